Context: an optimization exercise on an open-source flow, tuned for small area and a short achievable clock period. The choices shown serve that exercise and are no tape-out recipe.
At most, simulation tests tie the RTL to the original design; equivalence was not proved.
Order is by start time. A run may have started before the one above it ended, and the first run may already hold edits.
The series may have gaps, and a smaller design here may also do less where the tests do not look.
Function not checked in runs 2 to 7: the RTL went through the layout flow alone.

--- flow/design.v ---
module D_ff(input clk, input reset, input regWrite,input d, output reg q);
	always@(posedge clk)
		begin
			if(reset)
				q<=0;
			else
				if(regWrite == 1) begin q<=d; end
		end
endmodule
module D_ff_reg (input clk, input reset, input regWrite, input decOut1b, input d, output reg q);
	always @ (posedge clk)
		begin
			if(reset==1)
				q<=1;
			else
				if(regWrite == 1 && decOut1b==1)
					begin
						q<=d;
					end
		end
endmodule
module register16bit( input clk, input reset, input regWrite, input decOut1b, input [15:0] writeData, output  [15:0] outR );
	D_ff_reg d0(clk, reset, regWrite, decOut1b, writeData[0], outR[0]);
	D_ff_reg d1(clk, reset, regWrite, decOut1b, writeData[1], outR[1]);
	D_ff_reg d2(clk, reset, regWrite, decOut1b, writeData[2], outR[2]);
	D_ff_reg d3(clk, reset, regWrite, decOut1b, writeData[3], outR[3]);
	D_ff_reg d4(clk, reset, regWrite, decOut1b, writeData[4], outR[4]);
	D_ff_reg d5(clk, reset, regWrite, decOut1b, writeData[5], outR[5]);
	D_ff_reg d6(clk, reset, regWrite, decOut1b, writeData[6], outR[6]);
	D_ff_reg d7(clk, reset, regWrite, decOut1b, writeData[7], outR[7]);
	D_ff_reg d8(clk, reset, regWrite, decOut1b, writeData[8], outR[8]);
	D_ff_reg d9(clk, reset, regWrite, decOut1b, writeData[9], outR[9]);
	D_ff_reg d10(clk, reset, regWrite, decOut1b, writeData[10], outR[10]);
	D_ff_reg d11(clk, reset, regWrite, decOut1b, writeData[11], outR[11]);
	D_ff_reg d12(clk, reset, regWrite, decOut1b, writeData[12], outR[12]);
	D_ff_reg d13(clk, reset, regWrite, decOut1b, writeData[13], outR[13]);
	D_ff_reg d14(clk, reset, regWrite, decOut1b, writeData[14], outR[14]);
	D_ff_reg d15(clk, reset, regWrite, decOut1b, writeData[15], outR[15]);
endmodule
module registerSet( input clk, input reset, input regWrite, input [7:0] decOut, input [15:0] writeData,
output [15:0] outR0, output [15:0] outR1, output [15:0] outR2, output [15:0] outR3,
	output [15:0] outR4,output [15:0] outR5, output [15:0] outR6, output [15:0] outR7);
	register16bit rs0( clk, reset, regWrite, decOut[0], writeData, outR0 );
	register16bit rs1( clk, reset, regWrite, decOut[1], writeData, outR1 );
	register16bit rs2( clk, reset, regWrite, decOut[2], writeData, outR2 );
	register16bit rs3( clk, reset, regWrite, decOut[3], writeData, outR3 );
	register16bit rs4( clk, reset, regWrite, decOut[4], writeData, outR4 );
	register16bit rs5( clk, reset, regWrite, decOut[5], writeData, outR5 );
	register16bit rs6( clk, reset, regWrite, decOut[6], writeData, outR6 );
	register16bit rs7( clk, reset, regWrite, decOut[7], writeData, outR7 );
endmodule
module decoder( input [2:0] destReg, output reg [7:0] decOut);
always @(destReg)
	case(destReg)
	3'd0: decOut=8'b0000_0001;
	3'd1: decOut=8'b0000_0010;
	3'd2: decOut=8'b0000_0100;
	3'd3: decOut=8'b0000_1000;
	3'd4: decOut=8'b0001_0000;
	3'd5: decOut=8'b0010_0000;
	3'd6: decOut=8'b0100_0000;
	3'd7: decOut=8'b1000_0000;
	endcase
endmodule
module mux8to1( input [15:0] outR0, input [15:0] outR1, input [15:0] outR2, input [15:0] outR3, input [15:0] outR4, input [15:0] outR5, 
input [15:0] outR6, input [15:0] outR7, input [2:0] Sel, output reg [15:0] outBus );
always@(outR0,outR1,outR2,outR3,outR4,outR5,outR6,outR7,Sel)
	case(Sel)
		3'd0:outBus=outR0;
		3'd1:outBus=outR1;
		3'd2:outBus=outR2;
		3'd3:outBus=outR3;
		3'd4:outBus=outR4;
		3'd5:outBus=outR5;
		3'd6:outBus=outR6;
		3'd7:outBus=outR7;
	endcase
endmodule
module registerFile(input clk, input reset, input regWrite, input [2:0] rs, input [2:0] rt,input [2:0] rd, 
input [15:0] writeData, output [15:0] outR0, output [15:0] outR1);
	wire [7:0] decOut;
	wire [15:0] outR00,outR11, outR2, outR3, outR4, outR5, outR6, outR7;
	decoder dec(rd,decOut);
	registerSet rSet( clk, reset, regWrite,decOut, writeData,outR00,outR11, outR2, outR3, outR4, outR5, outR6, outR7);
	mux8to1 mux8_1_1( outR00, outR11,outR2,outR3,outR4, outR5, outR6,outR7, rs, outR0 );
	mux8to1 mux8_1_2( outR00, outR11,outR2,outR3,outR4, outR5, outR6,outR7, rt, outR1 );
endmodule
module register16bit_PC( input clk, input reset, input regWrite, input [15:0] writeData, output  [15:0] outR );
	D_ff d0(clk, reset, regWrite, writeData[0], outR[0]);
	D_ff d1(clk, reset, regWrite, writeData[1], outR[1]);
	D_ff d2(clk, reset, regWrite, writeData[2], outR[2]);
	D_ff d3(clk, reset, regWrite, writeData[3], outR[3]);
	D_ff d4(clk, reset, regWrite, writeData[4], outR[4]);
	D_ff d5(clk, reset, regWrite, writeData[5], outR[5]);
	D_ff d6(clk, reset, regWrite, writeData[6], outR[6]);
	D_ff d7(clk, reset, regWrite, writeData[7], outR[7]);
	D_ff d8(clk, reset, regWrite, writeData[8], outR[8]);
	D_ff d9(clk, reset, regWrite, writeData[9], outR[9]);
	D_ff d10(clk, reset, regWrite, writeData[10], outR[10]);
	D_ff d11(clk, reset, regWrite, writeData[11], outR[11]);
	D_ff d12(clk, reset, regWrite, writeData[12], outR[12]);
	D_ff d13(clk, reset, regWrite, writeData[13], outR[13]);
	D_ff d14(clk, reset, regWrite, writeData[14], outR[14]);
	D_ff d15(clk, reset, regWrite, writeData[15], outR[15]);
endmodule
module ctrlCkt	(input [3:0] opcode, output reg regWrite, output reg regDst, output reg [1:0] aluSrcB, output reg aluSrcC,
		output reg [1:0] aluOp, output reg hiWrite, output reg loWrite,output reg flagWr);
	always @ (opcode)
	begin
		regWrite=0;
		regDst=0;
		aluSrcB=2'b00;
		aluSrcC=0;
		aluOp=2'b00;
		hiWrite=0;
		loWrite=0;
		flagWr=0;
		case (opcode)
			4'b0000:
			begin
				regWrite=1;
				regDst=1;
				aluSrcB=2'b00;
				aluSrcC=0;
				aluOp=2'b00;
				hiWrite=0;
				loWrite=0;
				flagWr=1;
			end
			4'b0001:
			begin
				regWrite=1;
				regDst=1;
				aluSrcB=2'b00;
				aluSrcC=0;
				aluOp=2'b01;
				hiWrite=0;
				loWrite=0;
				flagWr=1;
			end
			4'b0010:
			begin
				regWrite=1;
				regDst=1;
				aluSrcB=2'b00;
				aluSrcC=1;
				aluOp=2'b00;
				hiWrite=0;
				loWrite=0;
				flagWr=1;
			end
			4'b0011:
			begin
				regWrite=1;
				regDst=0;
				aluSrcB=2'b01;
				aluSrcC=1;
				aluOp=2'b00;
				hiWrite=0;
				loWrite=0;
				flagWr=1;
			end
			4'b0100:
			begin
				regWrite=1;
				regDst=0;
				aluSrcB=2'b10;
				aluSrcC=0;
				aluOp=2'b10;
				hiWrite=0;
				loWrite=0;
				flagWr=1;
			end
			4'b0101:
			begin
				regWrite=0;
				regDst=0;
				aluSrcB=2'b00;
				aluSrcC=0;
				aluOp=2'b11;
				hiWrite=1;
				loWrite=1;
				flagWr=0;
			end
		endcase
	end
endmodule
module mux2to1_3bits(input [2:0] in1, input [2:0] in2, input sel, output reg [2:0] muxOut);
   always @ (in1 or in2 or sel)
   	begin
   		case (sel)
   			0:
   			begin
   				muxOut=in1;
   			end
   			1:
   			begin
   				muxOut=in2;
   			end
   		endcase
   	end
endmodule
module mux2to1_16bits(input [15:0] in1, input [15:0] in2, input sel, output reg [15:0] muxOut);
	always @ (in1 or in2 or sel)
   	begin
   		case (sel)
   			0:
   			begin
   				muxOut=in1;
   			end
   			1:
   			begin
   				muxOut=in2;
   			end
   		endcase
   	end
endmodule
module mux4to1_16bits(input [15:0] in1, input [15:0] in2, input [15:0] in3, input [1:0] sel, output reg [15:0] muxOut);
    always @ (in1 or in2 or in3 or sel)
   	begin
   		case (sel)
   			2'b00:
   			begin
   				muxOut=in1;
   			end
   			2'b01:
   			begin
   				muxOut=in2;
   			end
   			2'b10:
   			begin
   				muxOut=in3;
   			end
   			default:
   			begin
   				muxOut=in1;
   			end
   		endcase
   	end
endmodule
module adder(input [15:0] in1, input [15:0] in2, output reg [15:0] adder_out);
    always @ (in1 or in2)
    begin
    	adder_out=in1+in2;
    end
endmodule
module signExt6to16( input [5:0] offset, output reg [15:0] signExtOffset);
	always @ (offset)
	begin
		if (offset[5]==1)
		begin
			signExtOffset={10'b1111111111, offset};
		end
		else begin
			signExtOffset={10'd0, offset};
		end
	end
endmodule
module zeroExt4to16( input [3:0] offset, output reg [15:0] zeroExtOffset);
	always @ (offset)
	begin
		zeroExtOffset={12'd0, offset};
	end
endmodule
module alu(input [15:0] aluIn1, input [15:0] aluIn2,input [15:0] aluIn3, input [1:0] aluOp,output reg zero,output reg neg,output reg pos,
		output reg carry, output reg [15:0] aluOut1,output reg [15:0] aluOut2);
	always @ (aluIn1 or aluIn2 or aluIn3 or aluOp)
	begin
		carry=0;
		aluOut2=16'd0;
		zero=0;
		neg=0;
		pos=0;
		case (aluOp)
			2'b00:
			begin
				{carry, aluOut1}=aluIn1+aluIn2+aluIn3;
			end
			2'b01:
			begin
				{carry, aluOut1}=aluIn1-aluIn2;
			end
			2'b10:
			begin
				{carry, aluOut1}=aluIn1>>aluIn2;
			end
			2'b11:
			begin
				{aluOut2, aluOut1}=aluIn1*aluIn2;
			end
		endcase
		if (aluOut1>16'd0)
			pos=1;
		else if (aluOut1==16'd0)
			zero=1;
		else begin
			neg=1;
		end
	end
endmodule
module singleCycle(input clk, input reset, input [15:0] instr, output [15:0] pc, output [15:0] Result );
	wire [15:0] newPC, IR, addPC, writeData, aluIn1, regRt, aluIn2, aluIn3, signExtOffset, zeroExtOffset, aluOut2, hi, lo;
	wire [3:0] regRd;
	wire [1:0] aluSrcB, aluOp;
	wire regDst, aluSrcC, hiWrite, loWrite, flagWr, carry, zero, neg, pos, regWrite, cFlag, zFlag, pFlag, nFlag;
	register16bit_PC PC(clk, reset, 1, addPC, newPC);
	assign IR=instr;
	assign pc=newPC;
	adder a(newPC, 16'd2, addPC);
	ctrlCkt	CC(IR[15:12], regWrite, regDst, aluSrcB, aluSrcC, aluOp, hiWrite, loWrite, flagWr);
	mux2to1_3bits mux1(IR[8:6], IR[5:3], regDst, regRd);
	registerFile RF(clk, reset, regWrite, IR[11:9], IR[8:6], regRd, writeData, aluIn1, regRt);
	signExt6to16 sExt(IR[5:0], signExtOffset);
	zeroExt4to16 zExt(IR[3:0], zeroExtOffset);
	mux4to1_16bits mux2(regRt, signExtOffset, zeroExtOffset, aluSrcB, aluIn2);
	mux2to1_16bits mux3(16'd0, {15'd0, cFlag}, aluSrcC, aluIn3);
	alu ALU(aluIn1, aluIn2, aluIn3, aluOp, zero, neg, pos, carry, writeData, aluOut2);
	D_ff Fl0(clk, reset, flagWr, carry, cFlag);
	D_ff Fl1(clk, reset, flagWr, neg, nFlag);
	D_ff Fl2(clk, reset, flagWr, pos, pFlag);
	D_ff fl3(clk, reset, flagWr, zero, zFlag);
	register16bit_PC HI(clk, reset, hiWrite, aluOut2, hi);
	register16bit_PC LO(clk, reset, loWrite, writeData, lo);
	assign Result=writeData;
endmodule
--- flow/run.sh ---
#!/bin/bash
# synth_recipe.tcl (not shown) runs the flow's synth.tcl, then flattens the netlist and writes it again
# the make line also repeats each setting of config.mk as NAME=value (left out here)
make -C /OpenROAD-flow-scripts/flow DESIGN_CONFIG=/design/flow/config.mk WORK_HOME=/design/flow/orfs CLKGATE_MAP_FILE= SYNTH_SCRIPT=/design/flow/synth_recipe.tcl finish
--- flow/config.mk ---
export PLATFORM = sky130hd
export DESIGN_NAME = singleCycle
export DESIGN_NICKNAME = singleCycle
export VERILOG_FILES = /design/flow/design.v
export SDC_FILE = /design/flow/constraint.sdc
export NUM_CORES = 4
export LEC_CHECK = 0
export CAP_MARGIN = 20
export CORE_MARGIN = 2
export CORE_UTILIZATION = 40
export SLEW_MARGIN = 20
--- flow/constraint.sdc ---
create_clock -name core_clock -period 20.0 [get_ports {clk}]
set_input_delay 4.0000 -clock core_clock [delete_from_list [all_inputs] [get_ports {clk}]]
set_output_delay 4.0000 -clock core_clock [all_outputs]
set_load 0.01 [all_outputs]
==> results of run 1 <==
## worst register-to-register path, cell delays in order (launching register included)
cell and delay, ps:
dfxtp_1 350, mux2i_1 100, a221oi_1 270, a221oi_1 170
o21ai_1 1000, clkinv_1 690, nor2_1 310, fa_1 430
fa_1 440, ha_1 230, fa_1 530, inv_1 50
fa_1 480, fa_1 550, inv_1 40, ha_1 230
a2111oi_0 470, o31ai_1 270, xnor2_1 290, nor2_1 100
nor2_1 140, a32oi_1 110, o211ai_1 730, o21ai_0 210
## per-stage QoR
| step | cells | util (%) | hold WS, ps |
|---|---|---|---|
| 5_1_grt | 2258 | 43.9 | 510 |
| 3_3_place_gp | 2226 | 42.1 | 446 |
| 4_1_cts | 2258 | 43.9 | 478 |
| 6_report | 2259 | 43.9 | 475 |
| 2_1_floorplan | 1828 | - | 429 |
| 3_5_place_dp | 2226 | 42.1 | 463 |
## synthesized netlist by cell type (all sizes together), types with 5 or more instances
cell type / n / area (µm²)
o21bai: 8 / 60.1
o31ai: 13 / 143
nor3: 33 / 165
a221o: 5 / 50.1
and2: 12 / 75.1
o211ai: 70 / 526
inv: 194 / 731
mux2: 10 / 113
a221oi: 30 / 282
a22o: 12 / 105
mux4: 5 / 113
a211o: 11 / 96.3
dfxtp: 144 / 2880
a21boi: 6 / 45.0
and3: 15 / 93.8
nand3b: 18 / 135
nor2: 142 / 533
nand3: 44 / 220
o21ai: 90 / 450
o21a: 7 / 60.1
ha: 84 / 1050
nand2b: 28 / 175
or2: 13 / 81.3
o22ai: 18 / 113
nand2: 188 / 706
o221a: 5 / 56.3
o2bb2ai: 12 / 105
o221ai: 9 / 85.1
a31oi: 19 / 119
a22oi: 6 / 45.0
or3: 18 / 113
nor2b: 28 / 175
a211oi: 15 / 123
fa: 83 / 1660
or3b: 5 / 43.8
and3b: 5 / 43.8
xnor2: 36 / 315
mux2i: 36 / 360
a21oi: 112 / 561
buf: 70 / 459
clkbuf: 83 / 312
a21o: 12 / 90.1
xor2: 14 / 123
## worst paths after layout
path	from	end	slack, ps	depth (start not counted)
worst max register to register	RF.rSet.rs6.d3.q	RF.rSet.rs3.d12.q	11640	23
worst min register to register	PC.d1.q	PC.d1.q	470	1
worst min-delay path	PC.d1.q	PC.d1.q	470	1
worst max-delay path	instr[14]	Result[12]	1920	26
## layout make-up
class,instances,area share (%)
multi-input combinational,1335,64.2
sequential,144,18.5
timing repair buffer,90,4.92
inverter,196,4.74
tap,461,3.71
clock buffer,17,2.73
clock inverter,15,1.21
antenna,1,0.0161
## kinds of logic after synthesis
family / share of synthesized area, %
compound gates: 24.2
fa+ha+maj: 18.9
simple gates: 18.6
other cells: 0.0261
buf+inv: 10.5
flops: 20.1
xor+xnor: 3.68
mux: 4.08
## routing by layer
metal  GRT usage, %  wire (µm)  vias to the layer above
met5              0          0                        -
met4           10.7       1810                        0
met3           4.46       4130                      115
met2           45.2      24400                      653
met1           36.9      22100                     6687
li1               -          -                     6245
==> impl_metrics.yaml, run 1 <==
run_status:
  status: "complete, no violations"
clock_network:
  clkSinkCount: 144
  clk_transition_reported_paths_ps: 60
  cts_buffer_depth: 2
  clk-insertion-delay-late_ps: 440
  cts_post_setup_buffers_inserted: 0
  numCtsBuffers: 17
  cts_tree: "built"
  cts_max_level: 4
  hold_buffers: 0
  cts-root-buf: "clkbuf_16"
  cts_resized: 0
routing:
  routedWlPerCell_um: 23.2
  drt-total-wl_mm: 52.4
  num_vias: 13700
  drt_iter0_drc: 1406
  drc: 0
  postRouteAntennaNets: 0
  via_per_inst: 6.06
  dr.pass1.iters: 8
die:
  dieArea_um2: 37400
  die_y_um: 193
  core-area_um2: 35500
  start_util_pct: 40.5
  ios: 50
  fp.dieW_um: 193
  rows: 69
sta:
  slew_violations: 0
  tns_ps: 0
  tightest_slew_ps: 1210
  finalSetupViolations: 0
  hold_viol_final: 0
  rsz0062_at_grt: "no"
  max_freq_mhz: 55.3
  clock_skew_ps: 17.2
  relSlewSlack_pct: 18.9
  layout_min_cycle_time_ps: 18080
  layout_setup_ws_ps: 1920
  finalCritPeriodShare_pct: 90.4
synthesis:
  synthArstFlopShare_pct: 0
  synth_edf_count: 0
  syn_avg_cell_area_um2: 7.86
  synth_seq_cells: 144
  ys.flop_type: "dfxtp_1"
  yosysUniqueCellTypes: 85
  yosysSeqAreaShare_pct: 20.1
  syn_area_um2: 14400
  syn_nets: 2013
  yosys_warnings: 15
  syn_inst: 1828
finish:
  areaGrowthSynthToFinish_pct: 8.38
  fin_area_um2: 15600
  fill_cells: 3581
  mostFrequentLayoutCells: "inv_1, nand2_1, dfxtp_1, nor2_1, a21oi_1"
  drive_gt1_share_pct: 7.90
  seqCellArea_um2: 2880
  final_nets: 1969
  multi_input_area_um2: 9990
placement:
  portBuffers: 48
  place.gp.congestion: 0.975
  place_ws_ps: 2240
  place_hpwl_mm: 38.1
  place_area_um2: 14900
critical_path:
  cp.required_ps: 16000
  cp-start-kind: "primary input"
  worstPathMaxFanout: 18
  end_kind: "output pin"
  critPathArrivalTime_ps: 14080
  critPathKind: "primary input to output pin"
  max_stage_delay_ps: 960
  worst-path-buf-inv: 6
  timing.critical_path.mode_cell: "fa_1"
  critical-path-top-delay-family: "adder cells"
  crit_slowest_cell: "o21ai_1"
global_route:
  grt-ovfl-total: 0
  grt_pass1_vias: 13300
  grt_max_degree: 78
  antenna_found_initial: 0
  grtUsageTotal_pct: 27.8
  grt_pass1_wl_mm: 81.2
min_path:
  hold_path.class: "flip-flop to flip-flop"
job:
  cap_violations: 0
Power of run 1 is not shown: the default activity estimate is doubtful for this run.
==> run 2: changes to the inputs <==
==> flow/design.v (replaced) <==
module mul16lo(input [15:0] a, input [15:0] b, output [15:0] p);
  wire [15:0] pp [0:15];
  genvar gi;
  generate for (gi = 0; gi < 16; gi = gi + 1) begin : g_pp
    assign pp[gi] = a & {16{b[gi]}};
  end endgenerate
  wire s1, c2, s3, c4, s5, c6, s7, c8, s9, c10, s11, c12, s13, c14, s15, c16, s17, c18, s19, c20, s21, c22, s23, c24, s25, c26, s27, c28, s29, c30, s31, c32, s33, c34, s35, c36, s37, c38, s39, c40, s41, c42, s43, c44, s45, c46, s47, c48, s49, c50, s51, c52, s53, c54, s55, c56, s57, c58, s59, c60, s61, c62, s63, c64, s65, c66, s67, c68, s69, c70, s71, c72, s73, c74, s75, c76, s77, c78, s79, c80, s81, c82, s83, c84, s85, c86, s87, c88, s89, c90, s91, c92, s93, c94, s95, c96, s97, c98, s99, c100, s101, c102, s103, c104, s105, c106, s107, c108, s109, c110, s111, c112, s113, c114, s115, c116, s117, c118, s119, c120, s121, c122, s123, c124, s125, c126, s127, c128, s129, c130, s131, c132, s133, c134, s135, c136, s137, c138, s139, c140, s141, c142, s143, c144, s145, c146, s147, c148, s149, c150, s151, c152, s153, c154, s155, c156, s157, c158, s159, c160, s161, c162, s163, c164, s165, c166, s167, c168, s169, c170, s171, c172, s173, c174, s175, c176, s177, c178, s179, c180, s181, c182, x183, x184, x185, x186, x187, x188, x189, x190, x191, x192, x193, x194, x195, x196, x197, x198, x199, x200, x201, x202, x203, x204, x205, x206, x207, x208, x209;
  assign s1 = pp[2][0] ^ pp[1][1];
  assign c2 = pp[2][0] & pp[1][1];
  assign s3 = pp[3][0] ^ pp[2][1] ^ pp[1][2];
  assign c4 = (pp[3][0] & pp[2][1]) | (pp[3][0] & pp[1][2]) | (pp[2][1] & pp[1][2]);
  assign s5 = pp[0][3] ^ c2;
  assign c6 = pp[0][3] & c2;
  assign s7 = pp[4][0] ^ pp[3][1] ^ pp[2][2];
  assign c8 = (pp[4][0] & pp[3][1]) | (pp[4][0] & pp[2][2]) | (pp[3][1] & pp[2][2]);
  assign s9 = pp[1][3] ^ pp[0][4] ^ c4;
  assign c10 = (pp[1][3] & pp[0][4]) | (pp[1][3] & c4) | (pp[0][4] & c4);
  assign s11 = s7 ^ c6;
  assign c12 = s7 & c6;
  assign s13 = pp[5][0] ^ pp[4][1] ^ pp[3][2];
  assign c14 = (pp[5][0] & pp[4][1]) | (pp[5][0] & pp[3][2]) | (pp[4][1] & pp[3][2]);
  assign s15 = pp[2][3] ^ pp[1][4] ^ pp[0][5];
  assign c16 = (pp[2][3] & pp[1][4]) | (pp[2][3] & pp[0][5]) | (pp[1][4] & pp[0][5]);
  assign s17 = c8 ^ s13 ^ s15;
  assign c18 = (c8 & s13) | (c8 & s15) | (s13 & s15);
  assign s19 = c12 ^ c10;
  assign c20 = c12 & c10;
  assign s21 = pp[6][0] ^ pp[5][1] ^ pp[4][2];
  assign c22 = (pp[6][0] & pp[5][1]) | (pp[6][0] & pp[4][2]) | (pp[5][1] & pp[4][2]);
  assign s23 = pp[3][3] ^ pp[2][4] ^ pp[1][5];
  assign c24 = (pp[3][3] & pp[2][4]) | (pp[3][3] & pp[1][5]) | (pp[2][4] & pp[1][5]);
  assign s25 = pp[0][6] ^ c14 ^ c16;
  assign c26 = (pp[0][6] & c14) | (pp[0][6] & c16) | (c14 & c16);
  assign s27 = s21 ^ s23 ^ c18;
  assign c28 = (s21 & s23) | (s21 & c18) | (s23 & c18);
  assign s29 = s25 ^ c20;
  assign c30 = s25 & c20;
  assign s31 = pp[7][0] ^ pp[6][1] ^ pp[5][2];
  assign c32 = (pp[7][0] & pp[6][1]) | (pp[7][0] & pp[5][2]) | (pp[6][1] & pp[5][2]);
  assign s33 = pp[4][3] ^ pp[3][4] ^ pp[2][5];
  assign c34 = (pp[4][3] & pp[3][4]) | (pp[4][3] & pp[2][5]) | (pp[3][4] & pp[2][5]);
  assign s35 = pp[1][6] ^ pp[0][7] ^ c22;
  assign c36 = (pp[1][6] & pp[0][7]) | (pp[1][6] & c22) | (pp[0][7] & c22);
  assign s37 = c24 ^ s31 ^ s33;
  assign c38 = (c24 & s31) | (c24 & s33) | (s31 & s33);
  assign s39 = c26 ^ s35 ^ s37;
  assign c40 = (c26 & s35) | (c26 & s37) | (s35 & s37);
  assign s41 = c28 ^ c30;
  assign c42 = c28 & c30;
  assign s43 = pp[8][0] ^ pp[7][1] ^ pp[6][2];
  assign c44 = (pp[8][0] & pp[7][1]) | (pp[8][0] & pp[6][2]) | (pp[7][1] & pp[6][2]);
  assign s45 = pp[5][3] ^ pp[4][4] ^ pp[3][5];
  assign c46 = (pp[5][3] & pp[4][4]) | (pp[5][3] & pp[3][5]) | (pp[4][4] & pp[3][5]);
  assign s47 = pp[2][6] ^ pp[1][7] ^ pp[0][8];
  assign c48 = (pp[2][6] & pp[1][7]) | (pp[2][6] & pp[0][8]) | (pp[1][7] & pp[0][8]);
  assign s49 = c32 ^ c34 ^ s43;
  assign c50 = (c32 & c34) | (c32 & s43) | (c34 & s43);
  assign s51 = s45 ^ s47 ^ c36;
  assign c52 = (s45 & s47) | (s45 & c36) | (s47 & c36);
  assign s53 = c38 ^ s49 ^ s51;
  assign c54 = (c38 & s49) | (c38 & s51) | (s49 & s51);
  assign s55 = c40 ^ c42;
  assign c56 = c40 & c42;
  assign s57 = pp[9][0] ^ pp[8][1] ^ pp[7][2];
  assign c58 = (pp[9][0] & pp[8][1]) | (pp[9][0] & pp[7][2]) | (pp[8][1] & pp[7][2]);
  assign s59 = pp[6][3] ^ pp[5][4] ^ pp[4][5];
  assign c60 = (pp[6][3] & pp[5][4]) | (pp[6][3] & pp[4][5]) | (pp[5][4] & pp[4][5]);
  assign s61 = pp[3][6] ^ pp[2][7] ^ pp[1][8];
  assign c62 = (pp[3][6] & pp[2][7]) | (pp[3][6] & pp[1][8]) | (pp[2][7] & pp[1][8]);
  assign s63 = pp[0][9] ^ c44 ^ c46;
  assign c64 = (pp[0][9] & c44) | (pp[0][9] & c46) | (c44 & c46);
  assign s65 = c48 ^ s57 ^ s59;
  assign c66 = (c48 & s57) | (c48 & s59) | (s57 & s59);
  assign s67 = s61 ^ c50 ^ s63;
  assign c68 = (s61 & c50) | (s61 & s63) | (c50 & s63);
  assign s69 = s65 ^ c52 ^ s67;
  assign c70 = (s65 & c52) | (s65 & s67) | (c52 & s67);
  assign s71 = c54 ^ s69;
  assign c72 = c54 & s69;
  assign s73 = pp[10][0] ^ pp[9][1] ^ pp[8][2];
  assign c74 = (pp[10][0] & pp[9][1]) | (pp[10][0] & pp[8][2]) | (pp[9][1] & pp[8][2]);
  assign s75 = pp[7][3] ^ pp[6][4] ^ pp[5][5];
  assign c76 = (pp[7][3] & pp[6][4]) | (pp[7][3] & pp[5][5]) | (pp[6][4] & pp[5][5]);
  assign s77 = pp[4][6] ^ pp[3][7] ^ pp[2][8];
  assign c78 = (pp[4][6] & pp[3][7]) | (pp[4][6] & pp[2][8]) | (pp[3][7] & pp[2][8]);
  assign s79 = pp[1][9] ^ pp[0][10] ^ c58;
  assign c80 = (pp[1][9] & pp[0][10]) | (pp[1][9] & c58) | (pp[0][10] & c58);
  assign s81 = c60 ^ c62 ^ s73;
  assign c82 = (c60 & c62) | (c60 & s73) | (c62 & s73);
  assign s83 = s75 ^ s77 ^ c64;
  assign c84 = (s75 & s77) | (s75 & c64) | (s77 & c64);
  assign s85 = c66 ^ s79 ^ s81;
  assign c86 = (c66 & s79) | (c66 & s81) | (s79 & s81);
  assign s87 = c68 ^ s83 ^ s85;
  assign c88 = (c68 & s83) | (c68 & s85) | (s83 & s85);
  assign s89 = c70 ^ s87;
  assign c90 = c70 & s87;
  assign s91 = pp[11][0] ^ pp[10][1] ^ pp[9][2];
  assign c92 = (pp[11][0] & pp[10][1]) | (pp[11][0] & pp[9][2]) | (pp[10][1] & pp[9][2]);
  assign s93 = pp[8][3] ^ pp[7][4] ^ pp[6][5];
  assign c94 = (pp[8][3] & pp[7][4]) | (pp[8][3] & pp[6][5]) | (pp[7][4] & pp[6][5]);
  assign s95 = pp[5][6] ^ pp[4][7] ^ pp[3][8];
  assign c96 = (pp[5][6] & pp[4][7]) | (pp[5][6] & pp[3][8]) | (pp[4][7] & pp[3][8]);
  assign s97 = pp[2][9] ^ pp[1][10] ^ pp[0][11];
  assign c98 = (pp[2][9] & pp[1][10]) | (pp[2][9] & pp[0][11]) | (pp[1][10] & pp[0][11]);
  assign s99 = c74 ^ c76 ^ c78;
  assign c100 = (c74 & c76) | (c74 & c78) | (c76 & c78);
  assign s101 = s91 ^ s93 ^ s95;
  assign c102 = (s91 & s93) | (s91 & s95) | (s93 & s95);
  assign s103 = s97 ^ c80 ^ c82;
  assign c104 = (s97 & c80) | (s97 & c82) | (c80 & c82);
  assign s105 = s99 ^ s101 ^ c84;
  assign c106 = (s99 & s101) | (s99 & c84) | (s101 & c84);
  assign s107 = c86 ^ s103 ^ s105;
  assign c108 = (c86 & s103) | (c86 & s105) | (s103 & s105);
  assign s109 = c88 ^ c90;
  assign c110 = c88 & c90;
  assign s111 = pp[12][0] ^ pp[11][1] ^ pp[10][2];
  assign c112 = (pp[12][0] & pp[11][1]) | (pp[12][0] & pp[10][2]) | (pp[11][1] & pp[10][2]);
  assign s113 = pp[9][3] ^ pp[8][4] ^ pp[7][5];
  assign c114 = (pp[9][3] & pp[8][4]) | (pp[9][3] & pp[7][5]) | (pp[8][4] & pp[7][5]);
  assign s115 = pp[6][6] ^ pp[5][7] ^ pp[4][8];
  assign c116 = (pp[6][6] & pp[5][7]) | (pp[6][6] & pp[4][8]) | (pp[5][7] & pp[4][8]);
  assign s117 = pp[3][9] ^ pp[2][10] ^ pp[1][11];
  assign c118 = (pp[3][9] & pp[2][10]) | (pp[3][9] & pp[1][11]) | (pp[2][10] & pp[1][11]);
  assign s119 = pp[0][12] ^ c92 ^ c94;
  assign c120 = (pp[0][12] & c92) | (pp[0][12] & c94) | (c92 & c94);
  assign s121 = c96 ^ c98 ^ s111;
  assign c122 = (c96 & c98) | (c96 & s111) | (c98 & s111);
  assign s123 = s113 ^ s115 ^ s117;
  assign c124 = (s113 & s115) | (s113 & s117) | (s115 & s117);
  assign s125 = c100 ^ c102 ^ s119;
  assign c126 = (c100 & c102) | (c100 & s119) | (c102 & s119);
  assign s127 = s121 ^ s123 ^ c104;
  assign c128 = (s121 & s123) | (s121 & c104) | (s123 & c104);
  assign s129 = s125 ^ c106 ^ s127;
  assign c130 = (s125 & c106) | (s125 & s127) | (c106 & s127);
  assign s131 = c108 ^ s129;
  assign c132 = c108 & s129;
  assign s133 = pp[13][0] ^ pp[12][1] ^ pp[11][2];
  assign c134 = (pp[13][0] & pp[12][1]) | (pp[13][0] & pp[11][2]) | (pp[12][1] & pp[11][2]);
  assign s135 = pp[10][3] ^ pp[9][4] ^ pp[8][5];
  assign c136 = (pp[10][3] & pp[9][4]) | (pp[10][3] & pp[8][5]) | (pp[9][4] & pp[8][5]);
  assign s137 = pp[7][6] ^ pp[6][7] ^ pp[5][8];
  assign c138 = (pp[7][6] & pp[6][7]) | (pp[7][6] & pp[5][8]) | (pp[6][7] & pp[5][8]);
  assign s139 = pp[4][9] ^ pp[3][10] ^ pp[2][11];
  assign c140 = (pp[4][9] & pp[3][10]) | (pp[4][9] & pp[2][11]) | (pp[3][10] & pp[2][11]);
  assign s141 = pp[1][12] ^ pp[0][13] ^ c112;
  assign c142 = (pp[1][12] & pp[0][13]) | (pp[1][12] & c112) | (pp[0][13] & c112);
  assign s143 = c114 ^ c116 ^ c118;
  assign c144 = (c114 & c116) | (c114 & c118) | (c116 & c118);
  assign s145 = s133 ^ s135 ^ s137;
  assign c146 = (s133 & s135) | (s133 & s137) | (s135 & s137);
  assign s147 = s139 ^ c120 ^ c122;
  assign c148 = (s139 & c120) | (s139 & c122) | (c120 & c122);
  assign s149 = c124 ^ s141 ^ s143;
  assign c150 = (c124 & s141) | (c124 & s143) | (s141 & s143);
  assign s151 = s145 ^ c126 ^ s147;
  assign c152 = (s145 & c126) | (s145 & s147) | (c126 & s147);
  assign s153 = s149 ^ c128 ^ s151;
  assign c154 = (s149 & c128) | (s149 & s151) | (c128 & s151);
  assign s155 = c130 ^ s153;
  assign c156 = c130 & s153;
  assign s157 = pp[14][0] ^ pp[13][1] ^ pp[12][2];
  assign c158 = (pp[14][0] & pp[13][1]) | (pp[14][0] & pp[12][2]) | (pp[13][1] & pp[12][2]);
  assign s159 = pp[11][3] ^ pp[10][4] ^ pp[9][5];
  assign c160 = (pp[11][3] & pp[10][4]) | (pp[11][3] & pp[9][5]) | (pp[10][4] & pp[9][5]);
  assign s161 = pp[8][6] ^ pp[7][7] ^ pp[6][8];
  assign c162 = (pp[8][6] & pp[7][7]) | (pp[8][6] & pp[6][8]) | (pp[7][7] & pp[6][8]);
  assign s163 = pp[5][9] ^ pp[4][10] ^ pp[3][11];
  assign c164 = (pp[5][9] & pp[4][10]) | (pp[5][9] & pp[3][11]) | (pp[4][10] & pp[3][11]);
  assign s165 = pp[2][12] ^ pp[1][13] ^ pp[0][14];
  assign c166 = (pp[2][12] & pp[1][13]) | (pp[2][12] & pp[0][14]) | (pp[1][13] & pp[0][14]);
  assign s167 = c134 ^ c136 ^ c138;
  assign c168 = (c134 & c136) | (c134 & c138) | (c136 & c138);
  assign s169 = c140 ^ s157 ^ s159;
  assign c170 = (c140 & s157) | (c140 & s159) | (s157 & s159);
  assign s171 = s161 ^ s163 ^ s165;
  assign c172 = (s161 & s163) | (s161 & s165) | (s163 & s165);
  assign s173 = c142 ^ c144 ^ c146;
  assign c174 = (c142 & c144) | (c142 & c146) | (c144 & c146);
  assign s175 = s167 ^ s169 ^ s171;
  assign c176 = (s167 & s169) | (s167 & s171) | (s169 & s171);
  assign s177 = c148 ^ c150 ^ s173;
  assign c178 = (c148 & c150) | (c148 & s173) | (c150 & s173);
  assign s179 = s175 ^ c152 ^ s177;
  assign c180 = (s175 & c152) | (s175 & s177) | (c152 & s177);
  assign s181 = c154 ^ s179;
  assign c182 = c154 & s179;
  assign x183 = pp[15][0] ^ pp[14][1];
  assign x184 = pp[13][2] ^ pp[12][3];
  assign x185 = pp[11][4] ^ pp[10][5];
  assign x186 = pp[9][6] ^ pp[8][7];
  assign x187 = pp[7][8] ^ pp[6][9];
  assign x188 = pp[5][10] ^ pp[4][11];
  assign x189 = pp[3][12] ^ pp[2][13];
  assign x190 = pp[1][14] ^ pp[0][15];
  assign x191 = x183 ^ x184;
  assign x192 = x185 ^ x186;
  assign x193 = x187 ^ x188;
  assign x194 = x189 ^ x190;
  assign x195 = c158 ^ c160;
  assign x196 = c162 ^ c164;
  assign x197 = c166 ^ x191;
  assign x198 = x192 ^ x193;
  assign x199 = x194 ^ x195;
  assign x200 = x196 ^ x197;
  assign x201 = x198 ^ c168;
  assign x202 = c170 ^ c172;
  assign x203 = x199 ^ x200;
  assign x204 = x201 ^ x202;
  assign x205 = c174 ^ x203;
  assign x206 = c176 ^ x204;
  assign x207 = x205 ^ x206;
  assign x208 = c178 ^ x207;
  assign x209 = x208 ^ c180;
  wire [15:0] mx = {c182, c156, c132, c110, s107, c72, c56, s53, s39, s27, s17, s9, s3, pp[0][2], pp[1][0], pp[0][0]};
  wire [15:0] my = {x209, s181, s155, s131, s109, s89, s71, s55, s41, s29, s19, s11, s5, s1, pp[0][1], 1'b0};
  assign p = mx + my;
endmodule
module singleCycle(input clk, input reset, input [15:0] instr, output [15:0] pc, output [15:0] Result);
  reg [14:0] pcr;
  assign pc = {pcr, 1'b0};
  always @(posedge clk)
    if (reset) pcr <= 15'd0;
    else       pcr <= pcr + 15'd1;
  wire [3:0] op = instr[15:12];
  wire [2:0] s  = instr[11:9];
  wire [2:0] t  = instr[8:6];
  wire [2:0] d  = instr[5:3];
  reg [15:0] r0, r1, r2, r3, r4, r5, r6, r7;
  reg        C;
  reg [15:0] a, b;
  always @* begin
    case (s)
      3'd0: a = r0; 3'd1: a = r1; 3'd2: a = r2; 3'd3: a = r3;
      3'd4: a = r4; 3'd5: a = r5; 3'd6: a = r6; default: a = r7;
    endcase
    case (t)
      3'd0: b = r0; 3'd1: b = r1; 3'd2: b = r2; 3'd3: b = r3;
      3'd4: b = r4; 3'd5: b = r5; 3'd6: b = r6; default: b = r7;
    endcase
  end
  wire [15:0] sext = {{10{instr[5]}}, instr[5:0]};
  wire [15:0] bop  = (op[1] & op[0]) ? sext : (op[0] ? ~b : b);
  wire        cin  = op[1] ? C : op[0];
  wire [16:0] sum  = {1'b0, a} + {1'b0, bop} + {16'd0, cin};
  wire [15:0] shr = a >> instr[3:0];
  wire [15:0] mul;
  mul16lo u_mul(.a(a), .b(b), .p(mul));
  assign Result = op[2] ? (op[0] ? mul : shr) : sum[15:0];
  wire       we   = ~op[3] & ~(op[2] & (op[1] | op[0]));
  wire [2:0] dst  = (op[2] | (op[1] & op[0])) ? t : d;
  wire [15:0] wd  = Result | {16{reset}};
  wire [7:0] en;
  genvar gi;
  generate for (gi = 0; gi < 8; gi = gi + 1) begin : g_en
    assign en[gi] = reset | (we & (dst == gi));
  end endgenerate
  always @(posedge clk) begin
    if (en[0]) r0 <= wd;
    if (en[1]) r1 <= wd;
    if (en[2]) r2 <= wd;
    if (en[3]) r3 <= wd;
    if (en[4]) r4 <= wd;
    if (en[5]) r5 <= wd;
    if (en[6]) r6 <= wd;
    if (en[7]) r7 <= wd;
  end
  wire cnew = op[2] ? 1'b0 : (sum[16] ^ (~op[1] & op[0]));
  always @(posedge clk)
    if (reset)   C <= 1'b0;
    else if (we) C <= cnew;
endmodule
==> impl_metrics.yaml, run 2 <==
routing:
  dr.pass1.iters: 5
  num_vias: 9784
  via_per_inst: 5.92
  drt_iter0_drc: 1003
  routedWlPerCell_um: 23.2
  postRouteAntennaNets: 0
  drt-total-wl_mm: 38.3
  drc: 0
job:
  cap_violations: 0
synthesis:
  synth_seq_cells: 144
  yosysSeqAreaShare_pct: 33.6
  synth_top_area_share_pct: 31.0
  yosysUniqueCellTypes: 77
  synth_xor_area_share_pct: 4.61
  syn_area_um2: 12400
  synth_fa_ha_area_share_pct: 17.4
  ys.flop_type: "edfxtp_1"
  synth-simple-area-share_pct: 13.1
  ys_top_cells_by_area: "edfxtp_1, fa_1, ha_1, nor2_1, mux2i_1"
  synth_top_cells_by_count: "nor2_1, edfxtp_1, inv_1"
  synth_top_family_by_area: "adder cells"
  synth_edf_count: 128
  syn_avg_cell_area_um2: 10.2
  post-synth-top-count-cell: "nor2_1"
  synth_compound_area_share_pct: 15.6
  synthMuxAreaShare_pct: 8.91
  syn_nets: 1361
  synthArstFlopShare_pct: 0
  yosysTopAreaCell: "edfxtp_1"
  yosys_warnings: 2
  syn_inst: 1219
die:
  fp.dieW_um: 180
  rows: 64
  ios: 50
  dieArea_um2: 32400
  start_util_pct: 40.6
  die_y_um: 180
  core-area_um2: 30500
critical_path:
  critPathKind: "primary input to output pin"
  worstPathMaxFanout: 35
  critPathArrivalTime_ps: 12810
  cp.required_ps: 16000
  end_kind: "output pin"
  cp-start-kind: "primary input"
clock_network:
  cts_tree: "built"
  cts_max_level: 4
  hold_buffers: 0
  clk-insertion-delay-late_ps: 440
  cts-root-buf: "clkbuf_16"
  cts_resized: 0
  clk_transition_reported_paths_ps: 60
  cts_buffer_depth: 2
  clkSinkCount: 144
  numCtsBuffers: 17
  cts_post_setup_buffers_inserted: 0
global_route:
  grt_pass1_vias: 10000
  grt_pass1_wl_mm: 59.4
  grt-ovfl-total: 0
  antenna_found_initial: 1
  grt_max_degree: 63
  grtUsageTotal_pct: 23.8
finish:
  mostFrequentLayoutCells: "nor2_1, edfxtp_1, inv_1, fa_1"
  final_nets: 1385
  diodes: 0
  drive_gt1_share_pct: 13.9
  areaGrowthSynthToFinish_pct: 12.6
  final_common_cell: "nor2_1"
sta:
  hold_viol_final: 0
  finalSetupViolations: 0
  finalCritPeriodShare_pct: 84.1
  rsz0062_at_grt: "no"
  clock_skew_ps: 13.7
  tightest_slew_ps: 1100
  max_freq_mhz: 59.5
  slew_violations: 0
  layout_min_cycle_time_ps: 16810
  relSlewSlack_pct: 27.0
  tns_ps: 0
run_status:
  status: "complete, no violations"
placement:
  place_hpwl_mm: 26.4
  portBuffers: 48
  place.gp.congestion: 0.895
min_path:
  hold_path.class: "flip-flop to flip-flop"
## run 2: changes by cell type after synthesis, moves of 18 or more
cell,change
buf_4,-29
nor3_1,-27
nand3b_1,-18
or2_2,+34
dfxtp_1,-128
inv_1,-77
o211ai_1,-47
edfxtp_1,+128
nand2_1,-132
clkbuf_1,-40
a21oi_1,-65
ha_1,-41
nand3_1,-35
## run 2: layout make-up
| cell class | count | area (µm²) |
|---|---|---|
| inverter | 114 | 428 |
| fill | 2827 | 16600 |
| sequential | 144 | 4160 |
| clock inverter | 15 | 204 |
| timing repair buffer | 84 | 739 |
| multi-input combinational | 882 | 7490 |
| clock buffer | 17 | 425 |
| tap | 396 | 495 |
## run 2: worst paths after layout
| kind | from | endpoint | slack (ps) | cells after the start |
|---|---|---|---|---|
| max | instr[11] | Result[15] | 3190 | 24 |
| min | pcr[0] | pcr[0] | 470 | 1 |
| max reg2reg | r7[8] | r1[15] | 12380 | 23 |
| min reg2reg | pcr[0] | pcr[0] | 470 | 1 |
## run 2: metal layers
metal / up-vias / GRT usage [%] / wire length [µm]
li1: 4373 / - / -
met1: 4880 / 31.4 / 16100
met2: 443 / 38.7 / 18000
met3: 86 / 3.62 / 2530
met4: 2 / 11.0 / 1660
met5: - / 0 / 13
## run 2: cells by family (layout without fill, tap and decap cells)
| family | Yosys count | after routing |
|---|---|---|
| simple gates | 335 | 335 |
| compound gates | 276 | 276 |
| buf+inv | 193 | 230 |
| flops | 144 | 144 |
| fa+ha+maj | 124 | 124 |
| mux | 87 | 87 |
| xor+xnor | 59 | 59 |
| other cells | 1 | 1 |
## run 2: critical path: stages
cell	delay, ps
clkdlybuf4s50_1	460
buf_4	410
nand3_1	880
o22ai_1	1210
inv_1	250
nand2b_1	160
fa_1	440
fa_1	420
fa_1	400
fa_1	500
fa_1	550
inv_1	50
ha_1	200
xor2_1	150
xnor2_1	200
xnor2_1	150
xnor2_1	170
xnor2_1	150
xnor3_1	430
xnor3_1	350
xor2_1	160
a22oi_1	140
o21ai_0	320
clkdlybuf4s50_1	610
## run 2: metrics by stage
| stage | util [%] | hold slack, ps | instance area (µm²) | worst slack, ps | instances |
|---|---|---|---|---|---|
| floorplan | - | 469 | 12400 | 5680 | 1219 |
| global placement | 43.6 | 448 | 13300 | 3490 | 1619 |
| detailed placement | 43.6 | 458 | 13300 | 3350 | 1619 |
| CTS | 45.7 | 473 | 13900 | 3280 | 1651 |
| global route | 45.7 | 506 | 13900 | 2840 | 1652 |
| finish | 45.7 | 467 | 13900 | 3190 | 1652 |
Power of run 2 is left out: the tool's default activity adds up to more than one toggle a clock period on the data nets, which glitch-free logic cannot reach.
==> run 3: changes to the inputs <==
--- a/flow/config.mk
+++ b/flow/config.mk
@@ -8,4 +8,5 @@
 export CAP_MARGIN = 20
 export CORE_MARGIN = 2
 export CORE_UTILIZATION = 40
+export SETUP_SLACK_MARGIN = 5
 export SLEW_MARGIN = 20
==> impl_metrics.yaml, run 3 <==
run_status:
  status: "complete, no violations"
critical_path:
  timing.critical_path.mode_cell: "fa_1"
  max_stage_delay_ps: 610
  cp-start-kind: "primary input"
  critPathArrivalTime_ps: 10800
  end_kind: "output pin"
  cp.required_ps: 16000
  worstPathMaxFanout: 25
  critPathKind: "primary input to output pin"
  crit_slowest_cell: "clkdlybuf4s50_1"
finish:
  final_common_cell: "nor2_1"
  mostFrequentLayoutCells: "nor2_1, edfxtp_1, inv_1, fa_1, nand2_1"
  fin_cells: 1685
  multi_input_area_um2: 7690
  drive_gt1_share_pct: 18.3
  areaGrowthSynthToFinish_pct: 17.9
  diodes: 0
  final_nets: 1418
  fill_cells: 2757
  seqCellArea_um2: 4160
synthesis:
  syn_inst: 1219
  ys.flop_type: "edfxtp_1"
  synth_edf_count: 128
  synth_top_cells_by_count: "nor2_1, edfxtp_1, inv_1"
  synthArstFlopShare_pct: 0
  yosysUniqueCellTypes: 77
  syn_avg_cell_area_um2: 10.2
  syn_area_um2: 12400
  syn_nets: 1361
  yosysSeqAreaShare_pct: 33.6
  synth_top_area_share_pct: 31.0
  ys_top_cells_by_area: "edfxtp_1, fa_1, ha_1, nor2_1, mux2i_1"
  post-synth-top-count-cell: "nor2_1"
  synth_seq_cells: 144
  yosys_warnings: 2
  yosysTopAreaCell: "edfxtp_1"
sta:
  relSlewSlack_pct: 31.4
  finalSetupViolations: 0
  hold_viol_final: 0
  max_freq_mhz: 67.6
  layout_setup_ws_ps: 5200
  rsz0062_at_grt: "no"
  tightest_slew_ps: 1030
  slew_violations: 0
  finalCritPeriodShare_pct: 74.0
  tns_ps: 0
  layout_min_cycle_time_ps: 14800
  clock_skew_ps: 13.3
routing:
  routedWlPerCell_um: 23.9
  num_vias: 10000
  drt_iter0_drc: 1161
  drt-total-wl_mm: 40.4
  via_per_inst: 5.96
  drc: 0
  postRouteAntennaNets: 0
  dr.pass1.iters: 7
die:
  dieArea_um2: 32400
  fp.dieW_um: 180
  die_y_um: 180
  ios: 50
  rows: 64
  start_util_pct: 40.6
  core-area_um2: 30500
global_route:
  grt_max_degree: 63
  grt_util_met2_pct: 40.1
  grtUsageTotal_pct: 24.6
  grt_util_met3_pct: 3.94
  grt-ovfl-total: 0
  grt_pass1_wl_mm: 60.9
  top_usage_layer: "met2"
  antenna_found_initial: 1
  grt.met1_usage_pct: 32.1
  grt_pass1_vias: 10200
clock_network:
  clk-insertion-delay-late_ps: 440
  cts_buffer_depth: 2
  cts-root-buf: "clkbuf_16"
  cts_tree: "built"
  cts_max_level: 4
  clkSinkCount: 144
  clk_transition_reported_paths_ps: 60
  numCtsBuffers: 17
placement:
  place_hpwl_mm: 26.4
  place_ws_ps: 3350
  dp_cells: 1619
  portBuffers: 48
  place.gp.congestion: 0.895
job:
  cap_violations: 0
min_path:
  hold_path.class: "flip-flop to flip-flop"
## run 3: cell counts after synthesis
Identical to the previous run, type by type.
## run 3: what timing repair did
item / CTS / global route
pin swaps: 3 / 2
gates cloned: 3 / 3
hold buffers: 0 / 0
endpoints found under the setup margin: 6 / 2
resized for setup: 63 / 19
buffers inserted: 11 / 16
## run 3: critical path, delay by kind of cell
| family | cells | cell delay, ps |
|---|---|---|
| simple gates | 4 | 1040 |
| xor+xnor | 1 | 390 |
| compound gates | 6 | 1080 |
| fa+ha+maj | 7 | 2760 |
| buf+inv | 8 | 1480 |
## run 3: worst paths after layout
check | start | end | slack (ps) | cells after the start
max | instr[10] | Result[14] | 5200 | 26
min | pcr[0] | pcr[0] | 470 | 1
max reg2reg | r7[8] | r6[15] | 12760 | 24
min reg2reg | pcr[0] | pcr[0] | 470 | 1
## run 3: routing by layer
metal  share of wire, %  wire [µm]  vias to the layer above
met4                4.4       1770                        2
li1                   -          -                     4432
met5              0.032         13                        -
met3                6.9       2790                       96
met1                 42      16700                     5029
met2                 47      19000                      481
## run 3: kinds of logic after synthesis
family / Yosys count / share of synthesized area, %
AOI/OAI and AO/OA: 276 / 15.6
other: 1 / 0.0303
adders and majority gates: 124 / 17.4
buffers and inverters: 193 / 6.70
DFF: 144 / 33.6
muxes: 87 / 8.91
xor gates and xnor gates: 59 / 4.61
and+or+nand+nor: 335 / 13.1
## run 3: cell type report
cell class	instances	share of cell area, %
inverter	114	2.99
multi-input combinational	882	52.6
timing repair buffer	117	8.21
sequential	144	28.5
tap	396	3.39
clock buffer	17	2.91
clock inverter	15	1.40
## run 3: per-stage QoR
stage                     hold WS, ps  area, µm²  util [%]
after floorplan                   469      12400         -
after global placement            448      13300      43.6
after detailed placement          458      13300      43.6
after CTS                         473      14300      47.0
after global routing              506      14600      47.9
final                             467      14600      47.9
Power of run 3 is left out for the same reason.
==> run 4: changes to the inputs <==
==> flow/flow/run.sh (new file) <==
#!/bin/bash
# Standard ORFS layout (standard.sh, unchanged synthesis), with repair_timing
# asked to leave a larger setup margin so that it sizes the critical paths harder.
set -euo pipefail
bash standard.sh SETUP_SLACK_MARGIN=9 finish > flow_make.log 2>&1
==> flow/standard.sh (new file) <==
#!/bin/bash
# synth_recipe.tcl (not shown) runs the flow's synth.tcl, then flattens the netlist and writes it again
# the make line also repeats each setting of config.mk as NAME=value (left out here)
make -C /OpenROAD-flow-scripts/flow DESIGN_CONFIG=/design/flow/config.mk WORK_HOME=/design/flow/orfs CLKGATE_MAP_FILE= SYNTH_SCRIPT=/design/flow/synth_recipe.tcl "${@:-finish}"
--- a/flow/config.mk
+++ b/flow/config.mk
@@ -8,5 +8,4 @@
 export CAP_MARGIN = 20
 export CORE_MARGIN = 2
 export CORE_UTILIZATION = 40
-export SETUP_SLACK_MARGIN = 5
 export SLEW_MARGIN = 20
removed: flow/run.sh
==> impl_metrics.yaml, run 4 <==
run_status:
  status: "complete, no violations"
placement:
  place.gp.congestion: 0.879
  portBuffers: 48
  place_hpwl_mm: 26.0
die:
  ios: 50
  start_util_pct: 40.6
  core-area_um2: 30500
  dieArea_um2: 32400
  fp.dieW_um: 180
  die_y_um: 180
  rows: 64
sta:
  max_freq_mhz: 71.3
  layout_min_cycle_time_ps: 14030
  relSlewSlack_pct: 33.9
  finalSetupViolations: 0
  slew_violations: 0
  hold_viol_final: 0
  rsz0062_at_grt: "yes"
  finalCritPeriodShare_pct: 70.1
  tns_ps: 0
  clock_skew_ps: 10.5
  tightest_slew_ps: 989
clock_network:
  cts-root-buf: "clkbuf_16"
  cts_tree: "built"
  clk-insertion-delay-late_ps: 430
  hold_buffers: 0
  cts_max_level: 4
  cts_buffer_depth: 2
  clkSinkCount: 144
  clk_transition_reported_paths_ps: 60
  numCtsBuffers: 17
critical_path:
  crit_slowest_cell: "o22ai_1"
  rr_endpoint: "r1[15]"
  r2r-start: "r7[8]"
  critPathArrivalTime_ps: 10030
  critical-path-top-delay-family: "adder cells"
  reg2reg_depth: 24
  end_kind: "output pin"
  cp-start-kind: "primary input"
  critPathKind: "primary input to output pin"
  crit_start: "instr[7]"
  worst-path-buf-inv: 7
  max_stage_delay_ps: 550
  cp.required_ps: 16000
  rrSetupSlack_ps: 13320
  worstPathMaxFanout: 13
synthesis:
  synth_edf_count: 128
  synth_seq_cells: 144
  syn_inst: 1219
  synth_top_cells_by_count: "nor2_1, edfxtp_1, inv_1"
  synthArstFlopShare_pct: 0
  syn_area_um2: 12400
  yosysSeqAreaShare_pct: 33.6
  yosysTopAreaCell: "edfxtp_1"
  ys_top_cells_by_area: "edfxtp_1, fa_1, ha_1, nor2_1, mux2i_1"
  yosysUniqueCellTypes: 77
  post-synth-top-count-cell: "nor2_1"
  synth_top_area_share_pct: 31.0
  yosys_warnings: 2
  syn_avg_cell_area_um2: 10.2
  syn_nets: 1361
  ys.flop_type: "edfxtp_1"
routing:
  num_vias: 10900
  routedWlPerCell_um: 24.9
  drt-total-wl_mm: 44.4
  drc: 0
  dr.pass1.iters: 5
  drt_iter0_drc: 1192
  postRouteAntennaNets: 0
  via_per_inst: 6.08
global_route:
  grtUsageTotal_pct: 27.0
  grt-ovfl-total: 0
  antenna_found_initial: 0
  grt_pass1_wl_mm: 66.5
  grt_max_degree: 63
  grt_pass1_vias: 11100
finish:
  diodes: 0
  drive_gt1_share_pct: 34.7
  mostFrequentLayoutCells: "edfxtp_1, nor2_1, buf_4, inv_1, fa_1"
  final_common_cell: "edfxtp_1"
  final_nets: 1519
  areaGrowthSynthToFinish_pct: 34.3
  fill_cells: 2550
min_path:
  whs_path_depth: 1
  holdPathEnd: "pcr[0]"
  hold_path.class: "flip-flop to flip-flop"
  hold_start: "pcr[0]"
job:
  cap_violations: 0
run 4: cell counts after synthesis:
No cell type changed its count.
run 4: layout make-up:
cell class	instances	area (µm²)	share of cell area [%]
sequential	144	4160	25.0
clock buffer	17	425	2.56
multi-input combinational	882	8480	51.0
clock inverter	15	170	1.02
timing repair buffer	218	2460	14.8
inverter	114	445	2.68
tap	396	495	2.98
run 4: routing by layer:
metal,GRT usage (%),part of all wire (%)
met5,0,0
met4,13.6,5.4
met3,4.37,8.8
met2,44.7,47
met1,34.3,39
run 4: kinds of logic (layout without fill, tap and decap cells):
family | count (synthesis) | count (layout) | synth area share [%]
DFF | 144 | 144 | 33.6
buffers and inverters | 193 | 364 | 6.70
AOI/OAI and AO/OA | 276 | 276 | 15.6
adders and majority gates | 124 | 124 | 17.4
and+or+nand+nor | 335 | 335 | 13.1
other | 1 | 1 | 0.0303
xor gates and xnor gates | 59 | 59 | 4.61
muxes | 87 | 87 | 8.91
run 4: metrics by stage:
step	worst slack (ps)	hold slack, ps	instances	util [%]	area [µm²]
6_report	5970	466	1786	54.5	16600
5_1_grt	5780	501	1786	54.5	16600
4_1_cts	6130	474	1771	53.9	16400
3_5_place_dp	4330	457	1612	44.5	13600
3_3_place_gp	4230	450	1612	44.4	13600
2_1_floorplan	6580	469	1219	-	12800
run 4: repair_timing:
| action | CTS | global route |
|---|---|---|
| gates cloned | 15 | 1 |
| endpoints found under the setup margin | 32 | 16 |
| resized for setup | 272 | 16 |
| buffers inserted | 112 | 13 |
| pin swaps | 81 | 26 |
run 4: how the worst max path moves through the flow:
| stage | end | cells after the start |
|---|---|---|
| 2_1_floorplan | Result[15] | 26 |
| 3_3_place_gp | Result[15] | 24 |
| 3_5_place_dp | Result[15] | 29 |
| 4_1_cts | Result[15] | 27 |
| 5_1_grt | Result[15] | 30 |
| 6_report | Result[15] | 27 |
Power of run 4 is left out for the same reason.
==> run 5: changes to the inputs <==
==> flow/flow/run.sh (replaced) <==
#!/bin/bash
# Standard ORFS layout (standard.sh, unchanged synthesis), with repair_timing
# asked to leave a larger setup margin so that it sizes the critical paths harder.
set -euo pipefail
bash standard.sh SETUP_SLACK_MARGIN=7 finish > flow_make.log 2>&1
==> impl_metrics.yaml, run 5 <==
critical_path:
  r2r-start: "r7[8]"
  critPathArrivalTime_ps: 10040
  cp-start-kind: "primary input"
  reg2reg_depth: 25
  cp.required_ps: 16000
  rrSetupSlack_ps: 13140
  end_kind: "output pin"
  worstPathMaxFanout: 6
  rr_endpoint: "r2[15]"
  critPathKind: "primary input to output pin"
min_path:
  holdPathEnd: "pcr[0]"
  hold_start: "pcr[0]"
  hold_path.class: "flip-flop to flip-flop"
  whs_path_depth: 1
sta:
  finalSetupViolations: 0
  max_freq_mhz: 71.2
  layout_setup_ws_ps: 5960
  tns_ps: 0
  slew_violations: 0
  clock_skew_ps: 13.9
  relSlewSlack_pct: 25.3
  tightest_slew_ps: 1120
  finalCritPeriodShare_pct: 70.2
  hold_viol_final: 0
  rsz0062_at_grt: "yes"
  layout_min_cycle_time_ps: 14040
synthesis:
  syn_avg_cell_area_um2: 10.2
  yosysTopAreaCell: "edfxtp_1"
  syn_nets: 1361
  yosys_warnings: 2
  synth_compound_area_share_pct: 15.6
  synth_seq_cells: 144
  syn_inst: 1219
  post-synth-top-count-cell: "nor2_1"
  synth_edf_count: 128
  yosysSeqAreaShare_pct: 33.6
  syn_area_um2: 12400
  synth_xor_area_share_pct: 4.61
  synthMuxAreaShare_pct: 8.91
  ys.flop_type: "edfxtp_1"
  yosysUniqueCellTypes: 77
  synth_top_family_by_area: "adder cells"
  synthArstFlopShare_pct: 0
  synth_top_cells_by_count: "nor2_1, edfxtp_1, inv_1"
  synth-simple-area-share_pct: 13.1
  synth_fa_ha_area_share_pct: 17.4
  ys_top_cells_by_area: "edfxtp_1, fa_1, ha_1, nor2_1, mux2i_1"
  synth_top_area_share_pct: 31.0
routing:
  drt-total-wl_mm: 45.0
  dr.pass1.iters: 5
  drt_iter0_drc: 1148
  num_vias: 11000
  drc: 0
  postRouteAntennaNets: 0
  routedWlPerCell_um: 24.5
  via_per_inst: 5.97
finish:
  fill_cells: 2432
  mostFrequentLayoutCells: "buf_4, edfxtp_1, nor2_1, inv_1, fa_1"
  final_common_cell: "buf_4"
  final_nets: 1571
  diodes: 0
  seqCellArea_um2: 4160
  drive_gt1_share_pct: 37.3
  areaGrowthSynthToFinish_pct: 38.5
  multi_input_area_um2: 8550
  fin_area_um2: 17200
die:
  fp.dieW_um: 180
  rows: 64
  ios: 50
  start_util_pct: 40.6
  dieArea_um2: 32400
  die_y_um: 180
  core-area_um2: 30500
clock_network:
  cts_tree: "built"
  numCtsBuffers: 17
  cts_max_level: 4
  cts_buffer_depth: 2
  clkSinkCount: 144
  clk-insertion-delay-late_ps: 440
  clk_transition_reported_paths_ps: 50
  hold_buffers: 0
  cts-root-buf: "clkbuf_16"
placement:
  place_hpwl_mm: 26.1
  place.gp.congestion: 0.903
  place_ws_ps: 3900
  portBuffers: 48
  place_area_um2: 13400
run_status:
  status: "complete, no violations"
global_route:
  antenna_found_initial: 0
  grtUsageTotal_pct: 26.8
  grt_pass1_wl_mm: 66.1
  grt-ovfl-total: 0
  grt_max_degree: 63
  grt_pass1_vias: 11100
job:
  cap_violations: 0
run 5: cell count changes in the layout (fill, tap and decap cells not counted), moves of 5 or more:
cell / previous run / this run
buf_16: 5 / 12
ha_4: 17 / 11
buf_6: 28 / 48
nor2_2: 7 / 14
inv_8: 5 / 0
ha_1: 25 / 31
bufbuf_16: 10 / 3
buf_4: 108 / 136
buf_12: 21 / 26
nor2_1: 125 / 114
run 5: how the worst max path moves through the flow:
stage / from / to / cells after the start
final: instr[11] / Result[15] / 28
after global routing: instr[11] / Result[15] / 28
after floorplan: instr[11] / Result[15] / 29
after global placement: instr[9] / Result[15] / 26
after CTS: instr[10] / Result[15] / 27
after detailed placement: instr[9] / Result[15] / 26
run 5: final cells by class:
| class | instances | share of cell area (%) |
|---|---|---|
| inverters | 114 | 2.62 |
| well taps | 396 | 2.89 |
| repair buffers | 270 | 17.1 |
| multi-input cells | 882 | 49.8 |
| flip-flops and latches | 144 | 24.3 |
| clock inverters | 13 | 0.809 |
| clock buffers | 18 | 2.50 |
run 5: cells by family after synthesis:
kind of cell | Yosys count
AND/OR/NAND/NOR | 335
AO/OA/AOI/OAI | 276
buffers and inverters | 193
flip-flops | 144
adder cells (fa/ha/maj) | 124
multiplexers | 87
XOR/XNOR | 59
other | 1
run 5: through the flow:
step | cells | hold WS (ps) | util (%)
after floorplan | 1219 | 469 | -
after global placement | 1613 | 444 | 43.9
after detailed placement | 1613 | 463 | 43.9
after CTS | 1799 | 483 | 53.9
after global routing | 1837 | 511 | 56.3
final | 1837 | 479 | 56.3
run 5: layer usage:
layer	part of all wire, %	global-route usage (%)
met5	0	0
met4	5.2	13.8
met2	48	44.8
met3	8.2	4.83
met1	38	33.3
run 5: timing repair:
item,in CTS,in global routing
resized for setup,260,115
buffers inserted,143,36
endpoints found under the hold margin,0,0
endpoints found under the setup margin,14,16
pin swaps,72,60
gates cloned,12,1
run 5: worst max-delay path, stage by stage:
cell and delay (ps):
buf_8 110, buf_12 140, clkinvlp_4 240, buf_6 220
nor2_2 160, o32ai_4 110, buf_12 160, buf_4 140
or2_2 300, fa_1 470, fa_1 560, inv_1 70
fa_1 530, inv_2 50, fa_1 540, inv_1 50
ha_2 180, xor2_1 170, xnor2_1 140, xnor2_1 140
xnor2_1 230, xnor2_1 160, xnor3_1 240, xnor3_1 200
xor2_1 160, a22oi_2 250, o21ai_1 110, buf_2 180
Power of run 5 is left out for the same reason.
==> run 6: changes to the inputs <==
==> flow/flow/run.sh (replaced) <==
#!/bin/bash
# Standard ORFS layout (standard.sh, unchanged synthesis) with two changes:
# the port buffers are buf_2 cells instead of the default delay-buffer cell, and
# repair_timing aims for a larger setup margin.
set -euo pipefail
bash standard.sh "BUFFER_PORTS_ARGS=-buffer_cell sky130_fd_sc_hd__buf_2" SETUP_SLACK_MARGIN=6 finish > flow_make.log 2>&1
==> impl_metrics.yaml, run 6 <==
run_status:
  status: "complete, no violations"
synthesis:
  synthArstFlopShare_pct: 0
  yosysTopAreaCell: "edfxtp_1"
  synth_xor_area_share_pct: 4.61
  synth_compound_area_share_pct: 15.6
  post-synth-top-count-cell: "nor2_1"
  syn_nets: 1361
  yosysUniqueCellTypes: 77
  synth_seq_cells: 144
  yosys_warnings: 2
  synth_top_family_by_area: "adder cells"
  synth-simple-area-share_pct: 13.1
  yosysSeqAreaShare_pct: 33.6
  synth_top_cells_by_count: "nor2_1, edfxtp_1, inv_1"
  syn_avg_cell_area_um2: 10.2
  synth_top_area_share_pct: 31.0
  synth_edf_count: 128
  synthMuxAreaShare_pct: 8.91
  ys.flop_type: "edfxtp_1"
  syn_area_um2: 12400
  ys_top_cells_by_area: "edfxtp_1, fa_1, ha_1, nor2_1, mux2i_1"
  synth_fa_ha_area_share_pct: 17.4
  syn_inst: 1219
sta:
  rsz0062_at_grt: "yes"
  finalSetupViolations: 0
  clock_skew_ps: 12.6
  finalCritPeriodShare_pct: 70.3
  hold_viol_final: 0
  tns_ps: 0
  max_freq_mhz: 71.1
  relSlewSlack_pct: 41.7
  slew_violations: 0
  layout_min_cycle_time_ps: 14070
  tightest_slew_ps: 873
routing:
  drc: 0
  routedWlPerCell_um: 24.1
  postRouteAntennaNets: 0
  via_per_inst: 6.01
  dr.pass1.iters: 8
  num_vias: 10400
  drt-total-wl_mm: 41.6
  drt_iter0_drc: 1340
clock_network:
  cts_max_level: 4
  cts-root-buf: "clkbuf_16"
  cts_tree: "built"
  numCtsBuffers: 17
  clk-insertion-delay-late_ps: 440
  clkSinkCount: 144
  cts_buffer_depth: 2
  clk_transition_reported_paths_ps: 60
critical_path:
  cp-start-kind: "primary input"
  critPathArrivalTime_ps: 10070
  cp.required_ps: 16000
  rrSetupSlack_ps: 13140
  critPathKind: "primary input to output pin"
  end_kind: "output pin"
  worstPathMaxFanout: 5
global_route:
  grt_pass1_wl_mm: 62.1
  grt.met1_usage_pct: 32.7
  grt_util_met3_pct: 4.02
  grt-ovfl-total: 0
  top_usage_layer: "met2"
  grt_pass1_vias: 10300
  grt_max_degree: 63
  antenna_found_initial: 1
  grt_util_met2_pct: 41.7
  grtUsageTotal_pct: 25.2
die:
  rows: 64
  start_util_pct: 40.6
  core-area_um2: 30500
  fp.dieW_um: 180
  die_y_um: 180
  ios: 50
  dieArea_um2: 32400
job:
  cap_violations: 0
finish:
  final_common_cell: "nor2_1"
  diodes: 0
  areaGrowthSynthToFinish_pct: 23.5
  mostFrequentLayoutCells: "nor2_1, edfxtp_1, inv_1, fa_1, buf_4"
  final_nets: 1459
  fin_util_pct: 50.2
  drive_gt1_share_pct: 28.2
placement:
  place.gp.congestion: 0.861
  portBuffers: 48
  place_hpwl_mm: 25.8
min_path:
  hold_path.class: "flip-flop to flip-flop"
-- run 6: cell counts after synthesis --
No cell type changed its count.
-- run 6: area by class of cell --
| type | instances | area [µm²] |
|---|---|---|
| timing repair buffer | 157 | 1630 |
| tap | 396 | 495 |
| sequential | 144 | 4160 |
| clock inverter | 15 | 196 |
| fill | 2656 | 15200 |
| multi-input combinational | 883 | 7960 |
| clock buffer | 17 | 425 |
| inverter | 114 | 440 |
-- run 6: cells by family (layout without fill, tap and decap cells) --
group / Yosys count / count (layout)
AOI/OAI and AO/OA: 276 / 277
muxes: 87 / 87
adders and majority gates: 124 / 124
other: 1 / 1
buffers and inverters: 193 / 303
DFF: 144 / 144
xor gates and xnor gates: 59 / 59
and+or+nand+nor: 335 / 335
-- run 6: timing repair --
item,CTS,global route
setup buffers,51,13
hold buffers,0,0
cloned,9,3
endpoints found under the setup margin,7,5
resized for setup,123,40
endpoints found under the hold margin,0,0
pin swaps,34,35
-- run 6: path summary, 6_finish.rpt --
kind	from	end	cells past startpoint
max	instr[9]	Result[15]	28
min	pcr[0]	pcr[0]	1
max reg2reg	r7[8]	r2[15]	25
min reg2reg	pcr[0]	pcr[0]	1
-- run 6: routing by layer --
layer  part of all wire [%]  vias to the layer above
met2                     48                      568
met3                    8.3                      110
li1                       -                     4540
met1                     40                     5157
met4                    4.0                        0
met5                      0                        -
-- run 6: critical path: stages --
cell	delay, ps
buf_8	110
buf_12	130
mux4_2	500
nand2b_4	160
o2111ai_2	170
a21boi_4	350
buf_6	160
nor2_1	60
fa_1	500
inv_1	60
fa_1	540
inv_1	60
fa_1	520
inv_2	50
fa_1	550
inv_2	50
ha_4	170
xor2_4	160
xnor2_2	150
xnor2_1	180
xnor2_1	170
xnor2_1	160
xnor3_1	240
xnor3_1	230
xor2_1	190
a22oi_2	110
o21ai_2	190
buf_2	160
-- run 6: stage by stage --
step / cell area (µm²) / hold WS, ps / setup WS [ps] / instances
5_1_grt: 15300 / 514 / 5700 / 1726
3_3_place_gp: 13100 / 447 / 4370 / 1618
4_1_cts: 14900 / 474 / 6000 / 1710
3_5_place_dp: 13100 / 456 / 4230 / 1618
2_1_floorplan: 12400 / 469 / 6070 / 1219
6_report: 15300 / 472 / 5930 / 1726
Power of run 6 is left out for the same reason.
==> run 7: changes to the inputs <==
==> flow/flow/run.sh (replaced) <==
#!/bin/bash
# Standard ORFS layout (standard.sh, unchanged synthesis) with two changes:
# the port buffers are buf_2 cells instead of the default delay-buffer cell, and
# repair_timing aims for a larger setup margin.
set -euo pipefail
bash standard.sh "BUFFER_PORTS_ARGS=-buffer_cell sky130_fd_sc_hd__buf_2" SETUP_SLACK_MARGIN=5 finish > flow_make.log 2>&1
==> impl_metrics.yaml, run 7 <==
run_status:
  status: "complete, no violations"
critical_path:
  end_kind: "output pin"
  cp-start-kind: "primary input"
  cp-endpoint: "Result[15]"
  reg2reg_depth: 23
  rr_endpoint: "r0[15]"
  worstPathMaxFanout: 25
  r2r-start: "r7[8]"
  cp.required_ps: 16000
  crit_start: "instr[10]"
  rrSetupSlack_ps: 12810
  critPathArrivalTime_ps: 10720
  critPathKind: "primary input to output pin"
job:
  cap_violations: 0
placement:
  place_ws_ps: 4540
  place_hpwl_mm: 26.0
  place.gp.congestion: 0.899
  portBuffers: 48
sta:
  finalSetupViolations: 0
  tightest_slew_ps: 819
  max_freq_mhz: 67.9
  clock_skew_ps: 10.7
  tns_ps: 0
  rsz0062_at_grt: "no"
  relSlewSlack_pct: 45.3
  layout_setup_ws_ps: 5280
  slew_violations: 0
  layout_min_cycle_time_ps: 14720
  hold_viol_final: 0
  finalCritPeriodShare_pct: 73.6
finish:
  mostFrequentLayoutCells: "nor2_1, edfxtp_1, inv_1, fa_1, nand2_1"
  areaGrowthSynthToFinish_pct: 12.8
  fin_util_pct: 45.8
  final_nets: 1396
  drive_gt1_share_pct: 19.4
  final_common_cell: "nor2_1"
synthesis:
  yosysUniqueCellTypes: 77
  post-synth-top-count-cell: "nor2_1"
  syn_avg_cell_area_um2: 10.2
  syn_inst: 1219
  synth_edf_count: 128
  yosysTopAreaCell: "edfxtp_1"
  yosysSeqAreaShare_pct: 33.6
  synth_seq_cells: 144
  synthArstFlopShare_pct: 0
  ys.flop_type: "edfxtp_1"
  synth_top_area_share_pct: 31.0
  synth_top_cells_by_count: "nor2_1, edfxtp_1, inv_1"
  syn_nets: 1361
  yosys_warnings: 2
  ys_top_cells_by_area: "edfxtp_1, fa_1, ha_1, nor2_1, mux2i_1"
  syn_area_um2: 12400
die:
  die_y_um: 180
  core-area_um2: 30500
  fp.dieW_um: 180
  ios: 50
  dieArea_um2: 32400
  rows: 64
  start_util_pct: 40.6
clock_network:
  clkSinkCount: 144
  cts_max_level: 4
  hold_buffers: 0
  cts-root-buf: "clkbuf_16"
  cts_buffer_depth: 2
  clk_transition_reported_paths_ps: 60
  numCtsBuffers: 17
  cts_tree: "built"
  clk-insertion-delay-late_ps: 420
global_route:
  antenna_found_initial: 1
  grtUsageTotal_pct: 23.0
  grt-ovfl-total: 0
  grt_pass1_wl_mm: 57.2
  grt_max_degree: 63
  grt_pass1_vias: 9665
routing:
  drt-total-wl_mm: 37.8
  dr.pass1.iters: 5
  num_vias: 9787
  drc: 0
  routedWlPerCell_um: 22.7
  postRouteAntennaNets: 0
  drt_iter0_drc: 1082
  via_per_inst: 5.88
min_path:
  hold_path.class: "flip-flop to flip-flop"
[run 7: cell counts after synthesis]
Identical to the previous run, type by type.
[run 7: final cells by class]
class / instances / area (µm²)
Fill cell: 2790 / 16500
Multi-Input combinational cell: 882 / 7590
Sequential cell: 144 / 4160
Timing Repair Buffer: 95 / 692
Tap cell: 396 / 495
Inverter: 114 / 433
Clock buffer: 17 / 425
Clock inverter: 15 / 178
Antenna cell: 1 / 2.50
[run 7: how the worst min path moves through the flow]
stage          slack (ps)  cells after the start   start      to
2_1_floorplan         470                      1       C       C
3_3_place_gp          440                      1  pcr[0]  pcr[0]
3_5_place_dp          450                      1  pcr[0]  pcr[0]
4_1_cts               460                      1  pcr[0]  pcr[0]
5_1_grt               510                      1  pcr[0]  pcr[0]
6_report              460                      1  pcr[0]  pcr[0]
[run 7: logic make-up (layout without fill, tap and decap cells)]
| kind of cell | count (synthesis) | in the layout | share of synthesized area [%] |
|---|---|---|---|
| flip-flops | 144 | 144 | 33.6 |
| other | 1 | 2 | 0.0303 |
| multiplexers | 87 | 87 | 8.91 |
| XOR/XNOR | 59 | 59 | 4.61 |
| buffers and inverters | 193 | 241 | 6.70 |
| AO/OA/AOI/OAI | 276 | 276 | 15.6 |
| adder cells (fa/ha/maj) | 124 | 124 | 17.4 |
| AND/OR/NAND/NOR | 335 | 335 | 13.1 |
[run 7: stage by stage]
stage               std cells  instance area, µm²  hold slack, ps
finish                   1664               14000             461
global route             1663               14000             511
CTS                      1653               13800             464
detailed placement       1618               13100             449
global placement         1618               13100             443
floorplan                1219               12400             469
[run 7: layer usage]
layer	track usage (%)	vias to the layer above	part of all wire (%)	wire length, µm
li1	-	4392	-	-
met1	31.1	4902	43	16100
met2	37.0	426	46	17500
met3	3.29	67	7.0	2660
met4	9.94	0	4.1	1540
met5	0	-	0	0
[run 7: critical path, stage by stage]
cell	delay, ps
buf_2	180
buf_12	230
and2b_1	290
a221o_1	370
a21o_1	170
buf_4	190
inv_2	160
nand2b_1	100
fa_1	460
fa_1	510
fa_1	430
fa_1	490
fa_1	540
inv_1	40
ha_1	200
xor2_1	150
xnor2_1	260
xnor2_1	170
xnor2_1	160
xnor2_1	140
xnor3_1	430
xnor3_1	360
xor2_1	170
a22oi_2	200
o21ai_1	100
buf_2	180
[run 7: what timing repair did]
item | 4_1_cts | 5_1_grt
endpoints found under the setup margin | 2 | 1
setup buffers | 3 | 7
pin swaps | 0 | 1
cloned | 0 | 2
resized for setup | 18 | 26
Power of run 7 is left out for the same reason.
==> run 8: changes to the inputs <==
--- a/flow/design.v
+++ b/flow/design.v
@@ -4,7 +4,7 @@
   generate for (gi = 0; gi < 16; gi = gi + 1) begin : g_pp
     assign pp[gi] = a & {16{b[gi]}};
   end endgenerate
-  wire s1, c2, s3, c4, s5, c6, s7, c8, s9, c10, s11, c12, s13, c14, s15, c16, s17, c18, s19, c20, s21, c22, s23, c24, s25, c26, s27, c28, s29, c30, s31, c32, s33, c34, s35, c36, s37, c38, s39, c40, s41, c42, s43, c44, s45, c46, s47, c48, s49, c50, s51, c52, s53, c54, s55, c56, s57, c58, s59, c60, s61, c62, s63, c64, s65, c66, s67, c68, s69, c70, s71, c72, s73, c74, s75, c76, s77, c78, s79, c80, s81, c82, s83, c84, s85, c86, s87, c88, s89, c90, s91, c92, s93, c94, s95, c96, s97, c98, s99, c100, s101, c102, s103, c104, s105, c106, s107, c108, s109, c110, s111, c112, s113, c114, s115, c116, s117, c118, s119, c120, s121, c122, s123, c124, s125, c126, s127, c128, s129, c130, s131, c132, s133, c134, s135, c136, s137, c138, s139, c140, s141, c142, s143, c144, s145, c146, s147, c148, s149, c150, s151, c152, s153, c154, s155, c156, s157, c158, s159, c160, s161, c162, s163, c164, s165, c166, s167, c168, s169, c170, s171, c172, s173, c174, s175, c176, s177, c178, s179, c180, s181, c182, x183, x184, x185, x186, x187, x188, x189, x190, x191, x192, x193, x194, x195, x196, x197, x198, x199, x200, x201, x202, x203, x204, x205, x206, x207, x208, x209;
+  wire s1, c2, s3, c4, s5, c6, s7, c8, s9, c10, s11, c12, s13, c14, s15, c16, s17, c18, s19, c20, s21, c22, s23, c24, s25, c26, s27, c28, s29, c30, s31, c32, s33, c34, s35, c36, s37, c38, s39, c40, s41, c42, s43, c44, s45, c46, s47, c48, s49, c50, s51, c52, s53, c54, s55, c56, s57, c58, s59, c60, s61, c62, s63, c64, s65, c66, s67, c68, s69, c70, s71, c72, s73, c74, s75, c76, s77, c78, s79, c80, s81, c82, s83, c84, s85, c86, s87, c88, s89, c90, s91, c92, s93, c94, s95, c96, s97, c98, s99, c100, s101, c102, s103, c104, s105, c106, s107, c108, s109, c110, s111, c112, s113, c114, s115, c116, s117, c118, s119, c120, s121, c122, s123, c124, s125, c126, s127, c128, s129, c130, s131, c132, s133, c134, s135, c136, s137, c138, s139, c140, s141, c142, s143, c144, s145, c146, s147, c148, s149, c150, s151, c152, s153, c154, s155, c156, s157, c158, s159, c160, s161, c162, s163, c164, s165, c166, s167, c168, s169, c170, s171, c172, s173, c174, s175, c176, s177, c178, s179, c180, s181, c182, x183, x184, x185, x186, x187, x188, x189, x190, x191, x192, x193, x194, x195, x196;
   assign s1 = pp[2][0] ^ pp[1][1];
   assign c2 = pp[2][0] & pp[1][1];
   assign s3 = pp[3][0] ^ pp[2][1] ^ pp[1][2];
@@ -187,35 +187,22 @@
   assign c180 = (s175 & c152) | (s175 & s177) | (c152 & s177);
   assign s181 = c154 ^ s179;
   assign c182 = c154 & s179;
-  assign x183 = pp[15][0] ^ pp[14][1];
-  assign x184 = pp[13][2] ^ pp[12][3];
-  assign x185 = pp[11][4] ^ pp[10][5];
-  assign x186 = pp[9][6] ^ pp[8][7];
-  assign x187 = pp[7][8] ^ pp[6][9];
-  assign x188 = pp[5][10] ^ pp[4][11];
-  assign x189 = pp[3][12] ^ pp[2][13];
-  assign x190 = pp[1][14] ^ pp[0][15];
-  assign x191 = x183 ^ x184;
-  assign x192 = x185 ^ x186;
-  assign x193 = x187 ^ x188;
-  assign x194 = x189 ^ x190;
-  assign x195 = c158 ^ c160;
-  assign x196 = c162 ^ c164;
-  assign x197 = c166 ^ x191;
-  assign x198 = x192 ^ x193;
-  assign x199 = x194 ^ x195;
-  assign x200 = x196 ^ x197;
-  assign x201 = x198 ^ c168;
-  assign x202 = c170 ^ c172;
-  assign x203 = x199 ^ x200;
-  assign x204 = x201 ^ x202;
-  assign x205 = c174 ^ x203;
-  assign x206 = c176 ^ x204;
-  assign x207 = x205 ^ x206;
-  assign x208 = c178 ^ x207;
-  assign x209 = x208 ^ c180;
+  assign x183 = pp[15][0] ^ pp[14][1] ^ pp[13][2];
+  assign x184 = pp[12][3] ^ pp[11][4] ^ pp[10][5];
+  assign x185 = pp[9][6] ^ pp[8][7] ^ pp[7][8];
+  assign x186 = pp[6][9] ^ pp[5][10] ^ pp[4][11];
+  assign x187 = pp[3][12] ^ pp[2][13] ^ pp[1][14];
+  assign x188 = pp[0][15] ^ c158 ^ c160;
+  assign x189 = c162 ^ c164 ^ c166;
+  assign x190 = x183 ^ x184 ^ x185;
+  assign x191 = x186 ^ x187 ^ c168;
+  assign x192 = c170 ^ c172 ^ x188;
+  assign x193 = x189 ^ x190 ^ c174;
+  assign x194 = x191 ^ c176 ^ x192;
+  assign x195 = x193 ^ c178 ^ x194;
+  assign x196 = c180 ^ x195;
   wire [15:0] mx = {c182, c156, c132, c110, s107, c72, c56, s53, s39, s27, s17, s9, s3, pp[0][2], pp[1][0], pp[0][0]};
-  wire [15:0] my = {x209, s181, s155, s131, s109, s89, s71, s55, s41, s29, s19, s11, s5, s1, pp[0][1], 1'b0};
+  wire [15:0] my = {x196, s181, s155, s131, s109, s89, s71, s55, s41, s29, s19, s11, s5, s1, pp[0][1], 1'b0};
   assign p = mx + my;
 endmodule
 module singleCycle(input clk, input reset, input [15:0] instr, output [15:0] pc, output [15:0] Result);
@@ -230,17 +217,12 @@
   wire [2:0] d  = instr[5:3];
   reg [15:0] r0, r1, r2, r3, r4, r5, r6, r7;
   reg        C;
-  reg [15:0] a, b;
-  always @* begin
-    case (s)
-      3'd0: a = r0; 3'd1: a = r1; 3'd2: a = r2; 3'd3: a = r3;
-      3'd4: a = r4; 3'd5: a = r5; 3'd6: a = r6; default: a = r7;
-    endcase
-    case (t)
-      3'd0: b = r0; 3'd1: b = r1; 3'd2: b = r2; 3'd3: b = r3;
-      3'd4: b = r4; 3'd5: b = r5; 3'd6: b = r6; default: b = r7;
-    endcase
-  end
+  wire [15:0] a01 = s[0] ? r1 : r0, a23 = s[0] ? r3 : r2, a45 = s[0] ? r5 : r4, a67 = s[0] ? r7 : r6;
+  wire [15:0] a03 = s[1] ? a23 : a01, a47 = s[1] ? a67 : a45;
+  wire [15:0] a   = s[2] ? a47 : a03;
+  wire [15:0] b01 = t[0] ? r1 : r0, b23 = t[0] ? r3 : r2, b45 = t[0] ? r5 : r4, b67 = t[0] ? r7 : r6;
+  wire [15:0] b03 = t[1] ? b23 : b01, b47 = t[1] ? b67 : b45;
+  wire [15:0] b   = t[2] ? b47 : b03;
   wire [15:0] sext = {{10{instr[5]}}, instr[5:0]};
   wire [15:0] bop  = (op[1] & op[0]) ? sext : (op[0] ? ~b : b);
   wire        cin  = op[1] ? C : op[0];
==> flow/flow/run.sh (replaced) <==
#!/bin/bash
# The standard ORFS layout (standard.sh) with these make settings:
#   "BUFFER_PORTS_ARGS=-buffer_cell sky130_fd_sc_hd__buf_2" ADDER_MAP_FILE= SETUP_SLACK_MARGIN=7
# BUFFER_PORTS_ARGS: port buffers are buf_2 cells instead of the default delay-buffer cell.
# ADDER_MAP_FILE= (if set): Yosys keeps adders as plain gates for ABC, which then sees
#   the full timing paths through the multiplier tree (registers are unchanged).
# SETUP_SLACK_MARGIN: repair_timing aims for a larger setup margin.
set -euo pipefail
bash standard.sh "BUFFER_PORTS_ARGS=-buffer_cell sky130_fd_sc_hd__buf_2" ADDER_MAP_FILE= SETUP_SLACK_MARGIN=7 finish > flow_make.log 2>&1
==> impl_metrics.yaml, run 8 <==
run_status:
  status: "complete, no violations"
routing:
  dr.pass1.iters: 7
  postRouteAntennaNets: 0
  drt_iter0_drc: 843
  routedWlPerCell_um: 22.5
  via_per_inst: 5.84
  num_vias: 9698
  drc: 0
  drt-total-wl_mm: 37.4
synthesis:
  syn_avg_cell_area_um2: 10.8
  yosys_warnings: 2
  ys_top_cells_by_area: "edfxtp_1, mux4_2, xnor2_1, nor2_1, maj3_1"
  synth_seq_cells: 144
  synth_edf_count: 128
  synth_top_cells_by_count: "nor2_1, xnor2_1, edfxtp_1"
  syn_inst: 1198
  syn_nets: 1216
  yosysSeqAreaShare_pct: 32.2
  ys.flop_type: "edfxtp_1"
  yosysTopAreaCell: "edfxtp_1"
  synth_top_area_share_pct: 29.8
  syn_area_um2: 12900
  yosysUniqueCellTypes: 77
  post-synth-top-count-cell: "nor2_1"
  synthArstFlopShare_pct: 0
clock_network:
  hold_buffers: 0
  cts_max_level: 4
  numCtsBuffers: 17
  clk_transition_reported_paths_ps: 70
  clk-insertion-delay-late_ps: 420
  cts_buffer_depth: 2
  cts-root-buf: "clkbuf_16"
  cts_tree: "built"
  clkSinkCount: 144
critical_path:
  cp.required_ps: 16000
  crit_cells: 19
  critical-path-top-delay-family: "compound AO/OA/AOI/OAI gates"
  critPathArrivalTime_ps: 8780
  end_kind: "output pin"
  reg2reg_depth: 16
  worstPathMaxFanout: 13
  path_cells: "buf_2 -> buf_12 -> mux4_2 -> mux2_2 -> o31a_1 -> a211oi_4 -> a22oi_1 -> a211o_1 -> maj3_2 -> o211ai_1 -> a311oi_1 -> a2111o_1 -> a41oi_2 -> maj3_1 -> a21oi_1 -> xor2_1 -> a21boi_1 -> nand2_1 -> buf_2"
  cp-start-kind: "primary input"
  rrSetupSlack_ps: 14720
  timing.critical_path.mode_cell: "buf_2"
  worst-path-buf-inv: 3
  crit_slowest_cell: "mux4_2"
  critPathKind: "primary input to output pin"
  max_stage_delay_ps: 540
sta:
  slew_violations: 0
  clock_skew_ps: 8.92
  finalSetupViolations: 0
  relSlewSlack_pct: 32.4
  rsz0062_at_grt: "yes"
  finalCritPeriodShare_pct: 63.9
  max_freq_mhz: 78.2
  tns_ps: 0
  tightest_slew_ps: 1010
  hold_viol_final: 0
  layout_min_cycle_time_ps: 12780
  hold_slack_ps: 489
finish:
  mostFrequentLayoutCells: "nor2_1, xnor2_1, edfxtp_1, nand2_1, mux4_2"
  multi_input_area_um2: 8500
  diodes: 0
  final_nets: 1265
  seqCellArea_um2: 4160
  final_common_cell: "nor2_1"
  fill_cells: 2893
  fin_util_pct: 46.5
  fin_area_um2: 14700
  areaGrowthSynthToFinish_pct: 14.1
  drive_gt1_share_pct: 24.5
placement:
  place.gp.congestion: 0.880
  place_area_um2: 13400
  place_hpwl_mm: 24.9
  portBuffers: 48
global_route:
  grtUsageTotal_pct: 22.0
  top_usage_layer: "met2"
  grt_util_met3_pct: 2.77
  antenna_found_initial: 0
  grt_max_degree: 61
  grt.met1_usage_pct: 29.5
  grt_pass1_vias: 9296
  grt-ovfl-total: 0
  grt_util_met2_pct: 37.0
  grt_pass1_wl_mm: 55.5
min_path:
  whs_path_depth: 1
  hold_path.class: "flip-flop to flip-flop"
job:
  cap_violations: 0
die:
  fp.dieW_um: 184
  dieArea_um2: 33700
  ios: 50
  rows: 65
  core-area_um2: 31700
  start_util_pct: 40.7
  die_y_um: 184
-- run 8: changes by cell type in the layout (fill, tap and decap cells not counted), sizes merged, moves of 43 or more --
cell   change
maj3      +76
nor2      +48
mux4      +45
fa        -81
inv       -86
ha        -43
xnor2    +117
-- run 8: final timing paths --
kind / startpoint / end
setup / recovery: instr[9] / Result[14]
hold reg to reg: pcr[0] / pcr[0]
setup reg to reg: r7[0] / r1[14]
hold / removal: pcr[0] / pcr[0]
-- run 8: logic make-up (layout without fill, tap and decap cells) --
| family | Yosys count | after routing | synth area share, % |
|---|---|---|---|
| other cells | 1 | 1 | 0.0290 |
| xor+xnor | 224 | 224 | 18.9 |
| compound gates | 159 | 159 | 8.57 |
| simple gates | 358 | 358 | 12.1 |
| flops | 144 | 144 | 32.2 |
| buf+inv | 99 | 158 | 4.16 |
| fa+ha+maj | 76 | 76 | 6.20 |
| mux | 137 | 140 | 17.9 |
-- run 8: metal layers --
metal  wire, µm  part of all wire (%)  vias to the layer above
met4       1080                   2.9                        0
met1      16200                    43                     4784
met5          0                     0                        -
met2      17800                    48                      399
met3       2310                   6.2                       60
li1           -                     -                     4455
-- run 8: repair_timing --
item,CTS,global route
gates cloned,3,3
buffers inserted,27,4
resized for setup,25,24
pin swaps,1,3
setup endpoints to repair,8,7
-- run 8: final cells by class --
class	instances	share of cell area, %
clock buffers	17	2.89
clock inverters	15	1.28
inverters	25	0.637
multi-input cells	958	57.7
flip-flops and latches	144	28.3
well taps	402	3.41
repair buffers	101	5.85
-- run 8: metrics by stage --
step | setup slack (ps) | instances
after floorplan | 7790 | 1198
after CTS | 7010 | 1654
after global placement | 6030 | 1592
after global routing | 7000 | 1662
final | 7220 | 1662
after detailed placement | 6300 | 1592
Power of run 8 is left out for the same reason.
==> run 9: changes to the inputs <==
==> flow/flow/run.sh (replaced) <==
#!/bin/bash
# The standard ORFS layout (standard.sh) with these make settings:
#   "BUFFER_PORTS_ARGS=-buffer_cell sky130_fd_sc_hd__buf_2" ADDER_MAP_FILE= SETUP_SLACK_MARGIN=5
# BUFFER_PORTS_ARGS: port buffers are buf_2 cells instead of the default delay-buffer cell.
# ADDER_MAP_FILE= (if set): Yosys keeps adders as plain gates for ABC, which then sees
#   the full timing paths through the multiplier tree (registers are unchanged).
# SETUP_SLACK_MARGIN: repair_timing aims for a larger setup margin.
set -euo pipefail
bash standard.sh "BUFFER_PORTS_ARGS=-buffer_cell sky130_fd_sc_hd__buf_2" ADDER_MAP_FILE= SETUP_SLACK_MARGIN=5 finish > flow_make.log 2>&1
==> impl_metrics.yaml, run 9 <==
run_status:
  status: "complete, no violations"
routing:
  dr.pass1.iters: 5
  drc: 0
  postRouteAntennaNets: 0
  routedWlPerCell_um: 21.8
  drt_iter0_drc: 763
  num_vias: 9443
  via_per_inst: 5.81
  drt-total-wl_mm: 35.4
critical_path:
  max_stage_delay_ps: 770
  worstPathMaxFanout: 37
  path_cells: "buf_2 -> buf_4 -> mux4_2 -> mux2i_2 -> nor2_1 -> xor3_1 -> maj3_2 -> xnor3_1 -> maj3_2 -> nor3_1 -> a221oi_1 -> or2_2 -> o211ai_2 -> nand2_1 -> xnor2_1 -> a221oi_1 -> nor2_1 -> buf_2"
  reg2reg_depth: 15
  cp-endpoint: "Result[13]"
  rr_endpoint: "r4[13]"
  end_kind: "output pin"
  r2r-start: "r3[6]"
  crit_start: "instr[6]"
  critPathArrivalTime_ps: 9760
  crit_cells: 18
  crit_slowest_cell: "mux2i_2"
  rrSetupSlack_ps: 14120
  worst-path-buf-inv: 3
  critPathKind: "primary input to output pin"
  cp-start-kind: "primary input"
  cp.required_ps: 16000
  critical-path-top-delay-family: "multiplexers"
synthesis:
  yosysUniqueCellTypes: 77
  post-synth-top-count-cell: "nor2_1"
  synth_top_cells_by_count: "nor2_1, xnor2_1, edfxtp_1"
  syn_area_um2: 12900
  yosys_warnings: 2
  synth_top_area_share_pct: 29.8
  synth_seq_cells: 144
  synthArstFlopShare_pct: 0
  syn_nets: 1216
  syn_avg_cell_area_um2: 10.8
  yosysSeqAreaShare_pct: 32.2
  syn_inst: 1198
  ys_top_cells_by_area: "edfxtp_1, mux4_2, xnor2_1, nor2_1, maj3_1"
  ys.flop_type: "edfxtp_1"
  synth_edf_count: 128
  yosysTopAreaCell: "edfxtp_1"
clock_network:
  hold_buffers: 0
  clkSinkCount: 144
  clk_transition_reported_paths_ps: 70
  cts_resized: 0
  cts_max_level: 4
  numCtsBuffers: 17
  cts_buffer_depth: 2
  cts_tree: "built"
  cts_post_setup_buffers_inserted: 0
  cts-root-buf: "clkbuf_16"
  clk-insertion-delay-late_ps: 420
sta:
  tns_ps: 0
  max_freq_mhz: 72.7
  clock_skew_ps: 9.63
  layout_min_cycle_time_ps: 13760
  finalCritPeriodShare_pct: 68.8
  finalSetupViolations: 0
  slew_violations: 0
  rsz0062_at_grt: "no"
  tightest_slew_ps: 1070
  relSlewSlack_pct: 28.6
  hold_viol_final: 0
placement:
  place_hpwl_mm: 24.9
  place.gp.congestion: 0.880
  portBuffers: 48
  place_area_um2: 13400
min_path:
  hold_path.class: "flip-flop to flip-flop"
global_route:
  grt_pass1_vias: 9144
  antenna_found_initial: 0
  grt.met1_usage_pct: 29.3
  grt-ovfl-total: 0
  grt_util_met3_pct: 2.22
  grt_max_degree: 61
  grtUsageTotal_pct: 21.3
  top_usage_layer: "met2"
  grt_pass1_wl_mm: 54.0
  grt_util_met2_pct: 35.9
die:
  start_util_pct: 40.7
  fp.dieW_um: 184
  rows: 65
  dieArea_um2: 33700
  core-area_um2: 31700
  die_y_um: 184
  ios: 50
finish:
  fill_cells: 2969
  final_nets: 1227
  mostFrequentLayoutCells: "nor2_1, xnor2_1, edfxtp_1, nand2_1, mux4_2"
  final_common_cell: "nor2_1"
  drive_gt1_share_pct: 20.9
  fin_area_um2: 14000
  areaGrowthSynthToFinish_pct: 8.25
  diodes: 0
job:
  cap_violations: 0
-- run 9: cell counts after synthesis --
Identical to the previous run, type by type.
-- run 9: cells by family (layout without fill, tap and decap cells) --
logic type / after synthesis / in the layout / synth area share (%)
compound gates: 159 / 159 / 8.57
xor+xnor: 224 / 224 / 18.9
fa+ha+maj: 76 / 76 / 6.20
buf+inv: 99 / 123 / 4.16
flops: 144 / 144 / 32.2
mux: 137 / 137 / 17.9
other cells: 1 / 1 / 0.0290
simple gates: 358 / 358 / 12.1
-- run 9: cell type report --
cell class	instances	area, µm²	share of cell area (%)
multi-input combinational	955	8230	58.9
sequential	144	4160	29.8
tap	402	503	3.60
clock buffer	17	425	3.04
timing repair buffer	66	375	2.68
clock inverter	15	189	1.35
inverter	25	93.8	0.671
-- run 9: worst min path at each step --
stage / start / endpoint / slack, ps / cells after the start
detailed placement: pcr[0] / pcr[0] / 480 / 1
CTS: pcr[0] / pcr[0] / 490 / 1
global placement: pcr[0] / pcr[0] / 460 / 1
floorplan: pcr[0] / pcr[0] / 480 / 1
finish: pcr[0] / pcr[0] / 490 / 1
global route: pcr[0] / pcr[0] / 530 / 1
-- run 9: layer usage --
metal | part of all wire [%] | vias to the layer above
met5 | 0 | -
met4 | 2.1 | 0
met3 | 6.2 | 52
met2 | 48 | 367
met1 | 44 | 4646
li1 | - | 4378
-- run 9: through the flow --
stage                     hold slack [ps]  cells  utilization, %  setup slack, ps
final                                 489   1624            44.1             6240
after detailed placement              476   1592            42.1             6300
after floorplan                       484   1198               -             7790
after CTS                             492   1624            44.1             6270
after global routing                  530   1624            44.1             5870
after global placement                460   1592            42.1             6030
Power of run 9 is left out for the same reason.
==> run 10: changes to the inputs <==
==> flow/flow/run.sh (replaced) <==
#!/bin/bash
# The standard ORFS layout (standard.sh) with these make settings:
#   "BUFFER_PORTS_ARGS=-buffer_cell sky130_fd_sc_hd__buf_2" ADDER_MAP_FILE= SETUP_SLACK_MARGIN=7 CORE_UTILIZATION=60
# BUFFER_PORTS_ARGS: port buffers are buf_2 cells instead of the default delay-buffer cell.
# ADDER_MAP_FILE= (if set): Yosys keeps adders as plain gates for ABC, which then sees
#   the full timing paths through the multiplier tree (registers are unchanged).
# SETUP_SLACK_MARGIN: repair_timing aims for a larger setup margin.
set -euo pipefail
bash standard.sh "BUFFER_PORTS_ARGS=-buffer_cell sky130_fd_sc_hd__buf_2" ADDER_MAP_FILE= SETUP_SLACK_MARGIN=7 CORE_UTILIZATION=60 finish > flow_make.log 2>&1
==> impl_metrics.yaml, run 10 <==
finish:
  diodes: 0
  fin_area_um2: 14500
  fill_cells: 1609
  final_common_cell: "nor2_1"
  fin_cells: 1541
  final_nets: 1271
  mostFrequentLayoutCells: "nor2_1, xnor2_1, edfxtp_1, nand2_1, mux4_2"
  drive_gt1_share_pct: 24.4
  areaGrowthSynthToFinish_pct: 12.0
synthesis:
  yosysUniqueCellTypes: 77
  synth_edf_count: 128
  synth_top_area_share_pct: 29.8
  syn_inst: 1198
  syn_area_um2: 12900
  yosys_warnings: 2
  yosysSeqAreaShare_pct: 32.2
  syn_nets: 1216
  syn_avg_cell_area_um2: 10.8
  synth_seq_cells: 144
  synth_top_cells_by_count: "nor2_1, xnor2_1, edfxtp_1"
  yosysTopAreaCell: "edfxtp_1"
  ys_top_cells_by_area: "edfxtp_1, mux4_2, xnor2_1, nor2_1, maj3_1"
  post-synth-top-count-cell: "nor2_1"
  synthArstFlopShare_pct: 0
  ys.flop_type: "edfxtp_1"
routing:
  dr.pass1.iters: 5
  num_vias: 9965
  drt-total-wl_mm: 36.8
  drc: 0
  routedWlPerCell_um: 23.9
  drt_iter0_drc: 967
  postRouteAntennaNets: 0
  via_per_inst: 6.47
sta:
  relSlewSlack_pct: 26.1
  tightest_slew_ps: 1110
  finalSetupViolations: 0
  finalCritPeriodShare_pct: 64.1
  slew_violations: 0
  hold_viol_final: 0
  tns_ps: 0
  max_freq_mhz: 78.0
  layout_min_cycle_time_ps: 12820
  clock_skew_ps: 15.8
  rsz0062_at_grt: "yes"
clock_network:
  clk_transition_reported_paths_ps: 70
  cts_tree: "built"
  cts-root-buf: "clkbuf_16"
  cts_max_level: 4
  numCtsBuffers: 17
  cts_buffer_depth: 2
  clk-insertion-delay-late_ps: 430
  clkSinkCount: 144
global_route:
  grt.met1_usage_pct: 47.4
  grt_util_met3_pct: 4.64
  grt_pass1_wl_mm: 54.9
  grt_pass1_vias: 9298
  grt-ovfl-total: 0
  grtUsageTotal_pct: 33.0
  top_usage_layer: "met2"
  grt_max_degree: 61
  grt_util_met2_pct: 52.1
  antenna_found_initial: 0
die:
  core-area_um2: 21100
  rows: 53
  die_y_um: 151
  dieArea_um2: 22700
  fp.dieW_um: 151
  ios: 50
  start_util_pct: 61.3
critical_path:
  end_kind: "output pin"
  critPathArrivalTime_ps: 8820
  worstPathMaxFanout: 19
  cp.required_ps: 16000
  cp-start-kind: "primary input"
  critPathKind: "primary input to output pin"
placement:
  portBuffers: 48
  place_hpwl_mm: 24.2
  place.gp.congestion: 0.903
  place_area_um2: 13200
  dp_cells: 1468
run_status:
  status: "complete, no violations"
job:
  cap_violations: 0
min_path:
  hold_path.class: "flip-flop to flip-flop"
## run 10: cell counts after synthesis
No cell type changed its count.
## run 10: layout make-up
cell class,instances,area (µm²),share of cell area [%]
multi-input cells,958,8420,58.2
flip-flops and latches,144,4160,28.8
repair buffers,107,845,5.84
clock buffers,17,425,2.94
well taps,275,344,2.38
clock inverters,15,179,1.24
inverters,25,93.8,0.649
## run 10: cells by family (layout without fill, tap and decap cells)
kind of cell               count (synthesis)  in the layout  share of synthesized area (%)
other                                      1              1                         0.0290
muxes                                    137            140                           17.9
DFF                                      144            144                           32.2
AOI/OAI and AO/OA                        159            159                           8.57
xor gates and xnor gates                 224            224                           18.9
buffers and inverters                     99            164                           4.16
and+or+nand+nor                          358            358                           12.1
adders and majority gates                 76             76                           6.20
## run 10: through the flow
stage | utilization, % | hold slack [ps] | setup slack [ps]
3_3_place_gp | 62.7 | 459 | 6270
5_1_grt | 68.6 | 549 | 6970
6_report | 68.6 | 488 | 7180
4_1_cts | 67.5 | 487 | 7020
2_1_floorplan | - | 484 | 7790
3_5_place_dp | 62.7 | 473 | 6160
## run 10: worst paths after layout
path | from | slack [ps] | cells after the start | to
worst max register to register | r1[3] | 14680 | 17 | r3[13]
worst min-delay path | pcr[0] | 490 | 1 | pcr[0]
worst max-delay path | instr[6] | 7180 | 20 | Result[15]
worst min register to register | pcr[0] | 490 | 1 | pcr[0]
## run 10: worst max-delay path: stages
cell	delay (ps)
buf_2	150
buf_12	220
mux4_2	650
mux2i_4	200
buf_12	150
buf_4	120
nor2_1	50
maj3_2	350
maj3_2	350
maj3_2	350
maj3_1	420
xor2_1	210
xnor2_1	390
xnor2_4	210
o21ai_0	130
a31oi_1	190
a41oi_2	70
xnor2_2	210
a31o_1	240
buf_2	130
## run 10: repair_timing
item,in CTS,in global routing
gates cloned,3,2
hold endpoints to repair,0,0
setup buffers,28,8
pin swaps,0,2
resized for setup,18,19
endpoints found under the setup margin,9,5
hold buffers,0,0
## run 10: routing by layer
layer	share of wire (%)	wire, µm	vias up
li1	-	-	4481
met4	3.5	1290	0
met3	9.0	3310	100
met5	0	0	-
met2	45	16700	485
met1	42	15600	4899
Power of run 10 is left out for the same reason.
==> run 11: changes to the inputs <==
==> flow/flow/run.sh (replaced) <==
#!/bin/bash
# The standard ORFS layout (standard.sh) with these make settings:
#   "BUFFER_PORTS_ARGS=-buffer_cell sky130_fd_sc_hd__buf_2" ADDER_MAP_FILE= SETUP_SLACK_MARGIN=6 CORE_UTILIZATION=60 "CTS_BUF_LIST=sky130_fd_sc_hd__clkbuf_4 sky130_fd_sc_hd__clkbuf_8"
# BUFFER_PORTS_ARGS: port buffers are buf_2 cells instead of the default delay-buffer cell.
# ADDER_MAP_FILE= (if set): Yosys keeps adders as plain gates for ABC, which then sees
#   the full timing paths through the multiplier tree (registers are unchanged).
# SETUP_SLACK_MARGIN: repair_timing aims for a larger setup margin.
set -euo pipefail
bash standard.sh "BUFFER_PORTS_ARGS=-buffer_cell sky130_fd_sc_hd__buf_2" ADDER_MAP_FILE= SETUP_SLACK_MARGIN=6 CORE_UTILIZATION=60 "CTS_BUF_LIST=sky130_fd_sc_hd__clkbuf_4 sky130_fd_sc_hd__clkbuf_8" finish > flow_make.log 2>&1
==> impl_metrics.yaml, run 11 <==
finish:
  mostFrequentLayoutCells: "nor2_1, xnor2_1, edfxtp_1, nand2_1, mux4_2"
  final_nets: 1233
  areaGrowthSynthToFinish_pct: 5.94
  diodes: 0
  drive_gt1_share_pct: 21.1
  final_common_cell: "nor2_1"
global_route:
  grt-ovfl-total: 0
  grt_pass1_wl_mm: 52.9
  grt_max_degree: 61
  antenna_found_initial: 0
  grtUsageTotal_pct: 31.7
  grt_pass1_vias: 9057
critical_path:
  cp-start-kind: "primary input"
  crit_slowest_cell: "o22ai_1"
  critPathKind: "primary input to output pin"
  timing.critical_path.mode_cell: "xnor2_1"
  rrSetupSlack_ps: 14160
  worstPathMaxFanout: 33
  end_kind: "output pin"
  critical-path-top-delay-family: "XOR/XNOR gates"
  critPathArrivalTime_ps: 9610
  worst-path-buf-inv: 3
  cp.required_ps: 16000
  path_cells: "buf_2 -> nand2b_1 -> o22ai_1 -> or2_0 -> nor2_1 -> xor3_1 -> maj3_2 -> xnor2_1 -> xnor2_1 -> clkinv_1 -> maj3_1 -> xnor2_1 -> o21ai_0 -> a31oi_1 -> a41oi_2 -> xnor2_1 -> a31o_1 -> buf_2"
  max_stage_delay_ps: 740
sta:
  rsz0062_at_grt: "no"
  finalSetupViolations: 0
  slew_violations: 0
  clock_skew_ps: 20.6
  finalCritPeriodShare_pct: 68.0
  relSlewSlack_pct: 27.3
  max_freq_mhz: 73.5
  hold_viol_final: 0
  layout_min_cycle_time_ps: 13610
  tns_ps: 0
  tightest_slew_ps: 1090
  hold_slack_ps: 490
routing:
  wl_met2_mm: 16.6
  dr.pass1.iters: 5
  routedWlPerCell_um: 23.8
  drt-total-wl_mm: 35.7
  met1_length_mm: 15.7
  via_per_inst: 6.41
  drc: 0
  top_layer: "met4"
  drt_iter0_drc: 943
  met3_length_mm: 2.68
  num_vias: 9637
  postRouteAntennaNets: 0
synthesis:
  synth_top_cells_by_count: "nor2_1, xnor2_1, edfxtp_1"
  syn_inst: 1198
  ys.flop_type: "edfxtp_1"
  yosysUniqueCellTypes: 77
  post-synth-top-count-cell: "nor2_1"
  yosysTopAreaCell: "edfxtp_1"
  yosysSeqAreaShare_pct: 32.2
  synth_seq_cells: 144
  ys_top_cells_by_area: "edfxtp_1, mux4_2, xnor2_1, nor2_1, maj3_1"
  syn_avg_cell_area_um2: 10.8
  synth_top_area_share_pct: 29.8
  synth_edf_count: 128
  syn_area_um2: 12900
  yosys_warnings: 2
  synthArstFlopShare_pct: 0
  syn_nets: 1216
clock_network:
  clk-insertion-delay-late_ps: 460
  cts_tree: "built"
  hold_buffers: 0
  clk_transition_reported_paths_ps: 100
  cts-root-buf: "clkbuf_8"
  cts_max_level: 4
  numCtsBuffers: 17
  clkSinkCount: 144
  cts_buffer_depth: 2
placement:
  portBuffers: 48
  place_hpwl_mm: 24.2
  place.gp.congestion: 0.903
die:
  core-area_um2: 21100
  fp.dieW_um: 151
  rows: 53
  dieArea_um2: 22700
  ios: 50
  die_y_um: 151
  start_util_pct: 61.3
min_path:
  hold_path.class: "flip-flop to flip-flop"
job:
  cap_violations: 0
run_status:
  status: "complete, no violations"
==> run 11: cell counts after synthesis <==
No cell type changed its count.
==> run 11: cell families after synthesis <==
logic type	synth area share (%)
AND/OR/NAND/NOR	12.1
XOR/XNOR	18.9
AO/OA/AOI/OAI	8.57
flip-flops	32.2
multiplexers	17.9
buffers and inverters	4.16
adder cells (fa/ha/maj)	6.20
other	0.0290
==> run 11: repair_timing <==
| item | 4_1_cts | 5_1_grt |
|---|---|---|
| setup endpoints to repair | 0 | 4 |
| setup buffers | 0 | 0 |
| gates resized for setup | 0 | 3 |
==> run 11: path summary, 6_finish.rpt <==
kind	to	startpoint	cells after the start
worst min register to register	pcr[0]	pcr[0]	1
worst min-delay path	pcr[0]	pcr[0]	1
worst max register to register	r3[13]	r2[0]	17
worst max-delay path	Result[15]	instr[7]	18
==> run 11: cell type report <==
class                      instances  area (µm²)
multi-input combinational        958        8260
fill                            1709        7400
sequential                       144        4160
timing repair buffer              69         408
tap                              275         344
clock buffer                      17         234
clock inverter                    15         179
inverter                          25        93.8
==> run 11: metrics by stage <==
step	std cells	util, %	worst slack, ps	instance area [µm²]
2_1_floorplan	1198	-	7790	12900
3_3_place_gp	1468	62.7	6270	13200
3_5_place_dp	1468	62.7	6160	13200
4_1_cts	1500	64.6	6140	13600
5_1_grt	1503	64.9	6050	13700
6_report	1503	64.9	6390	13700
==> run 11: routing by layer <==
| layer | vias up | GRT usage [%] |
|---|---|---|
| li1 | 4407 | - |
| met1 | 4756 | 46.8 |
| met2 | 417 | 50.3 |
| met3 | 57 | 3.82 |
| met4 | 0 | 7.85 |
| met5 | - | 0 |
Power of run 11 is left out for the same reason.
==> run 12: changes to the inputs <==
==> flow/flow/run.sh (replaced) <==
#!/bin/bash
# The standard ORFS layout (standard.sh) with these make settings:
#   "BUFFER_PORTS_ARGS=-buffer_cell sky130_fd_sc_hd__buf_2" ADDER_MAP_FILE= SETUP_SLACK_MARGIN=7 CORE_UTILIZATION=60 "CTS_BUF_LIST=sky130_fd_sc_hd__clkbuf_4 sky130_fd_sc_hd__clkbuf_8"
# BUFFER_PORTS_ARGS: port buffers are buf_2 cells instead of the default delay-buffer cell.
# ADDER_MAP_FILE= (if set): Yosys keeps adders as plain gates for ABC, which then sees
#   the full timing paths through the multiplier tree (registers are unchanged).
# SETUP_SLACK_MARGIN: repair_timing aims for a larger setup margin.
set -euo pipefail
bash standard.sh "BUFFER_PORTS_ARGS=-buffer_cell sky130_fd_sc_hd__buf_2" ADDER_MAP_FILE= SETUP_SLACK_MARGIN=7 CORE_UTILIZATION=60 "CTS_BUF_LIST=sky130_fd_sc_hd__clkbuf_4 sky130_fd_sc_hd__clkbuf_8" finish > flow_make.log 2>&1
==> impl_metrics.yaml, run 12 <==
critical_path:
  cp-start-kind: "primary input"
  path_cells: "buf_2 -> buf_12 -> mux4_2 -> mux2i_4 -> nor2_1 -> maj3_1 -> maj3_2 -> maj3_2 -> maj3_1 -> xor2_1 -> xnor2_1 -> xnor2_4 -> o21ai_0 -> a31oi_1 -> a41oi_2 -> xnor2_2 -> a31o_1 -> buf_2"
  worstPathMaxFanout: 19
  max_stage_delay_ps: 550
  critPathKind: "primary input to output pin"
  critPathArrivalTime_ps: 8840
  cp.required_ps: 16000
  end_kind: "output pin"
  critical-path-top-delay-family: "adder cells"
  crit_slowest_cell: "mux4_2"
  worst-path-buf-inv: 3
placement:
  place.gp.congestion: 0.903
  place_ws_ps: 6160
  portBuffers: 48
  place_hpwl_mm: 24.2
synthesis:
  synthArstFlopShare_pct: 0
  syn_area_um2: 12900
  yosysSeqAreaShare_pct: 32.2
  syn_avg_cell_area_um2: 10.8
  synth_top_area_share_pct: 29.8
  yosysTopAreaCell: "edfxtp_1"
  syn_nets: 1216
  ys.flop_type: "edfxtp_1"
  yosys_warnings: 2
  syn_inst: 1198
  post-synth-top-count-cell: "nor2_1"
  ys_top_cells_by_area: "edfxtp_1, mux4_2, xnor2_1, nor2_1, maj3_1"
  synth_top_cells_by_count: "nor2_1, xnor2_1, edfxtp_1"
  synth_seq_cells: 144
  yosysUniqueCellTypes: 77
  synth_edf_count: 128
sta:
  finalCritPeriodShare_pct: 64.2
  layout_min_cycle_time_ps: 12840
  layout_setup_ws_ps: 7160
  slew_violations: 0
  relSlewSlack_pct: 28.6
  clock_skew_ps: 22.4
  tns_ps: 0
  rsz0062_at_grt: "yes"
  tightest_slew_ps: 1070
  max_freq_mhz: 77.9
  finalSetupViolations: 0
  hold_viol_final: 0
die:
  fp.dieW_um: 151
  dieArea_um2: 22700
  start_util_pct: 61.3
  rows: 53
  die_y_um: 151
  core-area_um2: 21100
  ios: 50
clock_network:
  cts_max_level: 4
  cts_buffer_depth: 2
  clk_transition_reported_paths_ps: 100
  numCtsBuffers: 17
  clkSinkCount: 144
  cts_tree: "built"
  hold_buffers: 0
  clk-insertion-delay-late_ps: 460
  cts-root-buf: "clkbuf_8"
global_route:
  grtUsageTotal_pct: 32.7
  antenna_found_initial: 0
  grt_max_degree: 61
  grt_pass1_vias: 9224
  grt-ovfl-total: 0
  grt_pass1_wl_mm: 54.4
routing:
  drt-total-wl_mm: 36.6
  num_vias: 9911
  dr.pass1.iters: 5
  met3_length_mm: 3.23
  drt_iter0_drc: 974
  top_layer: "met4"
  met1_length_mm: 15.4
  wl_met2_mm: 16.8
  postRouteAntennaNets: 0
  drc: 0
  via_per_inst: 6.44
  routedWlPerCell_um: 23.8
finish:
  diodes: 0
  drive_gt1_share_pct: 24.1
  mostFrequentLayoutCells: "nor2_1, xnor2_1, edfxtp_1, nand2_1, mux4_2"
  final_common_cell: "nor2_1"
  areaGrowthSynthToFinish_pct: 10.2
  final_nets: 1268
  fill_cells: 1647
min_path:
  hold_path.class: "flip-flop to flip-flop"
run_status:
  status: "complete, no violations"
job:
  cap_violations: 0
## run 12: layout make-up
class / instances / area, µm² / area share, %
Clock inverter: 15 / 179 / 1.26
Timing Repair Buffer: 104 / 822 / 5.78
Clock buffer: 17 / 234 / 1.64
Multi-Input combinational cell: 958 / 8390 / 59.0
Sequential cell: 144 / 4160 / 29.3
Inverter: 25 / 93.8 / 0.659
Tap cell: 275 / 344 / 2.42
## run 12: cells by family (layout without fill, tap and decap cells)
group | count (synthesis) | count (layout) | share of synthesized area (%)
other cells | 1 | 1 | 0.0290
compound gates | 159 | 159 | 8.57
fa+ha+maj | 76 | 76 | 6.20
flops | 144 | 144 | 32.2
buf+inv | 99 | 161 | 4.16
xor+xnor | 224 | 224 | 18.9
mux | 137 | 140 | 17.9
simple gates | 358 | 358 | 12.1
## run 12: routing by layer
metal,GRT usage (%),vias to the layer above
li1,-,4473
met1,46.9,4881
met2,51.7,481
met3,5.21,76
met4,10.2,0
met5,0,-
## run 12: worst paths after layout
check	start	to	slack (ps)	depth (start not counted)
setup / recovery	instr[6]	Result[15]	7160	18
hold / removal	pcr[0]	pcr[0]	490	1
setup reg to reg	r0[2]	r1[15]	14700	17
hold reg to reg	pcr[0]	pcr[0]	490	1
## run 12: metrics by stage
stage          utilization (%)  cells  hold WS (ps)  area, µm²
2_1_floorplan                -   1198           484      12900
3_5_place_dp              62.7   1468           473      13200
4_1_cts                   66.6   1531           495      14100
3_3_place_gp              62.7   1468           459      13200
6_report                  67.5   1538           495      14200
5_1_grt                   67.5   1538           557      14200
## run 12: what timing repair did
action / in CTS / in global routing
pin swaps: 0 / 2
gates resized for setup: 18 / 15
buffers inserted: 28 / 5
cloned: 3 / 2
endpoints found under the setup margin: 9 / 5
## run 12: worst register-to-register path: stages, from the launching register on
cell and delay (ps):
edfxtp_1 420, mux4_2 580, mux2i_4 200, buf_12 150
buf_4 120, nor2_1 50, xor3_1 420, maj3_2 350
maj3_2 350, maj3_1 430, xor2_1 200, xnor2_1 380
xnor2_4 220, o21ai_0 140, a31oi_1 190, a41oi_2 70
xnor2_2 210, a311o_1 490
Power of run 12 is left out for the same reason.

## afterwards: timing with drivers on the ports
In the flow no input, the clock included, has a driving cell. The finished layouts below were timed again as built, in two steps. Step 1 sets driving cells, clkbuf_16 on the clock port and buf_2 on the other inputs (assumed; they add their load-dependent delay and slew). Step 2 adds t to the input delays and takes it off the output delays; t is the mean of the earliest and latest rising clock arrival at the registers after step 1. Input paths then give back, and output paths get back, about the clock's delay inside the block. a / b / c = ideal ports / drivers / drivers and shift; a / b = the first two.
run | shift t [ns] | setup slack, ns | worst setup path at the end
run 1 | 0.482 | 1.921 / 1.890 / 1.890 | input to output
run 2 | 0.479 | 3.186 / 3.164 / 3.164 | input to output
run 3 | 0.482 | 5.199 / 5.179 / 5.179 | input to output
run 4 | 0.467 | 5.971 / 5.925 / 5.925 | input to output
run 5 | 0.480 | 5.961 / 5.862 / 5.862 | input to output
run 6 | 0.477 | 5.933 / 5.879 / 5.879 | input to output
run 7 | 0.463 | 5.279 / 5.245 / 5.245 | input to output
run 8 | 0.462 | 7.216 / 7.194 / 7.194 | input to output
run 9 | 0.458 | 6.238 / 6.219 / 6.219 | input to output
run 10 | 0.476 | 7.180 / 7.155 / 7.155 | input to output
run 11 | 0.493 | 6.391 / 6.366 / 6.366 | input to output
run 12 | 0.497 | 7.157 / 7.132 / 7.132 | input to output
After both steps setup and hold are still met in every run listed. The setup slack of run 5, which loses most, moves by -0.099 ns with the drivers and by -0.099 ns with both steps.
